From an optimization exercise on the open Yosys and OpenROAD flow, aimed at small area and a short achievable clock period; shortcuts taken in it are not production practice.
At most, simulation tests tie the RTL to the original design; equivalence was not proved.
Order is by start time. A run may have started before the one above it ended, and the first run may already hold edits.
Some runs may be left out. An edit can pass the tests and still lose a function that they never use.
The RTL of runs 1, 5 and 6 was laid out without a check of its function.
Power is estimated from default activity; no workload was simulated.

==> design.v <==
`timescale 1ns / 1ps
module alu_fwd_mux #(
    parameter DATA_WIDTH = 32
)(
    input  wire [1:0]            sel,
    input  wire [DATA_WIDTH-1:0] operand,
    input  wire [DATA_WIDTH-1:0] ex_mem_result,
    input  wire [DATA_WIDTH-1:0] mem_wb_result,
    output wire [DATA_WIDTH-1:0] out
);
    assign out = (sel == 2'b00) ? operand :
                 (sel == 2'b10) ? ex_mem_result : mem_wb_result;
endmodule
module alu_div_step #(
    parameter J = 1
)(
    input  wire [7:0] rem_in,    
    input  wire       a_bit,     
    input  wire [7:0] d,         
    output wire       q,         
    output wire [7:0] rem_out    
);
    wire [J-1:0] t;
    generate
        if (J == 1) begin : g_first
            assign t = a_bit;
        end else begin : g_next
            assign t = {rem_in[J-2:0], a_bit};
        end
    endgenerate
    wire hi_zero;
    generate
        if (J == 8) begin : g_full
            assign hi_zero = 1'b1;
        end else begin : g_part
            assign hi_zero = ~|d[7:J];
        end
    endgenerate
    wire [J:0] diff = {1'b0, t} - {1'b0, d[J-1:0]};
    assign q = hi_zero & ~diff[J];
    wire [J-1:0] r = q ? diff[J-1:0] : t;
    generate
        if (J == 8) begin : g_out_full
            assign rem_out = r;
        end else begin : g_out_part
            assign rem_out = {{(8-J){1'b0}}, r};
        end
    endgenerate
endmodule
`timescale 1ns / 1ps
module alu_unit #(
    parameter DATA_WIDTH = 32
)(
    input  wire                  clk,
    input  wire                  reset,
    input  wire                  in_valid,
    input  wire [3:0]            alu_op,
    input  wire [1:0]            forward_a,
    input  wire [1:0]            forward_b,
    input  wire [DATA_WIDTH-1:0] operand1,
    input  wire [DATA_WIDTH-1:0] operand2,
    input  wire [DATA_WIDTH-1:0] ex_mem_result,
    input  wire [DATA_WIDTH-1:0] mem_wb_result,
    output reg                   out_valid,
    output reg  [DATA_WIDTH-1:0] result,
    output wire                  zero_flag
);
    localparam K1 = 2;   
    localparam K2 = 5;   
    genvar gi;
    wire [31:0] a_sel, b_sel;
    alu_fwd_mux #(.DATA_WIDTH(32)) mux_a (
        .sel(forward_a), .operand(operand1), .ex_mem_result(ex_mem_result),
        .mem_wb_result(mem_wb_result), .out(a_sel));
    alu_fwd_mux #(.DATA_WIDTH(32)) mux_b (
        .sel(forward_b), .operand(operand2), .ex_mem_result(ex_mem_result),
        .mem_wb_result(mem_wb_result), .out(b_sel));
    wire [31:0] a_rev;
    generate
        for (gi = 0; gi < 32; gi = gi + 1) begin : g_rev
            assign a_rev[gi] = a_sel[31-gi];
        end
    endgenerate
    wire is_sll = (alu_op == 4'b0101);
    wire [7:0] rem1 [0:K1];
    wire [7:0] quo1;
    assign rem1[0] = 8'd0;
    generate
        for (gi = 1; gi <= K1; gi = gi + 1) begin : g_div1
            alu_div_step #(.J(gi)) step (
                .rem_in(rem1[gi-1]), .a_bit(a_sel[8-gi]), .d(b_sel[7:0]),
                .q(quo1[8-gi]), .rem_out(rem1[gi]));
        end
    endgenerate
    reg         s1_valid;
    reg [3:0]   s1_op;
    reg [31:0]  s1_a, s1_b;
    reg [K1-1:0] s1_rem, s1_quo;
    always @(posedge clk) begin
        if (reset) s1_valid <= 1'b0;
        else       s1_valid <= in_valid;
        s1_op  <= alu_op;
        s1_a   <= is_sll ? a_rev : a_sel;
        s1_b   <= b_sel;
        s1_rem <= rem1[K1][K1-1:0];
        s1_quo <= quo1[7:8-K1];
    end
    wire        sub = (s1_op == 4'b0001);
    wire [31:0] sum = s1_a + (s1_b ^ {32{sub}}) + {31'd0, sub};
    wire        fill = (s1_op == 4'b0111) & s1_a[31];
    wire [31:0] shr = $signed({fill, s1_a}) >>> s1_b[4:0];
    wire [31:0] shl;
    generate
        for (gi = 0; gi < 32; gi = gi + 1) begin : g_rev2
            assign shl[gi] = shr[31-gi];
        end
    endgenerate
    wire signed [15:0] prod = $signed(s1_a[7:0]) * $signed(s1_b[7:0]);
    wire [7:0] rem2 [K1:K2];
    wire [7:0] quo2;
    assign rem2[K1] = {{(8-K1){1'b0}}, s1_rem};
    assign quo2[7:8-K1] = s1_quo;
    generate
        for (gi = K1 + 1; gi <= K2; gi = gi + 1) begin : g_div2
            alu_div_step #(.J(gi)) step (
                .rem_in(rem2[gi-1]), .a_bit(s1_a[8-gi]), .d(s1_b[7:0]),
                .q(quo2[8-gi]), .rem_out(rem2[gi]));
        end
    endgenerate
    assign quo2[7-K2:0] = {(8-K2){1'b0}};
    reg [31:0] s2_next;
    always @(*) begin
        case (s1_op)
            4'b0000, 4'b0001: s2_next = sum;
            4'b0010: s2_next = s1_a & s1_b;
            4'b0011: s2_next = s1_a | s1_b;
            4'b0100: s2_next = s1_a ^ s1_b;
            4'b0101: s2_next = shl;
            4'b0110, 4'b0111: s2_next = shr;
            4'b1000: s2_next = {16'd0, prod};
            4'b1001: s2_next = {s1_a[7:0], s1_b[7:0], quo2, rem2[K2]};
            default: s2_next = 32'd0;
        endcase
    end
    reg        s2_valid;
    reg        s2_div;
    reg [31:0] s2_val;
    always @(posedge clk) begin
        if (reset) s2_valid <= 1'b0;
        else       s2_valid <= s1_valid;
        s2_div <= (s1_op == 4'b1001);
        s2_val <= s2_next;
    end
    wire [7:0] d3 = s2_val[23:16];
    wire [7:0] a3 = s2_val[31:24];
    wire [7:0] rem3 [K2:8];
    wire [7:0] quo3;
    assign rem3[K2] = s2_val[7:0];
    assign quo3[7:8-K2] = s2_val[15:16-K2];
    generate
        for (gi = K2 + 1; gi <= 8; gi = gi + 1) begin : g_div3
            alu_div_step #(.J(gi)) step (
                .rem_in(rem3[gi-1]), .a_bit(a3[8-gi]), .d(d3),
                .q(quo3[8-gi]), .rem_out(rem3[gi]));
        end
    endgenerate
    always @(posedge clk) begin
        if (reset) out_valid <= 1'b0;
        else       out_valid <= s2_valid;
        result <= s2_div ? {16'd0, quo3, rem3[8]} : s2_val;
    end
    assign zero_flag = (result == 32'd0);
endmodule
==> run.sh <==
#!/bin/bash
# synth_recipe.tcl (not shown) runs the flow's synth.tcl, then flattens the netlist and writes it again
# the make line also repeats each setting of config.mk as NAME=value (left out here)
make -C /OpenROAD-flow-scripts/flow DESIGN_CONFIG=/design/flow/config.mk WORK_HOME=/design/flow/orfs CLKGATE_MAP_FILE= SYNTH_SCRIPT=/design/flow/synth_recipe.tcl finish
==> config.mk <==
export PLATFORM = sky130hd
export DESIGN_NAME = alu_unit
export DESIGN_NICKNAME = alu_unit
export VERILOG_FILES = /design/flow/design.v
export SDC_FILE = /design/flow/constraint.sdc
export NUM_CORES = 4
export LEC_CHECK = 0
export CAP_MARGIN = 20
export CORE_MARGIN = 2
export CORE_UTILIZATION = 40
export SLEW_MARGIN = 20
==> constraint.sdc <==
create_clock -name core_clock -period 18.0 [get_ports {clk}]
set_input_delay 3.6000 -clock core_clock [delete_from_list [all_inputs] [get_ports {clk}]]
set_output_delay 3.6000 -clock core_clock [all_outputs]
set_load 0.01 [all_outputs]
==> results.cfg, run 1 <==
[power_and_ir_drop]
leakagePower_nw = 7.67
internal-power_mw = 1.10
peakVddDrop_uv = 118
comb_power_share = 0.618
power_switching_mw = 0.961
cellPowerDensity_nw_per_um2 = 119
pwr-share-seq = 0.198
pwr-share-clk = 0.185
finalPower_mw = 2.06
p_sw_frac = 0.466

[logic_synthesis]
synth_edf_count = 0
ys_types = 60
synthSimpleGateAreaFrac = 0.126
synthFlopType = dfxtp_1
synth.area.mux_share = 0.132
yosys.area.top_type = dfxtp_1
synth_seq_cells = 140
synth_area_leaders = dfxtp_1 19%, ha_1 14%, fa_1 8.6%, mux2i_1 8.6%, o21ai_0 4.8%
syn-instance-count = 1780
synth_compound_area_frac = 0.195
ys_warn_count = 1
synthAdderAreaFrac = 0.225
ys_seq_area_frac = 0.192
postSynthAreaPerCell_um2 = 8.19
synth_top_family_by_area = adder cells
synth-async-reset-ratio = 0
synth_top_area_share = 0.192
synth_area_um2 = 14600
synth_nets = 2144
synth_xor_area_frac = 0.0535
synth_most_common_cell = inv_1
synth_common_cells = 188 x inv_1, 162 x ha_1, 156 x nor2_1

[setup_path]
r2r_start = s2_val[17]
crit_family = simple AND/OR/NAND/NOR gates
crit_buf_inv = 1
arrival_ps = 7410
regToRegSetupSlack_ps = 11300
cp.depth = 9
crit_fanout = 32
rr_worst_depth = 28
critPathKind = primary input to flip-flop
crit_path_cell_trace = buf_2 > mux2i_1 > o21ai_0 > or4_1 > nor4b_1 > mux2_2 > fa_1 > nor4_1 > mux2i_1
crit_path_start_kind = primary input
regToRegEndpoint = result[1]
critPathMaxStageDelay_ps = 700
required_ps = 18370
slowest_stage = nor4_1
crit_top_cell = mux2i_1
end_kind = flip-flop

[finish]
n_antenna_cell = 0
final_cell_area_um2 = 17300
fin_nets = 2260
layout-drive-gt1-share = 0.0592
syn2layout_area_growth_pct = 18.8
final_core_util = 0.485

[clocking]
clock-sinks = 140
cts_resized = 0
htree_levels = 4
cts_tree = done
clkSlewWorstSetupHoldPaths_ps = 70
clk_latency_ps = 440
hold_buffers = 0
cts_root_buf = clkbuf_16
cts_buffers = 17
clock_path_buffers = 2
post-cts-setup-buffers = 0

[sta]
final_hold_viol_count = 0
skew_ps = 13.7
finalCriticalPeriod_ps = 7040
finalSetupViolCount = 0
period_share = 0.391
slew_violations = 0
layout_setup_ws_ps = 10960
timing.slew.headroom = 0.257
grt_setup_unrepaired = false
max_freq_mhz = 142
worst_pin_slew_ps = 1100
setup-tns-final_ps = 0

[routing]
wl_um = 50700
drcViolationCount = 0
drt_iter0_markers = 1284
wl_per_cell_um = 21.4
firstDrtPassIters = 7
avgViaCountPerCell = 5.70
ant_nets = 0
num_vias = 13505

[floorplanning]
io-pin-count = 173
start_util = 0.408
core_um2 = 35700
chipWidth_um = 195
rows = 69
die_h_um = 195
dieArea_um2 = 38000

[grt]
met1_usage = 0.346
grt_max_degree = 65
grt_pass1_wl_um = 78200
top_usage_layer = met2
antenna_found_initial = 1
grt_use_total = 0.267
grt_overflow = 0
first_global_vias = 13462
grtUsageMet2 = 0.426
grt_use_met3 = 0.0508

[placed_design]
io_buffers = 172
placed_cell_area_um2 = 16700
pre_cts_ws_ps = 10530
hpwl_um = 39600
place.gp.congestion = 1.00

[min_path]
hold_end = result[15]
min_from = s2_val[15]
min-delay-path-class = flip-flop to flip-flop
min_path_cells = 0

[run_status]
status = finished clean

[run]
drv_cap = 0
-- metrics by stage --
step                hold WS [ps]  instances
floorplan                    310       1780
global placement             316       2338
detailed placement           317       2338
CTS                          333       2370
global route                 344       2370
finish                       330       2370
-- power by group through the flow --
stage,Clock (mW),Sequential [mW],Combinational [mW]
finish,0.381,0.408,1.27
global route,0.399,0.414,1.42
CTS,0.384,0.408,1.27
detailed placement,0,0.415,1.26
global placement,0,0.415,1.23
floorplan,0,0.402,0.870
-- cells by family after synthesis --
logic type      after synthesis
simple gates                415
buf+inv                     292
xor+xnor                     89
compound gates              454
mux                         165
flops                       140
fa+ha+maj                   225
-- area by class of cell --
| class | instances | area, um^2 |
|---|---|---|
| Fill cell | 3518 | 18400 |
| Multi-Input combinational cell | 1348 | 10700 |
| Sequential cell | 140 | 2810 |
| Timing Repair Buffer | 195 | 1870 |
| Inverter | 194 | 728 |
| Tap cell | 461 | 577 |
| Clock buffer | 18 | 439 |
| Clock inverter | 14 | 176 |
-- flip-flops by register name, summed over array words and instances (netlist names) --
register and count:
out_valid 1, s1_rem 2, result 32, s2_val 32, s1_valid 1, s2_valid 1
s1_a 32, s1_quo 2, s2_div 1, s1_b 32, s1_op 4
-- worst reg2reg max path: cells and delay by family (launching register included) --
kind / cells / cell delay (ps)
AO/OA/AOI/OAI: 16 / 3570
adder cells (fa/ha/maj): 3 / 1050
multiplexers: 2 / 690
buffers and inverters: 3 / 450
AND/OR/NAND/NOR: 4 / 450
flip-flops: 1 / 420
-- worst max path at each step --
stage | from | endpoint | slack, ps
after floorplan | forward_b[1] | s1_rem[0] | 10900
after global routing | s2_val[17] | result[1] | 10670
after global placement | forward_b[1] | s1_rem[1] | 10740
after CTS | forward_b[1] | s1_rem[1] | 10970
after detailed placement | forward_b[1] | s1_rem[1] | 10530
final | forward_b[1] | s1_rem[1] | 10960
-- cells in the final DEF, fill, tap and decap left out, types with 6 or more instances in the layout --
master,n
nand4_1,10
inv_1,188
mux2_2,19
nand2b_1,9
buf_4,23
o211ai_1,18
xnor2_1,74
nor2b_1,23
o211a_1,6
and3_1,7
nand3_1,13
a22oi_1,6
o221ai_1,14
mux4_2,20
o21bai_1,10
nor3_1,12
a21oi_1,137
dfxtp_1,138
mux2i_1,126
nor4_1,9
a221oi_1,16
xor2_1,15
o31ai_1,6
nand2_1,152
a221o_1,9
fa_1,63
clkbuf_16,17
ha_1,162
nor2_1,155
a222oi_1,17
clkdlybuf4s50_1,168
o21ai_0,141
a21o_1,31
a211oi_1,11
-- per-layer routing --
metal	up-vias	part of all wire
met4	2	0.054
met1	6319	0.42
li1	6434	-
met5	-	0.00028
met3	115	0.081
met2	635	0.44
==> inputs of run 2 (changes only) <==
==> design.v (replaced) <==
`timescale 1ns / 1ps
module alu_fwd_mux #(
    parameter DATA_WIDTH = 32
)(
    input  wire [1:0]            sel,
    input  wire [DATA_WIDTH-1:0] operand,
    input  wire [DATA_WIDTH-1:0] ex_mem_result,
    input  wire [DATA_WIDTH-1:0] mem_wb_result,
    output wire [DATA_WIDTH-1:0] out
);
    assign out = (sel == 2'b00) ? operand :
                 (sel == 2'b10) ? ex_mem_result : mem_wb_result;
endmodule
module alu_div_step #(
    parameter J = 1
)(
    input  wire [7:0] rem_in,    
    input  wire       a_bit,     
    input  wire [7:0] d,         
    output wire       q,         
    output wire [7:0] rem_out    
);
    wire [J-1:0] t;
    generate
        if (J == 1) begin : g_first
            assign t = a_bit;
        end else begin : g_next
            assign t = {rem_in[J-2:0], a_bit};
        end
    endgenerate
    wire hi_zero;
    generate
        if (J == 8) begin : g_full
            assign hi_zero = 1'b1;
        end else begin : g_part
            assign hi_zero = ~|d[7:J];
        end
    endgenerate
    wire [J:0] diff = {1'b0, t} - {1'b0, d[J-1:0]};
    assign q = hi_zero & ~diff[J];
    wire [J-1:0] r = q ? diff[J-1:0] : t;
    generate
        if (J == 8) begin : g_out_full
            assign rem_out = r;
        end else begin : g_out_part
            assign rem_out = {{(8-J){1'b0}}, r};
        end
    endgenerate
endmodule
module alu_addlogic (
    input  wire [31:0] a,
    input  wire [31:0] b,
    input  wire        sub,      
    input  wire        arith,    
    input  wire        sel_and,
    input  wire        sel_or,
    output wire [31:0] s
);
    wire [31:0] bb = b ^ {32{sub}};
    wire [31:0] g0 = a & bb;
    wire [31:0] x0 = a ^ bb;
    wire [31:0] y  = (x0 & {32{~sel_and}}) | (g0 & {32{sel_and | sel_or}});
    reg [31:0] G, P;
    integer i, k;
    always @(*) begin
        G = g0 & {32{arith}};
        P = x0;
        G[0] = G[0] | (x0[0] & sub);
        for (k = 1; k < 32; k = k * 2)
            for (i = 2 * k - 1; i < 32; i = i + 2 * k) begin
                G[i] = G[i] | (P[i] & G[i-k]);
                P[i] = P[i] & P[i-k];
            end
        for (k = 8; k >= 1; k = k / 2)
            for (i = 3 * k - 1; i < 32; i = i + 2 * k) begin
                G[i] = G[i] | (P[i] & G[i-k]);
                P[i] = P[i] & P[i-k];
            end
    end
    wire [31:0] c = {G[30:0], sub};
    assign s = y ^ c;
endmodule
module alu_mul_csa (
    input  wire [7:0]  a,
    input  wire [7:0]  b,
    output wire [15:0] r0,
    output wire [15:0] r1
);
    wire pp_0_0 = a[0] & b[0];
    wire pp_0_1 = a[0] & b[1];
    wire pp_0_2 = a[0] & b[2];
    wire pp_0_3 = a[0] & b[3];
    wire pp_0_4 = a[0] & b[4];
    wire pp_0_5 = a[0] & b[5];
    wire pp_0_6 = a[0] & b[6];
    wire pp_0_7 = ~(a[0] & b[7]);
    wire pp_1_0 = a[1] & b[0];
    wire pp_1_1 = a[1] & b[1];
    wire pp_1_2 = a[1] & b[2];
    wire pp_1_3 = a[1] & b[3];
    wire pp_1_4 = a[1] & b[4];
    wire pp_1_5 = a[1] & b[5];
    wire pp_1_6 = a[1] & b[6];
    wire pp_1_7 = ~(a[1] & b[7]);
    wire pp_2_0 = a[2] & b[0];
    wire pp_2_1 = a[2] & b[1];
    wire pp_2_2 = a[2] & b[2];
    wire pp_2_3 = a[2] & b[3];
    wire pp_2_4 = a[2] & b[4];
    wire pp_2_5 = a[2] & b[5];
    wire pp_2_6 = a[2] & b[6];
    wire pp_2_7 = ~(a[2] & b[7]);
    wire pp_3_0 = a[3] & b[0];
    wire pp_3_1 = a[3] & b[1];
    wire pp_3_2 = a[3] & b[2];
    wire pp_3_3 = a[3] & b[3];
    wire pp_3_4 = a[3] & b[4];
    wire pp_3_5 = a[3] & b[5];
    wire pp_3_6 = a[3] & b[6];
    wire pp_3_7 = ~(a[3] & b[7]);
    wire pp_4_0 = a[4] & b[0];
    wire pp_4_1 = a[4] & b[1];
    wire pp_4_2 = a[4] & b[2];
    wire pp_4_3 = a[4] & b[3];
    wire pp_4_4 = a[4] & b[4];
    wire pp_4_5 = a[4] & b[5];
    wire pp_4_6 = a[4] & b[6];
    wire pp_4_7 = ~(a[4] & b[7]);
    wire pp_5_0 = a[5] & b[0];
    wire pp_5_1 = a[5] & b[1];
    wire pp_5_2 = a[5] & b[2];
    wire pp_5_3 = a[5] & b[3];
    wire pp_5_4 = a[5] & b[4];
    wire pp_5_5 = a[5] & b[5];
    wire pp_5_6 = a[5] & b[6];
    wire pp_5_7 = ~(a[5] & b[7]);
    wire pp_6_0 = a[6] & b[0];
    wire pp_6_1 = a[6] & b[1];
    wire pp_6_2 = a[6] & b[2];
    wire pp_6_3 = a[6] & b[3];
    wire pp_6_4 = a[6] & b[4];
    wire pp_6_5 = a[6] & b[5];
    wire pp_6_6 = a[6] & b[6];
    wire pp_6_7 = ~(a[6] & b[7]);
    wire pp_7_0 = ~(a[7] & b[0]);
    wire pp_7_1 = ~(a[7] & b[1]);
    wire pp_7_2 = ~(a[7] & b[2]);
    wire pp_7_3 = ~(a[7] & b[3]);
    wire pp_7_4 = ~(a[7] & b[4]);
    wire pp_7_5 = ~(a[7] & b[5]);
    wire pp_7_6 = ~(a[7] & b[6]);
    wire pp_7_7 = a[7] & b[7];
    wire hs1 = pp_0_6 ^ pp_1_5;
    wire hc1 = pp_0_6 & pp_1_5;
    wire fs2 = pp_0_7 ^ pp_1_6 ^ pp_2_5;
    wire fc2 = (pp_0_7 & pp_1_6) | (pp_0_7 & pp_2_5) | (pp_1_6 & pp_2_5);
    wire hs3 = pp_3_4 ^ pp_4_3;
    wire hc3 = pp_3_4 & pp_4_3;
    wire fs4 = pp_1_7 ^ pp_2_6 ^ pp_3_5;
    wire fc4 = (pp_1_7 & pp_2_6) | (pp_1_7 & pp_3_5) | (pp_2_6 & pp_3_5);
    wire fs5 = pp_4_4 ^ pp_5_3 ^ pp_6_2;
    wire fc5 = (pp_4_4 & pp_5_3) | (pp_4_4 & pp_6_2) | (pp_5_3 & pp_6_2);
    wire fs6 = pp_2_7 ^ pp_3_6 ^ pp_4_5;
    wire fc6 = (pp_2_7 & pp_3_6) | (pp_2_7 & pp_4_5) | (pp_3_6 & pp_4_5);
    wire hs7 = pp_0_4 ^ pp_1_3;
    wire hc7 = pp_0_4 & pp_1_3;
    wire fs8 = pp_0_5 ^ pp_1_4 ^ pp_2_3;
    wire fc8 = (pp_0_5 & pp_1_4) | (pp_0_5 & pp_2_3) | (pp_1_4 & pp_2_3);
    wire hs9 = pp_3_2 ^ pp_4_1;
    wire hc9 = pp_3_2 & pp_4_1;
    wire fs10 = hs1 ^ pp_2_4 ^ pp_3_3;
    wire fc10 = (hs1 & pp_2_4) | (hs1 & pp_3_3) | (pp_2_4 & pp_3_3);
    wire fs11 = pp_4_2 ^ pp_5_1 ^ pp_6_0;
    wire fc11 = (pp_4_2 & pp_5_1) | (pp_4_2 & pp_6_0) | (pp_5_1 & pp_6_0);
    wire fs12 = hc1 ^ fs2 ^ hs3;
    wire fc12 = (hc1 & fs2) | (hc1 & hs3) | (fs2 & hs3);
    wire fs13 = pp_5_2 ^ pp_6_1 ^ pp_7_0;
    wire fc13 = (pp_5_2 & pp_6_1) | (pp_5_2 & pp_7_0) | (pp_6_1 & pp_7_0);
    wire fs14 = fc2 ^ hc3 ^ fs4;
    wire fc14 = (fc2 & hc3) | (fc2 & fs4) | (hc3 & fs4);
    wire fs15 = fs5 ^ pp_7_1 ^ 1'b1;
    wire fc15 = (fs5 & pp_7_1) | (fs5 & 1'b1) | (pp_7_1 & 1'b1);
    wire fs16 = fc4 ^ fc5 ^ fs6;
    wire fc16 = (fc4 & fc5) | (fc4 & fs6) | (fc5 & fs6);
    wire fs17 = pp_5_4 ^ pp_6_3 ^ pp_7_2;
    wire fc17 = (pp_5_4 & pp_6_3) | (pp_5_4 & pp_7_2) | (pp_6_3 & pp_7_2);
    wire fs18 = fc6 ^ pp_3_7 ^ pp_4_6;
    wire fc18 = (fc6 & pp_3_7) | (fc6 & pp_4_6) | (pp_3_7 & pp_4_6);
    wire fs19 = pp_5_5 ^ pp_6_4 ^ pp_7_3;
    wire fc19 = (pp_5_5 & pp_6_4) | (pp_5_5 & pp_7_3) | (pp_6_4 & pp_7_3);
    wire fs20 = pp_4_7 ^ pp_5_6 ^ pp_6_5;
    wire fc20 = (pp_4_7 & pp_5_6) | (pp_4_7 & pp_6_5) | (pp_5_6 & pp_6_5);
    wire hs21 = pp_0_3 ^ pp_1_2;
    wire hc21 = pp_0_3 & pp_1_2;
    wire fs22 = hs7 ^ pp_2_2 ^ pp_3_1;
    wire fc22 = (hs7 & pp_2_2) | (hs7 & pp_3_1) | (pp_2_2 & pp_3_1);
    wire fs23 = hc7 ^ fs8 ^ hs9;
    wire fc23 = (hc7 & fs8) | (hc7 & hs9) | (fs8 & hs9);
    wire fs24 = fc8 ^ hc9 ^ fs10;
    wire fc24 = (fc8 & hc9) | (fc8 & fs10) | (hc9 & fs10);
    wire fs25 = fc10 ^ fc11 ^ fs12;
    wire fc25 = (fc10 & fc11) | (fc10 & fs12) | (fc11 & fs12);
    wire fs26 = fc12 ^ fc13 ^ fs14;
    wire fc26 = (fc12 & fc13) | (fc12 & fs14) | (fc13 & fs14);
    wire fs27 = fc14 ^ fc15 ^ fs16;
    wire fc27 = (fc14 & fc15) | (fc14 & fs16) | (fc15 & fs16);
    wire fs28 = fc16 ^ fc17 ^ fs18;
    wire fc28 = (fc16 & fc17) | (fc16 & fs18) | (fc17 & fs18);
    wire fs29 = fc18 ^ fc19 ^ fs20;
    wire fc29 = (fc18 & fc19) | (fc18 & fs20) | (fc19 & fs20);
    wire fs30 = fc20 ^ pp_5_7 ^ pp_6_6;
    wire fc30 = (fc20 & pp_5_7) | (fc20 & pp_6_6) | (pp_5_7 & pp_6_6);
    wire hs31 = pp_0_2 ^ pp_1_1;
    wire hc31 = pp_0_2 & pp_1_1;
    wire fs32 = hs21 ^ pp_2_1 ^ pp_3_0;
    wire fc32 = (hs21 & pp_2_1) | (hs21 & pp_3_0) | (pp_2_1 & pp_3_0);
    wire fs33 = hc21 ^ fs22 ^ pp_4_0;
    wire fc33 = (hc21 & fs22) | (hc21 & pp_4_0) | (fs22 & pp_4_0);
    wire fs34 = fc22 ^ fs23 ^ pp_5_0;
    wire fc34 = (fc22 & fs23) | (fc22 & pp_5_0) | (fs23 & pp_5_0);
    wire fs35 = fc23 ^ fs24 ^ fs11;
    wire fc35 = (fc23 & fs24) | (fc23 & fs11) | (fs24 & fs11);
    wire fs36 = fc24 ^ fs25 ^ fs13;
    wire fc36 = (fc24 & fs25) | (fc24 & fs13) | (fs25 & fs13);
    wire fs37 = fc25 ^ fs26 ^ fs15;
    wire fc37 = (fc25 & fs26) | (fc25 & fs15) | (fs26 & fs15);
    wire fs38 = fc26 ^ fs27 ^ fs17;
    wire fc38 = (fc26 & fs27) | (fc26 & fs17) | (fs27 & fs17);
    wire fs39 = fc27 ^ fs28 ^ fs19;
    wire fc39 = (fc27 & fs28) | (fc27 & fs19) | (fs28 & fs19);
    wire fs40 = fc28 ^ fs29 ^ pp_7_4;
    wire fc40 = (fc28 & fs29) | (fc28 & pp_7_4) | (fs29 & pp_7_4);
    wire fs41 = fc29 ^ fs30 ^ pp_7_5;
    wire fc41 = (fc29 & fs30) | (fc29 & pp_7_5) | (fs30 & pp_7_5);
    wire fs42 = fc30 ^ pp_6_7 ^ pp_7_6;
    wire fc42 = (fc30 & pp_6_7) | (fc30 & pp_7_6) | (pp_6_7 & pp_7_6);
    assign r0 = {1'b1, fc42, fc41, fc40, fc39, fc38, fc37, fc36, fc35, fc34, fc33, fc32, hc31, hs31, pp_0_1, pp_0_0};
    assign r1 = {1'b0, pp_7_7, fs42, fs41, fs40, fs39, fs38, fs37, fs36, fs35, fs34, fs33, fs32, pp_2_0, pp_1_0, 1'b0};
endmodule
`timescale 1ns / 1ps
module alu_unit #(
    parameter DATA_WIDTH = 32
)(
    input  wire                  clk,
    input  wire                  reset,
    input  wire                  in_valid,
    input  wire [3:0]            alu_op,
    input  wire [1:0]            forward_a,
    input  wire [1:0]            forward_b,
    input  wire [DATA_WIDTH-1:0] operand1,
    input  wire [DATA_WIDTH-1:0] operand2,
    input  wire [DATA_WIDTH-1:0] ex_mem_result,
    input  wire [DATA_WIDTH-1:0] mem_wb_result,
    output reg                   out_valid,
    output reg  [DATA_WIDTH-1:0] result,
    output reg                   zero_flag
);
    localparam KD = 5;   
    genvar gi;
    wire [31:0] a_sel, b_sel;
    alu_fwd_mux #(.DATA_WIDTH(32)) mux_a (
        .sel(forward_a), .operand(operand1), .ex_mem_result(ex_mem_result),
        .mem_wb_result(mem_wb_result), .out(a_sel));
    alu_fwd_mux #(.DATA_WIDTH(32)) mux_b (
        .sel(forward_b), .operand(operand2), .ex_mem_result(ex_mem_result),
        .mem_wb_result(mem_wb_result), .out(b_sel));
    reg         s1_valid;
    reg [3:0]   s1_op;
    reg [31:0]  s1_a, s1_b;
    always @(posedge clk) begin
        if (reset) s1_valid <= 1'b0;
        else       s1_valid <= in_valid;
        s1_op <= alu_op;
        s1_a  <= a_sel;
        s1_b  <= b_sel;
    end
    wire op_add = (s1_op == 4'b0000);
    wire op_sub = (s1_op == 4'b0001);
    wire op_and = (s1_op == 4'b0010);
    wire op_or  = (s1_op == 4'b0011);
    wire op_xor = (s1_op == 4'b0100);
    wire op_sll = (s1_op == 4'b0101);
    wire op_srl = (s1_op == 4'b0110);
    wire op_sra = (s1_op == 4'b0111);
    wire op_mul = (s1_op == 4'b1000);
    wire op_div = (s1_op == 4'b1001);
    wire [31:0] al;
    alu_addlogic addlogic (
        .a(s1_a), .b(s1_b), .sub(op_sub), .arith(op_add | op_sub),
        .sel_and(op_and), .sel_or(op_or), .s(al));
    wire [31:0] a_rev, shr, shl;
    generate
        for (gi = 0; gi < 32; gi = gi + 1) begin : g_rev
            assign a_rev[gi] = s1_a[31-gi];
            assign shl[gi]   = shr[31-gi];
        end
    endgenerate
    wire [31:0] sh_in = op_sll ? a_rev : s1_a;
    wire        fill  = op_sra & s1_a[31];
    assign shr = $signed({fill, sh_in}) >>> s1_b[4:0];
    wire [15:0] mr0, mr1;
    alu_mul_csa mul_csa (.a(s1_a[7:0]), .b(s1_b[7:0]), .r0(mr0), .r1(mr1));
    wire [7:0] rem2 [0:KD];
    wire [7:0] quo2;
    assign rem2[0] = 8'd0;
    generate
        for (gi = 1; gi <= KD; gi = gi + 1) begin : g_div2
            alu_div_step #(.J(gi)) step (
                .rem_in(rem2[gi-1]), .a_bit(s1_a[8-gi]), .d(s1_b[7:0]),
                .q(quo2[8-gi]), .rem_out(rem2[gi]));
        end
    endgenerate
    assign quo2[7-KD:0] = {(8-KD){1'b0}};
    reg [31:0] s2_next;
    always @(*) begin
        s2_next = 32'd0;
        if (op_add | op_sub | op_and | op_or | op_xor) s2_next = al;
        if (op_sll) s2_next = shl;
        if (op_srl | op_sra) s2_next = shr;
        if (op_mul) s2_next = {mr1, mr0};
        if (op_div) s2_next = {s1_a[7:0], s1_b[7:0], quo2, rem2[KD]};
    end
    reg        s2_valid, s2_div, s2_mul;
    reg [31:0] s2_val;
    always @(posedge clk) begin
        if (reset) s2_valid <= 1'b0;
        else       s2_valid <= s1_valid;
        s2_div <= op_div;
        s2_mul <= op_mul;
        s2_val <= s2_next;
    end
    wire [15:0] prod = s2_val[15:0] + s2_val[31:16];
    wire [7:0] d3 = s2_val[23:16];
    wire [7:0] a3 = s2_val[31:24];
    wire [7:0] rem3 [KD:8];
    wire [7:0] quo3;
    assign rem3[KD] = s2_val[7:0];
    assign quo3[7:8-KD] = s2_val[15:16-KD];
    generate
        for (gi = KD + 1; gi <= 8; gi = gi + 1) begin : g_div3
            alu_div_step #(.J(gi)) step (
                .rem_in(rem3[gi-1]), .a_bit(a3[8-gi]), .d(d3),
                .q(quo3[8-gi]), .rem_out(rem3[gi]));
        end
    endgenerate
    wire div_zero = (a3 == 8'd0) & (d3 != 8'd0);
    always @(posedge clk) begin
        if (reset) out_valid <= 1'b0;
        else       out_valid <= s2_valid;
        result    <= s2_div ? {16'd0, quo3, rem3[8]} :
                     s2_mul ? {16'd0, prod} : s2_val;
        zero_flag <= s2_div ? div_zero :
                     s2_mul ? (prod == 16'd0) : (s2_val == 32'd0);
    end
endmodule
==> run 2 against run 1 <==
Combinational power down about 30%. Clock power down 9.2%. First-iteration DRC count down 13%. Wire length down 6.1%. Sequential cell count down 2. Worst hold slack better by 110 ps. Highest routed layer is now met4. Register-to-register slack worse by 1800 ps. Count of clock-buffer cells in the layout unchanged. Final area down 6.8%. Critical path depth up 17.
==> results.cfg, run 2 <==
[run_status]
status = finished clean

[finish]
final_common_cell = nand2_1
final_core_util = 0.483
num-fill-cells = 3241
fin_nets = 1993
n_antenna_cell = 0
layout_common_cells = 186 x nand2_1, 168 x clkdlybuf4s50_1, 138 x dfxtp_1
final_cell_area_um2 = 16100
layout-drive-gt1-share = 0.0861
syn2layout_area_growth_pct = 19.0
final_cells = 2178

[power_and_ir_drop]
pwr-share-seq = 0.242
power_switching_mw = 0.705
comb_power_share = 0.547
internal-power_mw = 0.928
leakagePower_nw = 6.92
p_sw_frac = 0.432
pwr-share-clk = 0.212
peakVddDrop_uv = 78.0
cellPowerDensity_nw_per_um2 = 101

[logic_synthesis]
synth-async-reset-ratio = 0
synth_seq_cells = 138
synth_area_um2 = 13600
ys_seq_area_frac = 0.204
synth_common_cells = 186 x nand2_1, 138 x dfxtp_1, 134 x o21ai_0
ys_types = 72
synth_area_leaders = dfxtp_1 20%, mux2i_1 9.5%, ha_1 8.7%, mux4_2 7.3%, fa_1 6.3%
synth_nets = 1888
synth_edf_count = 0
syn-instance-count = 1612
synth_most_common_cell = nand2_1
yosys.area.top_type = dfxtp_1
synthFlopType = dfxtp_1
postSynthAreaPerCell_um2 = 8.42
synth_top_area_share = 0.204
ys_warn_count = 2

[grt]
first_global_vias = 12588
grt_max_degree = 65
grt_overflow = 0
antenna_found_initial = 0
grt_use_total = 0.269
grt_pass1_wl_um = 73500

[setup_path]
crit_path_start_kind = flip-flop
critPathMaxStageDelay_ps = 720
crit_family = compound AO/OA/AOI/OAI gates
crit_fanout = 12
crit_buf_inv = 2
crit_top_cell = o21ai_0
critPathKind = flip-flop to flip-flop
slowest_stage = a211oi_1
required_ps = 18280
arrival_ps = 8760
end_kind = flip-flop

[clocking]
cts_root_buf = clkbuf_16
cts_buffers = 17
cts_tree = done
htree_levels = 4
clock-sinks = 138
clk_latency_ps = 440
clock_path_buffers = 2
hold_buffers = 0
post-cts-setup-buffers = 0
clkSlewWorstSetupHoldPaths_ps = 60
cts_resized = 0

[floorplanning]
core_um2 = 33400
die_h_um = 188
io-pin-count = 173
chipWidth_um = 188
rows = 67
start_util = 0.406
dieArea_um2 = 35400

[sta]
grt_setup_unrepaired = false
slew_violations = 0
timing.slew.headroom = 0.305
period_share = 0.471
worst_pin_slew_ps = 1040
setup-tns-final_ps = 0
finalCriticalPeriod_ps = 8480
final_hold_viol_count = 0
max_freq_mhz = 118
skew_ps = 9.25
finalSetupViolCount = 0

[routing]
drcViolationCount = 0
firstDrtPassIters = 6
wl_um = 47600
avgViaCountPerCell = 5.86
wl_per_cell_um = 21.8
ant_nets = 0
num_vias = 12755
drt_iter0_markers = 1114

[run]
drv_cap = 0

[placed_design]
hpwl_um = 37200
place.gp.congestion = 1.06
dp.cells = 2146
placed_cell_area_um2 = 15600
io_buffers = 172

[min_path]
min-delay-path-class = flip-flop to flip-flop
## run 2: final timing paths
kind	from	endpoint	slack, ps	cells past startpoint
min reg2reg	s1_valid	s2_valid	440	1
max	s1_a[7]	s2_val[1]	9520	26
min	s1_valid	s2_valid	440	1
max reg2reg	s1_a[7]	s2_val[1]	9520	26
## run 2: logic make-up after synthesis
group                    synth area share
AO/OA/AOI/OAI                       0.202
XOR/XNOR                           0.0426
adder cells (fa/ha/maj)             0.150
buffers and inverters              0.0562
flip-flops                          0.204
multiplexers                        0.191
AND/OR/NAND/NOR                     0.155
## run 2: power groups by stage
stage,Clock (mW),Combinational (mW),Sequential (mW)
after floorplan,0,0.612,0.386
after global routing,0.363,0.981,0.400
after CTS,0.350,0.882,0.394
after detailed placement,0,0.877,0.401
after global placement,0,0.863,0.401
final,0.346,0.893,0.394
## run 2: final cells by class
cell class / instances / area (um^2) / area share
clock buffers: 18 / 439 / 0.0272
clock inverters: 14 / 129 / 0.00798
inverters: 93 / 349 / 0.0216
multi-input cells: 1276 / 10100 / 0.623
flip-flops and latches: 138 / 2760 / 0.171
well taps: 448 / 561 / 0.0347
repair buffers: 191 / 1840 / 0.114
## run 2: routing by layer
metal	vias up	GRT usage	share of wire
li1	6052	-	-
met1	5982	0.342	0.42
met2	592	0.431	0.45
met3	129	0.0421	0.064
met4	0	0.163	0.065
met5	-	0	0
## run 2: metrics by stage
| stage | hold slack (ps) | worst slack [ps] | total power [mW] |
|---|---|---|---|
| detailed placement | 427 | 9590 | 1.28 |
| floorplan | 414 | 10630 | 0.998 |
| finish | 439 | 9520 | 1.63 |
| global placement | 421 | 9940 | 1.26 |
| global route | 463 | 8880 | 1.74 |
| CTS | 447 | 9570 | 1.63 |
==> inputs of run 3 (changes only) <==
--- a/design.v
+++ b/design.v
@@ -8,8 +8,12 @@
     input  wire [DATA_WIDTH-1:0] mem_wb_result,
     output wire [DATA_WIDTH-1:0] out
 );
-    assign out = (sel == 2'b00) ? operand :
-                 (sel == 2'b10) ? ex_mem_result : mem_wb_result;
+    wire s_op  = (sel == 2'b00);
+    wire s_exm = (sel == 2'b10);
+    wire s_mwb = sel[0];
+    assign out = (operand & {DATA_WIDTH{s_op}}) |
+                 (ex_mem_result & {DATA_WIDTH{s_exm}}) |
+                 (mem_wb_result & {DATA_WIDTH{s_mwb}});
 endmodule
 module alu_div_step #(
     parameter J = 1
@@ -255,7 +259,8 @@
     output reg  [DATA_WIDTH-1:0] result,
     output reg                   zero_flag
 );
-    localparam KD = 5;   
+    localparam K2 = 4;   
+    localparam K3 = 6;   
     genvar gi;
     wire [31:0] a_sel, b_sel;
     alu_fwd_mux #(.DATA_WIDTH(32)) mux_a (
@@ -266,14 +271,16 @@
         .mem_wb_result(mem_wb_result), .out(b_sel));
     reg         s1_valid;
     reg [3:0]   s1_op;
-    reg [31:0]  s1_a, s1_b;
+    reg [31:0]  s1_a_n, s1_b_n;
     always @(posedge clk) begin
         if (reset) s1_valid <= 1'b0;
         else       s1_valid <= in_valid;
-        s1_op <= alu_op;
-        s1_a  <= a_sel;
-        s1_b  <= b_sel;
+        s1_op  <= alu_op;
+        s1_a_n <= ~a_sel;
+        s1_b_n <= ~b_sel;
     end
+    wire [31:0] s1_a = ~s1_a_n;
+    wire [31:0] s1_b = ~s1_b_n;
     wire op_add = (s1_op == 4'b0000);
     wire op_sub = (s1_op == 4'b0001);
     wire op_and = (s1_op == 4'b0010);
@@ -300,17 +307,17 @@
     assign shr = $signed({fill, sh_in}) >>> s1_b[4:0];
     wire [15:0] mr0, mr1;
     alu_mul_csa mul_csa (.a(s1_a[7:0]), .b(s1_b[7:0]), .r0(mr0), .r1(mr1));
-    wire [7:0] rem2 [0:KD];
+    wire [7:0] rem2 [0:K2];
     wire [7:0] quo2;
     assign rem2[0] = 8'd0;
     generate
-        for (gi = 1; gi <= KD; gi = gi + 1) begin : g_div2
+        for (gi = 1; gi <= K2; gi = gi + 1) begin : g_div2
             alu_div_step #(.J(gi)) step (
                 .rem_in(rem2[gi-1]), .a_bit(s1_a[8-gi]), .d(s1_b[7:0]),
                 .q(quo2[8-gi]), .rem_out(rem2[gi]));
         end
     endgenerate
-    assign quo2[7-KD:0] = {(8-KD){1'b0}};
+    assign quo2[7-K2:0] = {(8-K2){1'b0}};
     reg [31:0] s2_next;
     always @(*) begin
         s2_next = 32'd0;
@@ -318,7 +325,7 @@
         if (op_sll) s2_next = shl;
         if (op_srl | op_sra) s2_next = shr;
         if (op_mul) s2_next = {mr1, mr0};
-        if (op_div) s2_next = {s1_a[7:0], s1_b[7:0], quo2, rem2[KD]};
+        if (op_div) s2_next = {s1_a[7:0], s1_b[7:0], quo2, rem2[K2]};
     end
     reg        s2_valid, s2_div, s2_mul;
     reg [31:0] s2_val;
@@ -330,26 +337,47 @@
         s2_val <= s2_next;
     end
     wire [15:0] prod = s2_val[15:0] + s2_val[31:16];
-    wire [7:0] d3 = s2_val[23:16];
-    wire [7:0] a3 = s2_val[31:24];
-    wire [7:0] rem3 [KD:8];
+    wire [7:0] d2 = s2_val[23:16];
+    wire [7:0] a2 = s2_val[31:24];
+    wire [7:0] rem3 [K2:K3];
     wire [7:0] quo3;
-    assign rem3[KD] = s2_val[7:0];
-    assign quo3[7:8-KD] = s2_val[15:16-KD];
+    assign rem3[K2] = s2_val[7:0];
+    assign quo3[7:8-K2] = s2_val[15:16-K2];
     generate
-        for (gi = KD + 1; gi <= 8; gi = gi + 1) begin : g_div3
+        for (gi = K2 + 1; gi <= K3; gi = gi + 1) begin : g_div3
             alu_div_step #(.J(gi)) step (
-                .rem_in(rem3[gi-1]), .a_bit(a3[8-gi]), .d(d3),
+                .rem_in(rem3[gi-1]), .a_bit(a2[8-gi]), .d(d2),
                 .q(quo3[8-gi]), .rem_out(rem3[gi]));
         end
     endgenerate
+    assign quo3[7-K3:0] = {(8-K3){1'b0}};
+    reg        s3_valid, s3_div;
+    reg [31:0] s3_val;
+    always @(posedge clk) begin
+        if (reset) s3_valid <= 1'b0;
+        else       s3_valid <= s2_valid;
+        s3_div <= s2_div;
+        s3_val <= s2_div ? {a2, d2, quo3, rem3[K3]} :
+                  s2_mul ? {16'd0, prod} : s2_val;
+    end
+    wire [7:0] d3 = s3_val[23:16];
+    wire [7:0] a3 = s3_val[31:24];
+    wire [7:0] rem4 [K3:8];
+    wire [7:0] quo4;
+    assign rem4[K3] = s3_val[7:0];
+    assign quo4[7:8-K3] = s3_val[15:16-K3];
+    generate
+        for (gi = K3 + 1; gi <= 8; gi = gi + 1) begin : g_div4
+            alu_div_step #(.J(gi)) step (
+                .rem_in(rem4[gi-1]), .a_bit(a3[8-gi]), .d(d3),
+                .q(quo4[8-gi]), .rem_out(rem4[gi]));
+        end
+    endgenerate
     wire div_zero = (a3 == 8'd0) & (d3 != 8'd0);
     always @(posedge clk) begin
         if (reset) out_valid <= 1'b0;
-        else       out_valid <= s2_valid;
-        result    <= s2_div ? {16'd0, quo3, rem3[8]} :
-                     s2_mul ? {16'd0, prod} : s2_val;
-        zero_flag <= s2_div ? div_zero :
-                     s2_mul ? (prod == 16'd0) : (s2_val == 32'd0);
+        else       out_valid <= s3_valid;
+        result    <= s3_div ? {16'd0, quo4, rem4[8]} : s3_val;
+        zero_flag <= s3_div ? div_zero : (s3_val == 32'd0);
     end
 endmodule
--- a/config.mk
+++ b/config.mk
@@ -5,6 +5,7 @@
 export SDC_FILE = /design/flow/constraint.sdc
 export NUM_CORES = 4
 export LEC_CHECK = 0
+export ABC_AREA = 1
 export CAP_MARGIN = 20
 export CORE_MARGIN = 2
 export CORE_UTILIZATION = 40
==> run 3 against run 2 <==
Register-to-register slack better by 2900 ps. Sequential power is 23% higher. Sequential cell count is 34 higher. Still clean. Wire length is 3.8% higher.
==> results.cfg, run 3 <==
[run_status]
status = finished clean

[finish]
layout_common_cells = 377 x nand2_1, 283 x inv_1, 201 x nor2_1
final_common_cell = nand2_1
syn2layout_area_growth_pct = 19.3
n_antenna_cell = 0
final_cells = 2585
final_cell_area_um2 = 16400
final_core_util = 0.487
fin_nets = 2399
layout-drive-gt1-share = 0.0445

[setup_path]
critPathMaxStageDelay_ps = 650
regToRegEndpoint = s2_val[1]
rr_worst_depth = 25
crit_family = simple AND/OR/NAND/NOR gates
r2r_start = s1_b_n[4]
critPathKind = flip-flop to flip-flop
arrival_ps = 5880
crit_buf_inv = 5
crit_top_cell = nand2_1
cp-startpoint = s1_b_n[4]
end_kind = flip-flop
regToRegSetupSlack_ps = 12410
crit_path_start_kind = flip-flop
required_ps = 18280
slowest_stage = nor4_1
crit_end = s2_val[1]
crit_fanout = 45
cp.depth = 25

[routing]
avgViaCountPerCell = 5.43
drcViolationCount = 0
wl_um = 49400
wl_per_cell_um = 19.1
num_vias = 14041
ant_nets = 0
firstDrtPassIters = 6
drt_iter0_markers = 1154

[logic_synthesis]
synth_area_leaders = dfxtp_1 25%, nand2_1 10%, ha_1 8.5%, inv_1 7.7%, fa_1 6.3%
synthAdderAreaFrac = 0.147
synth_seq_cells = 172
synth_compound_area_frac = 0.224
ys_seq_area_frac = 0.250
synth_nets = 2283
synth_most_common_cell = nand2_1
synth.area.mux_share = 0.00682
synth_top_family_by_area = compound AO/OA/AOI/OAI gates
synth-async-reset-ratio = 0
synthFlopType = dfxtp_1
synth_top_area_share = 0.250
synth_xor_area_frac = 0.0401
synth_area_um2 = 13800
yosys.area.top_type = dfxtp_1
ys_types = 51
postSynthAreaPerCell_um2 = 6.85
syn-instance-count = 2008
synth_edf_count = 0
ys_warn_count = 2
synth_common_cells = 378 x nand2_1, 283 x inv_1, 204 x nor2_1
synthSimpleGateAreaFrac = 0.219

[floorplanning]
die_h_um = 189
rows = 67
core_um2 = 33700
chipWidth_um = 189
io-pin-count = 173
start_util = 0.408
dieArea_um2 = 35900

[placed_design]
dp.cells = 2553
place.gp.congestion = 0.958
placed_cell_area_um2 = 15800
io_buffers = 172
hpwl_um = 38500

[grt]
grt_max_degree = 81
grt_overflow = 0
grt_use_total = 0.276
antenna_found_initial = 0
grt_pass1_wl_um = 76400
first_global_vias = 13632

[clocking]
cts_buffers = 17
post-cts-setup-buffers = 0
clock_path_buffers = 2
htree_levels = 4
cts_root_buf = clkbuf_16
clk_latency_ps = 450
clkSlewWorstSetupHoldPaths_ps = 80
cts_tree = done
hold_buffers = 0
cts_resized = 0
clock-sinks = 172

[min_path]
min-delay-path-class = flip-flop to flip-flop
min_path_cells = 0

[sta]
setup-tns-final_ps = 0
slew_violations = 0
period_share = 0.311
worst_pin_slew_ps = 1060
finalCriticalPeriod_ps = 5590
max_freq_mhz = 179
skew_ps = 20.7
final_hold_viol_count = 0
timing.slew.headroom = 0.287
grt_setup_unrepaired = false
finalSetupViolCount = 0

[power_and_ir_drop]
pwr-share-seq = 0.303
power_switching_mw = 0.679
comb_power_share = 0.453
leakagePower_nw = 7.59
peakVddDrop_uv = 63.4
cellPowerDensity_nw_per_um2 = 97.6
pwr-share-clk = 0.244
p_sw_frac = 0.424
internal-power_mw = 0.923

[run]
drv_cap = 0
==> run 3: cell types whose count changed after synthesis, moves of 25 or more <==
cell,previous run,this run
nand3_1,35,81
inv_1,90,283
nor2_1,91,204
and2_1,41,2
dfxtp_1,138,172
mux2i_1,129,6
o21ai_1,3,111
a22oi_1,26,1
mux4_2,44,0
nand2_1,186,378
a21oi_1,80,114
a22o_1,4,32
==> run 3: worst register-to-register path, stage by stage, from the launching register on <==
cell and delay [ps]:
dfxtp_1 330, buf_4 430, inv_1 420, nor4_1 650, nand2_1 110, inv_1 120
nand2_1 90, nor2_1 90, a21oi_1 70, fa_1 390, nand3_1 100, inv_1 90
o21ai_0 360, ha_1 310, nand3_1 80, nand2_1 50, nand2_1 160, mux2_2 380
ha_1 340, nand2_1 70, o21ai_0 150, nand2_1 100, inv_1 150, nor2_1 80
a21oi_1 170, o311ai_1 130
==> run 3: final cells by class <==
type                       instances  area [um^2]
tap                              448          561
sequential                       172         3440
multi-input combinational       1445         8770
timing repair buffer             198         1920
fill                            3435        17300
clock inverter                    15          210
clock buffer                      17          425
inverter                         290         1090
==> run 3: cells by family (layout without fill, tap and decap cells) <==
group                    count (synthesis)  in the layout
AND/OR/NAND/NOR                        727            727
AO/OA/AOI/OAI                          510            510
buffers and inverters                  391            520
flip-flops                             172            172
adder cells (fa/ha/maj)                136            136
XOR/XNOR                                63             63
multiplexers                             9              9
==> run 3: worst min-delay path by stage <==
stage,from,end
after global placement,s3_val[10],result[10]
final,s3_val[10],result[10]
after global routing,s3_val[10],result[10]
after floorplan,s3_val[12],result[12]
after CTS,s3_val[10],result[10]
after detailed placement,s3_val[13],result[13]
==> run 3: power by group through the flow <==
stage	logic, mW	registers (mW)	clock network, mW
floorplan	0.491	0.480	0
global placement	0.708	0.494	0
detailed placement	0.717	0.494	0
CTS	0.722	0.485	0.396
global route	0.819	0.490	0.412
finish	0.725	0.485	0.391
==> run 3: stage by stage <==
step | setup WS (ps) | power [mW] | hold WS, ps
after floorplan | 13280 | 0.971 | 331
after global placement | 11680 | 1.20 | 349
after detailed placement | 12100 | 1.21 | 350
after CTS | 12510 | 1.60 | 350
after global routing | 11990 | 1.72 | 359
final | 12410 | 1.60 | 349
==> run 3: routing by layer <==
metal / share of wire / up-vias / wire (um) / GRT usage
met3: 0.061 / 94 / 2990 / 0.0324
met4: 0.050 / 0 / 2480 / 0.130
met5: 0 / - / 0 / 0
met2: 0.47 / 592 / 23300 / 0.476
met1: 0.42 / 6468 / 20600 / 0.341
li1: - / 6887 / - / -
==> inputs of run 4 (changes only) <==
==> flow/run.sh (new file) <==
#!/bin/bash
# The standard layout, with the port buffers made from buf_2 cells instead of
# the cell buffer_ports picks by itself (a larger delay buffer).
set -euo pipefail
bash standard.sh "BUFFER_PORTS_ARGS=-buffer_cell sky130_fd_sc_hd__buf_2" finish > flow.log 2>&1
==> standard.sh (new file) <==
#!/bin/bash
# synth_recipe.tcl (not shown) runs the flow's synth.tcl, then flattens the netlist and writes it again
# the make line also repeats each setting of config.mk as NAME=value (left out here)
make -C /OpenROAD-flow-scripts/flow DESIGN_CONFIG=/design/flow/config.mk WORK_HOME=/design/flow/orfs CLKGATE_MAP_FILE= SYNTH_SCRIPT=/design/flow/synth_recipe.tcl "${@:-finish}"
removed: run.sh
==> run 4 against run 3 <==
Die area unchanged. Count of clock-buffer cells in the layout is the same. Combinational power fell by 4.0%. Wire length shrank 4.3%. Critical endpoint unchanged. Highest routed layer unchanged.
==> results.cfg, run 4 <==
[sta]
worst_pin_slew_ps = 1050
setup-tns-final_ps = 0
grt_setup_unrepaired = false
skew_ps = 11.8
timing.slew.headroom = 0.294
finalCriticalPeriod_ps = 5440
finalSetupViolCount = 0
final_hold_viol_count = 0
slew_violations = 0
period_share = 0.302
max_freq_mhz = 184

[power_and_ir_drop]
peakVddDrop_uv = 66.8
cellPowerDensity_nw_per_um2 = 99.7
leakagePower_nw = 7.61

[logic_synthesis]
synth_seq_cells = 172
synthAdderAreaFrac = 0.147
ys_types = 51
synth_xor_area_frac = 0.0401
synth-async-reset-ratio = 0
synth_area_leaders = dfxtp_1 25%, nand2_1 10%, ha_1 8.5%, inv_1 7.7%, fa_1 6.3%
synthFlopType = dfxtp_1
synth_most_common_cell = nand2_1
synthSimpleGateAreaFrac = 0.219
yosys.area.top_type = dfxtp_1
synth_compound_area_frac = 0.224
synth_edf_count = 0
synth_nets = 2283
ys_warn_count = 2
synth_top_family_by_area = compound AO/OA/AOI/OAI gates
synth_top_area_share = 0.250
synth_common_cells = 378 x nand2_1, 283 x inv_1, 204 x nor2_1
ys_seq_area_frac = 0.250
synth_area_um2 = 13800
postSynthAreaPerCell_um2 = 6.85
synth.area.mux_share = 0.00682
syn-instance-count = 2008

[setup_path]
regToRegSetupSlack_ps = 12560
cp-startpoint = s1_b_n[4]
end_kind = flip-flop
arrival_ps = 5730
crit_path_start_kind = flip-flop
crit_end = s2_val[1]
crit_fanout = 45
regToRegEndpoint = s2_val[1]
rr_worst_depth = 25
required_ps = 18290
critPathKind = flip-flop to flip-flop
r2r_start = s1_b_n[4]

[placed_design]
io_buffers = 172
place.gp.congestion = 1.01
placed_cell_area_um2 = 14900
hpwl_um = 37200

[routing]
drt_iter0_markers = 1138
drcViolationCount = 0
wl_um = 47300
wl_per_cell_um = 18.3
ant_nets = 0
firstDrtPassIters = 8
avgViaCountPerCell = 5.41
num_vias = 13972

[finish]
regArea_um2 = 3440
layout_common_cells = 377 x nand2_1, 283 x inv_1, 202 x nor2_1
syn2layout_area_growth_pct = 12.6
fin_nets = 2398
final_common_cell = nand2_1
n_antenna_cell = 0
layout-drive-gt1-share = 0.124
num-fill-cells = 3532
multi_input_area_um2 = 8770
final_cell_area_um2 = 15500

[floorplanning]
rows = 67
chipWidth_um = 189
io-pin-count = 173
core_um2 = 33700
start_util = 0.408
die_h_um = 189
dieArea_um2 = 35900

[clocking]
clock_path_buffers = 2
hold_buffers = 0
htree_levels = 4
clk_latency_ps = 440
cts_resized = 0
cts_tree = done
cts_root_buf = clkbuf_16
clkSlewWorstSetupHoldPaths_ps = 70
cts_buffers = 17
clock-sinks = 172
post-cts-setup-buffers = 0

[grt]
grt_use_total = 0.264
antenna_found_initial = 0
grt_overflow = 0
grt_max_degree = 81
grt_pass1_wl_um = 73600
first_global_vias = 13379

[min_path]
min_from = s3_val[11]
min-delay-path-class = flip-flop to flip-flop

[run_status]
status = finished clean

[run]
drv_cap = 0
run 4: cell counts after synthesis:
No cell type changed its count.
run 4: how the worst min path moves through the flow:
stage | end | cells past startpoint
after global placement | result[10] | 0
after CTS | result[11] | 0
after global routing | result[10] | 0
after floorplan | result[12] | 0
after detailed placement | result[10] | 0
final | result[11] | 0
run 4: layout make-up:
| class | count | share of cell area |
|---|---|---|
| clock inverters | 15 | 0.0102 |
| multi-input cells | 1445 | 0.566 |
| flip-flops and latches | 172 | 0.222 |
| repair buffers | 197 | 0.0677 |
| well taps | 448 | 0.0362 |
| clock buffers | 17 | 0.0275 |
| inverters | 290 | 0.0703 |
run 4: kinds of logic (layout without fill, tap and decap cells):
| kind of cell | after synthesis | count (layout) |
|---|---|---|
| fa+ha+maj | 136 | 136 |
| simple gates | 727 | 727 |
| compound gates | 510 | 510 |
| xor+xnor | 63 | 63 |
| mux | 9 | 9 |
| flops | 172 | 172 |
| buf+inv | 391 | 519 |
run 4: metrics by stage:
| step | util | hold WS [ps] | total power [mW] | std cells | worst slack [ps] |
|---|---|---|---|---|---|
| floorplan | - | 331 | 0.971 | 2008 | 13280 |
| global placement | 0.442 | 349 | 1.17 | 2552 | 12600 |
| detailed placement | 0.442 | 350 | 1.18 | 2552 | 12640 |
| CTS | 0.460 | 360 | 1.54 | 2584 | 12680 |
| global route | 0.460 | 363 | 1.67 | 2584 | 12060 |
| finish | 0.460 | 358 | 1.54 | 2584 | 12560 |
run 4: critical path, cell delays in order, from the launching register on:
cell and delay, ps:
dfxtp_1 310, buf_4 410, inv_1 370, nor4_1 570, nand2_1 90, inv_1 110, nand2_1 90, nor2_1 90
a21oi_1 70, fa_1 390, nand3_1 100, inv_1 80, o21ai_0 350, ha_1 310, nand3_1 80, nand2_1 60
nand2_1 160, mux2_2 380, ha_1 350, nand2_1 60, o21ai_0 170, nand2_1 100, inv_1 150, nor2_1 80
a21oi_1 190, o311ai_1 140
run 4: power by group:
group	switching (mW)	internal [mW]
Sequential	0.0454	0.439
Clock	0.180	0.185
Combinational	0.433	0.262
Total	0.658	0.886
run 4: routing by layer:
metal / part of all wire / track usage
met3: 0.064 / 0.0397
met5: 0 / 0
met1: 0.42 / 0.331
met4: 0.054 / 0.135
met2: 0.46 / 0.440
==> inputs of run 5 (changes only) <==
--- a/design.v
+++ b/design.v
@@ -8,12 +8,8 @@
     input  wire [DATA_WIDTH-1:0] mem_wb_result,
     output wire [DATA_WIDTH-1:0] out
 );
-    wire s_op  = (sel == 2'b00);
-    wire s_exm = (sel == 2'b10);
-    wire s_mwb = sel[0];
-    assign out = (operand & {DATA_WIDTH{s_op}}) |
-                 (ex_mem_result & {DATA_WIDTH{s_exm}}) |
-                 (mem_wb_result & {DATA_WIDTH{s_mwb}});
+    wire [DATA_WIDTH-1:0] t = sel[1] ? ex_mem_result : operand;
+    assign out = sel[0] ? mem_wb_result : t;
 endmodule
 module alu_div_step #(
     parameter J = 1
@@ -84,6 +80,34 @@
     wire [31:0] c = {G[30:0], sub};
     assign s = y ^ c;
 endmodule
+module alu_div_stage #(
+    parameter FROM = 0,
+    parameter TO   = 8
+)(
+    input  wire [31:0] st_in,
+    output wire [31:0] st_out
+);
+    wire [7:0] a = st_in[31:24];
+    wire [7:0] d = st_in[23:16];
+    wire [7:0] rem [FROM:TO];
+    wire [7:0] q;
+    assign rem[FROM] = st_in[7:0];
+    genvar j;
+    generate
+        for (j = FROM + 1; j <= TO; j = j + 1) begin : g_step
+            alu_div_step #(.J(j)) step (
+                .rem_in(rem[j-1]), .a_bit(a[8-j]), .d(d),
+                .q(q[8-j]), .rem_out(rem[j]));
+        end
+        if (FROM > 0) begin : g_qin
+            assign q[7:8-FROM] = st_in[15:16-FROM];
+        end
+        if (TO < 8) begin : g_qrest
+            assign q[7-TO:0] = {(8-TO){1'b0}};
+        end
+    endgenerate
+    assign st_out = {a, d, q, rem[TO]};
+endmodule
 module alu_mul_csa (
     input  wire [7:0]  a,
     input  wire [7:0]  b,
@@ -259,8 +283,9 @@
     output reg  [DATA_WIDTH-1:0] result,
     output reg                   zero_flag
 );
-    localparam K2 = 4;   
-    localparam K3 = 6;   
+    localparam K2 = 3;   
+    localparam K3 = 5;   
+    localparam K4 = 7;   
     genvar gi;
     wire [31:0] a_sel, b_sel;
     alu_fwd_mux #(.DATA_WIDTH(32)) mux_a (
@@ -269,18 +294,19 @@
     alu_fwd_mux #(.DATA_WIDTH(32)) mux_b (
         .sel(forward_b), .operand(operand2), .ex_mem_result(ex_mem_result),
         .mem_wb_result(mem_wb_result), .out(b_sel));
+    wire in_shift = (alu_op == 4'b0101) | (alu_op == 4'b0110) | (alu_op == 4'b0111);
     reg         s1_valid;
     reg [3:0]   s1_op;
-    reg [31:0]  s1_a_n, s1_b_n;
+    reg [31:0]  s1_a, s1_b;
+    reg [4:0]   s1_sh;
     always @(posedge clk) begin
         if (reset) s1_valid <= 1'b0;
         else       s1_valid <= in_valid;
-        s1_op  <= alu_op;
-        s1_a_n <= ~a_sel;
-        s1_b_n <= ~b_sel;
+        s1_op <= alu_op;
+        s1_a  <= a_sel;
+        s1_b  <= b_sel;
+        s1_sh <= b_sel[4:0] & {5{in_shift}};
     end
-    wire [31:0] s1_a = ~s1_a_n;
-    wire [31:0] s1_b = ~s1_b_n;
     wire op_add = (s1_op == 4'b0000);
     wire op_sub = (s1_op == 4'b0001);
     wire op_and = (s1_op == 4'b0010);
@@ -304,20 +330,12 @@
     endgenerate
     wire [31:0] sh_in = op_sll ? a_rev : s1_a;
     wire        fill  = op_sra & s1_a[31];
-    assign shr = $signed({fill, sh_in}) >>> s1_b[4:0];
+    assign shr = $signed({fill, sh_in}) >>> s1_sh;
     wire [15:0] mr0, mr1;
     alu_mul_csa mul_csa (.a(s1_a[7:0]), .b(s1_b[7:0]), .r0(mr0), .r1(mr1));
-    wire [7:0] rem2 [0:K2];
-    wire [7:0] quo2;
-    assign rem2[0] = 8'd0;
-    generate
-        for (gi = 1; gi <= K2; gi = gi + 1) begin : g_div2
-            alu_div_step #(.J(gi)) step (
-                .rem_in(rem2[gi-1]), .a_bit(s1_a[8-gi]), .d(s1_b[7:0]),
-                .q(quo2[8-gi]), .rem_out(rem2[gi]));
-        end
-    endgenerate
-    assign quo2[7-K2:0] = {(8-K2){1'b0}};
+    wire [31:0] div2;
+    alu_div_stage #(.FROM(0), .TO(K2)) div_s2 (
+        .st_in({s1_a[7:0], s1_b[7:0], 16'd0}), .st_out(div2));
     reg [31:0] s2_next;
     always @(*) begin
         s2_next = 32'd0;
@@ -325,7 +343,7 @@
         if (op_sll) s2_next = shl;
         if (op_srl | op_sra) s2_next = shr;
         if (op_mul) s2_next = {mr1, mr0};
-        if (op_div) s2_next = {s1_a[7:0], s1_b[7:0], quo2, rem2[K2]};
+        if (op_div) s2_next = div2;
     end
     reg        s2_valid, s2_div, s2_mul;
     reg [31:0] s2_val;
@@ -337,47 +355,33 @@
         s2_val <= s2_next;
     end
     wire [15:0] prod = s2_val[15:0] + s2_val[31:16];
-    wire [7:0] d2 = s2_val[23:16];
-    wire [7:0] a2 = s2_val[31:24];
-    wire [7:0] rem3 [K2:K3];
-    wire [7:0] quo3;
-    assign rem3[K2] = s2_val[7:0];
-    assign quo3[7:8-K2] = s2_val[15:16-K2];
-    generate
-        for (gi = K2 + 1; gi <= K3; gi = gi + 1) begin : g_div3
-            alu_div_step #(.J(gi)) step (
-                .rem_in(rem3[gi-1]), .a_bit(a2[8-gi]), .d(d2),
-                .q(quo3[8-gi]), .rem_out(rem3[gi]));
-        end
-    endgenerate
-    assign quo3[7-K3:0] = {(8-K3){1'b0}};
+    wire [31:0] div3;
+    alu_div_stage #(.FROM(K2), .TO(K3)) div_s3 (.st_in(s2_val), .st_out(div3));
     reg        s3_valid, s3_div;
     reg [31:0] s3_val;
     always @(posedge clk) begin
         if (reset) s3_valid <= 1'b0;
         else       s3_valid <= s2_valid;
         s3_div <= s2_div;
-        s3_val <= s2_div ? {a2, d2, quo3, rem3[K3]} :
-                  s2_mul ? {16'd0, prod} : s2_val;
+        s3_val <= s2_div ? div3 : s2_mul ? {16'd0, prod} : s2_val;
     end
-    wire [7:0] d3 = s3_val[23:16];
-    wire [7:0] a3 = s3_val[31:24];
-    wire [7:0] rem4 [K3:8];
-    wire [7:0] quo4;
-    assign rem4[K3] = s3_val[7:0];
-    assign quo4[7:8-K3] = s3_val[15:16-K3];
-    generate
-        for (gi = K3 + 1; gi <= 8; gi = gi + 1) begin : g_div4
-            alu_div_step #(.J(gi)) step (
-                .rem_in(rem4[gi-1]), .a_bit(a3[8-gi]), .d(d3),
-                .q(quo4[8-gi]), .rem_out(rem4[gi]));
-        end
-    endgenerate
-    wire div_zero = (a3 == 8'd0) & (d3 != 8'd0);
+    wire [31:0] div4;
+    alu_div_stage #(.FROM(K3), .TO(K4)) div_s4 (.st_in(s3_val), .st_out(div4));
+    reg        s4_valid, s4_div;
+    reg [31:0] s4_val;
+    always @(posedge clk) begin
+        if (reset) s4_valid <= 1'b0;
+        else       s4_valid <= s3_valid;
+        s4_div <= s3_div;
+        s4_val <= s3_div ? div4 : s3_val;
+    end
+    wire [31:0] div5;
+    alu_div_stage #(.FROM(K4), .TO(8)) div_s5 (.st_in(s4_val), .st_out(div5));
+    wire div_zero = (s4_val[31:24] == 8'd0) & (s4_val[23:16] != 8'd0);
     always @(posedge clk) begin
         if (reset) out_valid <= 1'b0;
-        else       out_valid <= s3_valid;
-        result    <= s3_div ? {16'd0, quo4, rem4[8]} : s3_val;
-        zero_flag <= s3_div ? div_zero : (s3_val == 32'd0);
+        else       out_valid <= s4_valid;
+        result    <= s4_div ? {16'd0, div5[15:0]} : s4_val;
+        zero_flag <= s4_div ? div_zero : (s4_val == 32'd0);
     end
 endmodule
==> run 5 against run 4 <==
Fmax increased by 5.4%. Die area rose by 9.7%. Global-route usage is 2.2 points lower. Wire length is 0.40% higher. Largest cell class unchanged. Non-clock buffer count down 6. Clock power is 41% higher. Final area rose by 11%. Synthesized cell count is 12% higher. Worst setup slack gained 280 ps. Combinational power increased by 0.9%.
==> results.cfg, run 5 <==
[logic_synthesis]
synth.area.mux_share = 0.00670
yosys.area.top_type = dfxtp_1
synthSimpleGateAreaFrac = 0.210
synth_edf_count = 0
synth_top_area_share = 0.279
synth_area_leaders = dfxtp_1 28%, nand2_1 12%, inv_1 8.6%, ha_1 7.6%, o21ai_0 6.3%
synthFlopType = dfxtp_1
synth_common_cells = 493 x nand2_1, 346 x inv_1, 211 x dfxtp_1
synthAdderAreaFrac = 0.133
synth_area_um2 = 15100
synth_xor_area_frac = 0.0371
synth-async-reset-ratio = 0
synth_seq_cells = 211
ys_types = 50
synth_most_common_cell = nand2_1
synth_compound_area_frac = 0.213
synth_nets = 2515
synth_top_family_by_area = compound AO/OA/AOI/OAI gates
ys_seq_area_frac = 0.279
ys_warn_count = 6
syn-instance-count = 2241
postSynthAreaPerCell_um2 = 6.75

[setup_path]
crit_family = buffers and inverters
slowest_stage = clkinv_1
crit_path_start_kind = primary input
critPathKind = primary input to flip-flop
crit_path_cell_trace = buf_2 > clkinv_1 > o21ai_0 > inv_1 > nor2_1
crit_fanout = 37
arrival_ps = 5640
end_kind = flip-flop
required_ps = 18480
crit_buf_inv = 3
critPathMaxStageDelay_ps = 850

[clocking]
clkSlewWorstSetupHoldPaths_ps = 60
cts_tree = done
htree_levels = 1
clock_path_buffers = 3
clock-sinks = 211
cts_resized = 0
clk_latency_ps = 550
post-cts-setup-buffers = 0
hold_buffers = 0
cts_buffers = 23
cts_root_buf = clkbuf_16

[run_status]
status = finished clean

[grt]
grt_overflow = 0
grt_use_total = 0.242
first_global_vias = 14205
grt_pass1_wl_um = 74900
antenna_found_initial = 0
grt_max_degree = 64

[routing]
num_vias = 14732
drcViolationCount = 0
drt_iter0_markers = 1105
avgViaCountPerCell = 5.14
wl_um = 47400
firstDrtPassIters = 6
wl_per_cell_um = 16.5
ant_nets = 0

[sta]
worst_pin_slew_ps = 1060
skew_ps = 10.6
finalSetupViolCount = 0
setup-tns-final_ps = 0
finalCriticalPeriod_ps = 5160
final_hold_viol_count = 0
period_share = 0.287
slew_violations = 0
layout_setup_ws_ps = 12840
timing.slew.headroom = 0.293
max_freq_mhz = 194
grt_setup_unrepaired = false

[finish]
final_core_util = 0.458
syn2layout_area_growth_pct = 13.4
final_cells = 2868
final_common_cell = nand2_1
fin_nets = 2614
layout-drive-gt1-share = 0.110
num-fill-cells = 3877
n_antenna_cell = 0
layout_common_cells = 492 x nand2_1, 345 x inv_1, 211 x dfxtp_1

[power_and_ir_drop]
peakVddDrop_uv = 60.9
leakagePower_nw = 8.52
cellPowerDensity_nw_per_um2 = 106
finalPower_mw = 1.82

[floorplanning]
core_um2 = 37400
dieArea_um2 = 39400
chipWidth_um = 198
io-pin-count = 173
rows = 71
start_util = 0.404
die_h_um = 198

[placed_design]
pre_cts_ws_ps = 12260
io_buffers = 172
hpwl_um = 37800
place.gp.congestion = 1.00
dp.cells = 2825

[min_path]
min-delay-path-class = flip-flop to flip-flop

[run]
drv_cap = 0
## run 5: layout make-up
class	instances	area [um^2]	share of cell area
clock buffers	28	614	0.0358
flip-flops and latches	211	4220	0.246
clock inverters	14	230	0.0134
repair buffers	191	1020	0.0597
multi-input cells	1560	9080	0.530
inverters	353	1330	0.0775
well taps	511	639	0.0373
## run 5: kinds of logic (layout without fill, tap and decap cells)
family / Yosys count / after routing
buffers and inverters: 470 / 586
muxes: 10 / 10
DFF: 211 / 211
adders and majority gates: 135 / 135
AOI/OAI and AO/OA: 578 / 578
and+or+nand+nor: 773 / 773
xor gates and xnor gates: 64 / 64
## run 5: stage by stage
stage          cell area [um^2]  hold WS [ps]
6_report                  17100           320
5_1_grt                   17100           331
4_1_cts                   17100           321
3_5_place_dp              16300           312
3_3_place_gp              16300           315
2_1_floorplan             15100           310
## run 5: per-layer routing
metal / GRT usage / wire length (um) / vias to the layer above
met5: 0 / 0 / -
met4: 0.104 / 2110 / 0
met3: 0.0319 / 2640 / 104
met2: 0.425 / 22400 / 498
met1: 0.296 / 20300 / 6658
li1: - / - / 7472
## run 5: worst register-to-register path, cell delays in order (launching register included)
cell and delay, ps:
dfxtp_1 330, inv_1 100, ha_1 200, inv_1 90, fa_1 210, nand3_1 70, and2_1 190, o21bai_1 150
a21o_1 140, nand3_1 260, o21ai_0 460, inv_1 130, ha_1 300, nand2_1 50, o21ai_0 280, a21oi_1 140
inv_1 70, a21oi_1 80, o21ai_0 200, a21o_1 140, nand2_1 110, inv_1 290, a21oi_1 100, o21ai_0 120
nand2_1 80
## run 5: power by group
part / total, mW / leakage, nW / internal (mW) / switching [mW]
Sequential: 0.599 / 1.76 / 0.542 / 0.0563
Clock: 0.515 / 0.407 / 0.319 / 0.196
Combinational: 0.702 / 6.35 / 0.265 / 0.438
Total: 1.82 / 8.52 / 1.13 / 0.690
## run 5: final timing paths
check / slack (ps) / depth (start not counted) / to / from
setup / recovery: 12840 / 5 / s1_sh[1] / forward_b[0]
hold / removal: 320 / 0 / s4_val[15] / s3_val[15]
hold reg to reg: 320 / 0 / s4_val[15] / s3_val[15]
setup reg to reg: 13620 / 24 / s4_val[5] / s3_val[26]
==> inputs of run 6 (changes only) <==
==> flow/run.sh (replaced) <==
#!/bin/bash
# Own layout flow: the standard flow (standard.sh), with two changes to how
# the layout is made:
#  - the port buffers that buffer_ports inserts are buf_2 cells;
#  - after placement, the driver of every net with a large fanout is swapped
#    for a stronger cell of the same function (flow/upsize.tcl), and the
#    placement is legalised again.
# Each tool's output goes to a log file of its own in this folder.
set -euo pipefail
ARGS=("BUFFER_PORTS_ARGS=-buffer_cell sky130_fd_sc_hd__buf_2")
bash standard.sh "${ARGS[@]}" place > flow_place.log 2>&1
openroad -no_init -exit flow/upsize.tcl > flow_upsize.log 2>&1
bash standard.sh "${ARGS[@]}" finish > flow_finish.log 2>&1
==> flow/upsize.tcl (new file) <==
# Swap the driver of each high-fanout net for a stronger cell of the same
# function, then legalise the placement. Reads and rewrites 3_place.odb.
set results orfs/results/$::env(FLOW_PLATFORM)/alu_unit/base
read_db $results/3_place.odb
read_liberty $::env(FLOW_HOME)/platforms/$::env(FLOW_PLATFORM)/lib/sky130_fd_sc_hd__tt_025C_1v80.lib

set n 0
foreach inst [get_cells *] {
  set ref [get_property $inst ref_name]
  if {![regexp {^(sky130_fd_sc_hd__[a-z0-9]+)_([0-9]+)$} $ref -> base drv]} continue
  # leave registers, fill, tap and tie cells alone
  if {[regexp {__(df|sdf|edf|fill|tap|conb|decap)} $base]} continue
  set fo 0
  set on_clock 0
  foreach pin [get_pins -of_objects $inst] {
    set net [get_nets -quiet -of_objects $pin]
    if {$net == ""} continue
    if {[get_full_name $net] == "clk"} { set on_clock 1 }
    if {[get_property $pin direction] != "output"} continue
    set f [llength [get_pins -quiet -of_objects $net -filter "direction==input"]]
    if {$f > $fo} { set fo $f }
  }
  if {$on_clock} continue
  set want 0
  if {$fo >= 24} { set want 8 } elseif {$fo >= 12} { set want 4 } elseif {$fo >= 6} { set want 2 }
  if {$want <= $drv} continue
  set best ""
  foreach d {8 6 4 3 2} {
    if {$d > $want || $d <= $drv} continue
    if {[get_lib_cells -quiet */${base}_$d] != ""} { set best ${base}_$d; break }
  }
  if {$best == ""} continue
  replace_cell $inst $best
  incr n
}
puts "upsized $n cells"
detailed_placement
check_placement
write_db $results/3_place.odb
==> run 6 against run 5 <==
Clock power hardly changed. Die area stayed put. Core utilization is 0.55 points higher. Still clean on timing, DRC and antenna. Clock skew about the same. Combinational power rose by 1%. Total power is 0.54% higher. Synthesized cell count is the same.
==> results.cfg, run 6 <==
[run_status]
status = finished clean

[finish]
final_cells = 2867
layout-drive-gt1-share = 0.121
final_common_cell = nand2_1
fin_nets = 2613
syn2layout_area_growth_pct = 14.7
layout_common_cells = 489 x nand2_1, 335 x inv_1, 211 x dfxtp_1
n_antenna_cell = 0

[clocking]
htree_levels = 1
cts_buffers = 23
post-cts-setup-buffers = 0
cts_resized = 0
clock-sinks = 211
clkSlewWorstSetupHoldPaths_ps = 60
hold_buffers = 0
clock_path_buffers = 3
clk_latency_ps = 550
cts_root_buf = clkbuf_16
cts_tree = done

[setup_path]
regToRegSetupSlack_ps = 13880
crit_buf_inv = 1
slowest_stage = dfxtp_1
arrival_ps = 980
required_ps = 14400
rr_worst_depth = 23
regToRegEndpoint = s4_val[5]
crit_path_cell_trace = buf_2
critPathMaxStageDelay_ps = 300
crit_path_start_kind = flip-flop
crit_fanout = 1
critPathKind = flip-flop to primary output
r2r_start = s3_val[26]
crit_family = flip-flops
end_kind = primary output

[power_and_ir_drop]
cellPowerDensity_nw_per_um2 = 105
pwr-share-seq = 0.328
peakVddDrop_uv = 60.9
internal-power_mw = 1.13
comb_power_share = 0.389
pwr-share-clk = 0.282
power_switching_mw = 0.695
leakagePower_nw = 8.55
p_sw_frac = 0.381

[logic_synthesis]
ys_types = 50
ys_seq_area_frac = 0.279
synth_most_common_cell = nand2_1
synth_edf_count = 0
synth-async-reset-ratio = 0
synth_top_area_share = 0.279
yosys.area.top_type = dfxtp_1
synthFlopType = dfxtp_1
synth_common_cells = 493 x nand2_1, 346 x inv_1, 211 x dfxtp_1
ys_warn_count = 6
synth_nets = 2515
synth_seq_cells = 211
postSynthAreaPerCell_um2 = 6.75
synth_area_um2 = 15100
synth_area_leaders = dfxtp_1 28%, nand2_1 12%, inv_1 8.6%, ha_1 7.6%, o21ai_0 6.3%
syn-instance-count = 2241

[routing]
num_vias = 14733
wl_um = 47300
avgViaCountPerCell = 5.14
ant_nets = 0
firstDrtPassIters = 5
drt_iter0_markers = 1133
wl_per_cell_um = 16.5
drcViolationCount = 0

[sta]
worst_pin_slew_ps = 967
slew_violations = 0
timing.slew.headroom = 0.354
finalSetupViolCount = 0
finalCriticalPeriod_ps = 4580
skew_ps = 10.7
period_share = 0.254
final_hold_viol_count = 0
grt_setup_unrepaired = false
setup-tns-final_ps = 0
max_freq_mhz = 219

[floorplanning]
rows = 71
core_um2 = 37400
dieArea_um2 = 39400
chipWidth_um = 198
start_util = 0.404
io-pin-count = 173
die_h_um = 198

[grt]
grt_use_total = 0.242
first_global_vias = 14253
grt_pass1_wl_um = 75100
antenna_found_initial = 0
grt_max_degree = 64
grt_overflow = 0

[placed_design]
io_buffers = 172
hpwl_um = 37800
place.gp.congestion = 1.00
dp.cells = 2825

[min_path]
min_path_cells = 0
min_from = s3_val[15]
hold_end = s4_val[15]
min-delay-path-class = flip-flop to flip-flop

[run]
drv_cap = 0
==> run 6: cell count changes in the layout (fill, tap and decap cells not counted), moves of 5 or more <==
cell / delta
inv_8: +5
buf_4: -5
clkinv_1: -5
buf_8: +8
inv_1: -10
==> run 6: power by group through the flow <==
stage | Combinational, mW | Sequential [mW] | Clock, mW
3_5_place_dp | 0.696 | 0.609 | 0
2_1_floorplan | 0.507 | 0.589 | 0
3_3_place_gp | 0.680 | 0.608 | 0
6_report | 0.711 | 0.599 | 0.516
5_1_grt | 0.810 | 0.609 | 0.546
4_1_cts | 0.710 | 0.599 | 0.526
==> run 6: kinds of logic (layout without fill, tap and decap cells) <==
family | Yosys count | in the layout | synth area share
adder cells (fa/ha/maj) | 135 | 135 | 0.133
XOR/XNOR | 64 | 64 | 0.0371
buffers and inverters | 470 | 585 | 0.120
AND/OR/NAND/NOR | 773 | 773 | 0.210
AO/OA/AOI/OAI | 578 | 578 | 0.213
multiplexers | 10 | 10 | 0.00670
flip-flops | 211 | 211 | 0.279
==> run 6: worst max path at each step <==
stage	start	to	slack (ps)	cells past startpoint
3_3_place_gp	forward_b[0]	s1_sh[4]	12330	6
2_1_floorplan	forward_b[0]	s1_sh[0]	13340	6
5_1_grt	result[18]	result[18]	13370	1
3_5_place_dp	forward_b[0]	s1_sh[1]	12260	5
6_report	result[18]	result[18]	13420	1
4_1_cts	result[18]	result[18]	13400	1
==> run 6: per-layer routing <==
layer,track usage,part of all wire
met4,0.109,0.048
met1,0.296,0.42
met2,0.422,0.47
met5,0,0
met3,0.0336,0.061
==> run 6: cell type report <==
| cell class | count | area [um^2] |
|---|---|---|
| Fill cell | 3853 | 20100 |
| Multi-Input combinational cell | 1560 | 9160 |
| Sequential cell | 211 | 4220 |
| Inverter | 353 | 1410 |
| Timing Repair Buffer | 190 | 1060 |
| Tap cell | 511 | 639 |
| Clock buffer | 28 | 614 |
| Clock inverter | 14 | 230 |
==> run 6: metrics by stage <==
step / hold slack, ps / power [mW] / util / worst slack [ps] / cell area (um^2)
after CTS: 321 / 1.83 / 0.464 / 13400 / 17300
after global routing: 331 / 1.96 / 0.464 / 13370 / 17300
after detailed placement: 312 / 1.30 / 0.435 / 12260 / 16300
after global placement: 315 / 1.29 / 0.435 / 12330 / 16300
final: 320 / 1.83 / 0.464 / 13420 / 17300
after floorplan: 310 / 1.10 / - / 13340 / 15100
==> inputs of run 7 (changes only) <==
--- a/design.v
+++ b/design.v
@@ -8,8 +8,12 @@
     input  wire [DATA_WIDTH-1:0] mem_wb_result,
     output wire [DATA_WIDTH-1:0] out
 );
-    wire [DATA_WIDTH-1:0] t = sel[1] ? ex_mem_result : operand;
-    assign out = sel[0] ? mem_wb_result : t;
+    wire s_op  = (sel == 2'b00);
+    wire s_exm = (sel == 2'b10);
+    wire s_mwb = sel[0];
+    assign out = (operand & {DATA_WIDTH{s_op}}) |
+                 (ex_mem_result & {DATA_WIDTH{s_exm}}) |
+                 (mem_wb_result & {DATA_WIDTH{s_mwb}});
 endmodule
 module alu_div_step #(
     parameter J = 1
@@ -108,6 +112,69 @@
     endgenerate
     assign st_out = {a, d, q, rem[TO]};
 endmodule
+module alu_div_first #(
+    parameter TO = 3
+)(
+    input  wire [7:0]  a,
+    input  wire [7:0]  d,
+    output wire [31:0] st_out    
+);
+    wire [2:0] q_head, r_head;
+    alu_div_head head (
+        .a_hi(a[7:5]), .d_lo(d[2:0]), .hi_zero(~|d[7:3]),
+        .q(q_head), .r(r_head));
+    alu_div_stage #(.FROM(3), .TO(TO)) rest (
+        .st_in({a, d, q_head, 5'd0, 5'd0, r_head}), .st_out(st_out));
+endmodule
+module alu_div_head (
+    input  wire [2:0] a_hi,    
+    input  wire [2:0] d_lo,    
+    input  wire       hi_zero,
+    output wire [2:0] q,       
+    output wire [2:0] r        
+);
+    wire [5:0] idx = {a_hi, d_lo};
+    localparam [63:0] TQ0 = 64'hf7753b190f050301;
+    localparam [63:0] TR0 = 64'h5d20d508f500fd00;
+    localparam [63:0] TQ1 = 64'h0f0f050503030101;
+    localparam [63:0] TR1 = 64'h31910800f1f90000;
+    localparam [63:0] TQ2 = 64'h0303030301010101;
+    localparam [63:0] TR2 = 64'h0181c1e100000000;
+    wire [2:0] tq, tr;
+    assign tq[0] = TQ0[idx];
+    assign tr[0] = TR0[idx];
+    assign tq[1] = TQ1[idx];
+    assign tr[1] = TR1[idx];
+    assign tq[2] = TQ2[idx];
+    assign tr[2] = TR2[idx];
+    assign q = hi_zero ? tq : 3'd0;
+    assign r = hi_zero ? tr : a_hi;
+endmodule
+module alu_cpa16 (
+    input  wire [15:0] x,
+    input  wire [15:0] y,
+    output wire [15:0] s
+);
+    wire [15:0] g0 = x & y;
+    wire [15:0] p0 = x ^ y;
+    reg [15:0] G, P;
+    integer i, k;
+    always @(*) begin
+        G = g0;
+        P = p0;
+        for (k = 1; k < 16; k = k * 2)
+            for (i = 2 * k - 1; i < 16; i = i + 2 * k) begin
+                G[i] = G[i] | (P[i] & G[i-k]);
+                P[i] = P[i] & P[i-k];
+            end
+        for (k = 4; k >= 1; k = k / 2)
+            for (i = 3 * k - 1; i < 16; i = i + 2 * k) begin
+                G[i] = G[i] | (P[i] & G[i-k]);
+                P[i] = P[i] & P[i-k];
+            end
+    end
+    assign s = p0 ^ {G[14:0], 1'b0};
+endmodule
 module alu_mul_csa (
     input  wire [7:0]  a,
     input  wire [7:0]  b,
@@ -283,9 +350,8 @@
     output reg  [DATA_WIDTH-1:0] result,
     output reg                   zero_flag
 );
-    localparam K2 = 3;   
-    localparam K3 = 5;   
-    localparam K4 = 7;   
+    localparam K2 = 4;   
+    localparam K3 = 6;   
     genvar gi;
     wire [31:0] a_sel, b_sel;
     alu_fwd_mux #(.DATA_WIDTH(32)) mux_a (
@@ -294,18 +360,15 @@
     alu_fwd_mux #(.DATA_WIDTH(32)) mux_b (
         .sel(forward_b), .operand(operand2), .ex_mem_result(ex_mem_result),
         .mem_wb_result(mem_wb_result), .out(b_sel));
-    wire in_shift = (alu_op == 4'b0101) | (alu_op == 4'b0110) | (alu_op == 4'b0111);
     reg         s1_valid;
     reg [3:0]   s1_op;
     reg [31:0]  s1_a, s1_b;
-    reg [4:0]   s1_sh;
     always @(posedge clk) begin
         if (reset) s1_valid <= 1'b0;
         else       s1_valid <= in_valid;
         s1_op <= alu_op;
         s1_a  <= a_sel;
         s1_b  <= b_sel;
-        s1_sh <= b_sel[4:0] & {5{in_shift}};
     end
     wire op_add = (s1_op == 4'b0000);
     wire op_sub = (s1_op == 4'b0001);
@@ -330,12 +393,11 @@
     endgenerate
     wire [31:0] sh_in = op_sll ? a_rev : s1_a;
     wire        fill  = op_sra & s1_a[31];
-    assign shr = $signed({fill, sh_in}) >>> s1_sh;
+    assign shr = $signed({fill, sh_in}) >>> s1_b[4:0];
     wire [15:0] mr0, mr1;
     alu_mul_csa mul_csa (.a(s1_a[7:0]), .b(s1_b[7:0]), .r0(mr0), .r1(mr1));
     wire [31:0] div2;
-    alu_div_stage #(.FROM(0), .TO(K2)) div_s2 (
-        .st_in({s1_a[7:0], s1_b[7:0], 16'd0}), .st_out(div2));
+    alu_div_first #(.TO(K2)) div_s2 (.a(s1_a[7:0]), .d(s1_b[7:0]), .st_out(div2));
     reg [31:0] s2_next;
     always @(*) begin
         s2_next = 32'd0;
@@ -354,7 +416,8 @@
         s2_mul <= op_mul;
         s2_val <= s2_next;
     end
-    wire [15:0] prod = s2_val[15:0] + s2_val[31:16];
+    wire [15:0] prod;
+    alu_cpa16 mul_cpa (.x(s2_val[15:0]), .y(s2_val[31:16]), .s(prod));
     wire [31:0] div3;
     alu_div_stage #(.FROM(K2), .TO(K3)) div_s3 (.st_in(s2_val), .st_out(div3));
     reg        s3_valid, s3_div;
@@ -366,22 +429,12 @@
         s3_val <= s2_div ? div3 : s2_mul ? {16'd0, prod} : s2_val;
     end
     wire [31:0] div4;
-    alu_div_stage #(.FROM(K3), .TO(K4)) div_s4 (.st_in(s3_val), .st_out(div4));
-    reg        s4_valid, s4_div;
-    reg [31:0] s4_val;
-    always @(posedge clk) begin
-        if (reset) s4_valid <= 1'b0;
-        else       s4_valid <= s3_valid;
-        s4_div <= s3_div;
-        s4_val <= s3_div ? div4 : s3_val;
-    end
-    wire [31:0] div5;
-    alu_div_stage #(.FROM(K4), .TO(8)) div_s5 (.st_in(s4_val), .st_out(div5));
-    wire div_zero = (s4_val[31:24] == 8'd0) & (s4_val[23:16] != 8'd0);
+    alu_div_stage #(.FROM(K3), .TO(8)) div_s4 (.st_in(s3_val), .st_out(div4));
+    wire div_zero = (s3_val[31:24] == 8'd0) & (s3_val[23:16] != 8'd0);
     always @(posedge clk) begin
         if (reset) out_valid <= 1'b0;
-        else       out_valid <= s4_valid;
-        result    <= s4_div ? {16'd0, div5[15:0]} : s4_val;
-        zero_flag <= s4_div ? div_zero : (s4_val == 32'd0);
+        else       out_valid <= s3_valid;
+        result    <= s3_div ? {16'd0, div4[15:0]} : s3_val;
+        zero_flag <= s3_div ? div_zero : (s3_val == 32'd0);
     end
 endmodule
--- a/flow/upsize.tcl
+++ b/flow/upsize.tcl
@@ -21,6 +21,15 @@
     if {$f > $fo} { set fo $f }
   }
   if {$on_clock} continue
+  # input port buffers that drive one or two pins can be the smallest buffer
+  if {$base == "sky130_fd_sc_hd__buf" && $fo <= 2 && $drv > 1} {
+    set in_net [get_nets -quiet -of_objects [get_pins -of_objects $inst -filter "direction==input"]]
+    if {$in_net != "" && [get_ports -quiet [get_full_name $in_net]] != ""} {
+      replace_cell $inst sky130_fd_sc_hd__buf_1
+      incr n
+      continue
+    }
+  }
   set want 0
   if {$fo >= 24} { set want 8 } elseif {$fo >= 12} { set want 4 } elseif {$fo >= 6} { set want 2 }
   if {$want <= $drv} continue
--- a/config.mk
+++ b/config.mk
@@ -9,4 +9,5 @@
 export CAP_MARGIN = 20
 export CORE_MARGIN = 2
 export CORE_UTILIZATION = 40
+export CTS_BUF_LIST = sky130_fd_sc_hd__clkbuf_8
 export SLEW_MARGIN = 20
==> run 7 against run 6 <==
Via count shrank 4.5%. Worst hold slack gained 37 ps. Worst setup slack improved by 40 ps. Critical path type unchanged. Wire length fell by 0.20%. Synthesized cell count decreased by 7.0%. Clock skew up 2.9 ps. Global-route usage is 2.2 points higher.
==> results.cfg, run 7 <==
[grt]
grt_use_total = 0.264
grt_overflow = 0
grt_max_degree = 63
antenna_found_initial = 0
grt_pass1_wl_um = 74000
first_global_vias = 13598

[setup_path]
end_kind = primary output
arrival_ps = 940
crit_fanout = 1
crit_path_cell_trace = buf_2
crit_path_start_kind = flip-flop
required_ps = 14400
crit_family = flip-flops
slowest_stage = dfxtp_1
critPathMaxStageDelay_ps = 340
crit_buf_inv = 1
critPathKind = flip-flop to primary output

[routing]
ant_nets = 0
firstDrtPassIters = 6
drt_iter0_markers = 1032
wl_per_cell_um = 17.8
num_vias = 14070
drcViolationCount = 0
avgViaCountPerCell = 5.29
wl_um = 47200

[run_status]
status = finished clean

[clocking]
cts_resized = 0
clock-sinks = 172
cts_tree = done
clock_path_buffers = 2
cts_root_buf = clkbuf_8
clk_latency_ps = 480
post-cts-setup-buffers = 0
hold_buffers = 0
clkSlewWorstSetupHoldPaths_ps = 100
cts_buffers = 17
htree_levels = 4

[run]
drv_cap = 0

[finish]
layout_common_cells = 594 x nand2_1, 241 x inv_1, 172 x dfxtp_1
layout-drive-gt1-share = 0.0767
syn2layout_area_growth_pct = 11.2
final_core_util = 0.449
n_antenna_cell = 0
final_cells = 2659
final_cell_area_um2 = 15400
fin_nets = 2467
final_common_cell = nand2_1
num-fill-cells = 3706

[sta]
max_freq_mhz = 221
grt_setup_unrepaired = false
finalCriticalPeriod_ps = 4540
fin_hold_ws_ps = 357
timing.slew.headroom = 0.419
setup-tns-final_ps = 0
worst_pin_slew_ps = 871
period_share = 0.252
layout_setup_ws_ps = 13460
skew_ps = 13.6
finalSetupViolCount = 0
final_hold_viol_count = 0
slew_violations = 0

[floorplanning]
chipWidth_um = 190
die_h_um = 190
start_util = 0.403
io-pin-count = 173
core_um2 = 34400
rows = 68
dieArea_um2 = 36200

[logic_synthesis]
ys_types = 52
synth_top_area_share = 0.248
synth_area_leaders = dfxtp_1 25%, nand2_1 16%, ha_1 8.0%, fa_1 6.9%, inv_1 6.8%
synth_most_common_cell = nand2_1
synth_common_cells = 598 x nand2_1, 250 x inv_1, 172 x dfxtp_1
synth_nets = 2361
postSynthAreaPerCell_um2 = 6.65
synth_seq_cells = 172
synth_area_um2 = 13900
synth_edf_count = 0
ys_warn_count = 6
syn-instance-count = 2085
synth-async-reset-ratio = 0
yosys.area.top_type = dfxtp_1
ys_seq_area_frac = 0.248
synthFlopType = dfxtp_1

[placed_design]
io_buffers = 172
pre_cts_ws_ps = 12790
place.gp.congestion = 0.963
dp.cells = 2627
hpwl_um = 37000
placed_cell_area_um2 = 15000

[power_and_ir_drop]
cellPowerDensity_nw_per_um2 = 92.8
finalPower_mw = 1.43
peakVddDrop_uv = 48.1
leakagePower_nw = 7.32

[min_path]
min-delay-path-class = flip-flop to flip-flop
## run 7: path summary, 6_finish.rpt
check | startpoint | endpoint | slack [ps] | cells past startpoint
worst max-delay path | result[21] | result[21] | 13460 | 1
worst min-delay path | s3_val[12] | result[12] | 360 | 0
worst max register to register | s3_val[18] | result[1] | 13710 | 27
worst min register to register | s3_val[12] | result[12] | 360 | 0
## run 7: logic make-up after synthesis
family                   share of synthesized area
flip-flops                                   0.248
XOR/XNOR                                    0.0366
multiplexers                               0.00451
buffers and inverters                        0.106
AND/OR/NAND/NOR                              0.284
adder cells (fa/ha/maj)                      0.150
AO/OA/AOI/OAI                                0.172
## run 7: metal layers
metal / vias to the layer above / routed length, um / track usage
met5: - / 0 / 0
met4: 0 / 2240 / 0.115
met3: 75 / 2200 / 0.0282
met2: 460 / 22500 / 0.461
met1: 6557 / 20300 / 0.329
li1: 6978 / - / -
## run 7: cell type report
| cell class | instances | area [um^2] | share of cell area |
|---|---|---|---|
| Multi-Input combinational cell | 1544 | 9010 | 0.584 |
| Sequential cell | 172 | 3440 | 0.223 |
| Inverter | 259 | 1020 | 0.0661 |
| Timing Repair Buffer | 197 | 997 | 0.0647 |
| Tap cell | 455 | 569 | 0.0369 |
| Clock buffer | 17 | 234 | 0.0152 |
| Clock inverter | 15 | 149 | 0.00965 |
## run 7: power by group
group / internal, mW / leakage, nW / switching, mW
Combinational: 0.253 / 5.68 / 0.419
Sequential: 0.439 / 1.44 / 0.0498
Clock: 0.103 / 0.199 / 0.166
==> inputs of run 8 (changes only) <==
--- a/config.mk
+++ b/config.mk
@@ -8,6 +8,5 @@
 export ABC_AREA = 1
 export CAP_MARGIN = 20
 export CORE_MARGIN = 2
-export CORE_UTILIZATION = 40
-export CTS_BUF_LIST = sky130_fd_sc_hd__clkbuf_8
+export CORE_UTILIZATION = 60
 export SLEW_MARGIN = 20
==> run 8 against run 7 <==
Count of clock-buffer cells in the layout is 2 higher. Sequential share of layout area hardly changed. Core utilization is 23 points higher. Fmax is 1.2% higher. Via count is 2.4% higher. Sequential cell count stayed put. Worst hold slack worse by 4.8 ps. Die area is 33% lower. Synthesized cell count stayed put. Combinational power is 0.6% higher. Synthesized area stayed put. Critical path depth stayed put.
==> results.cfg, run 8 <==
[grt]
grt_use_met3 = 0.0644
met1_usage = 0.445
antenna_found_initial = 1
grt_use_total = 0.375
grt_pass1_wl_um = 70800
grt_overflow = 0
first_global_vias = 13560
grtUsageMet2 = 0.639
top_usage_layer = met2
grt_max_degree = 63

[logic_synthesis]
yosys.area.top_type = dfxtp_1
syn-instance-count = 2085
ys_seq_area_frac = 0.248
ys_warn_count = 6
synth_seq_cells = 172
synth_nets = 2361
synth_common_cells = 598 x nand2_1, 250 x inv_1, 172 x dfxtp_1
synth_edf_count = 0
synth_top_area_share = 0.248
ys_types = 52
synth-async-reset-ratio = 0
synthFlopType = dfxtp_1
synth_area_leaders = dfxtp_1 25%, nand2_1 16%, ha_1 8.0%, fa_1 6.9%, inv_1 6.8%
postSynthAreaPerCell_um2 = 6.65
synth_most_common_cell = nand2_1
synth_area_um2 = 13900

[min_path]
min-delay-path-class = flip-flop to flip-flop
min_from = s3_val[14]
hold_end = result[14]
min_path_cells = 0

[floorplanning]
die_h_um = 156
rows = 55
core_um2 = 22600
start_util = 0.612
io-pin-count = 173
chipWidth_um = 156
dieArea_um2 = 24300

[sta]
slew_violations = 0
timing.slew.headroom = 0.349
layout_setup_ws_ps = 13520
period_share = 0.249
final_hold_viol_count = 0
setup-tns-final_ps = 0
grt_setup_unrepaired = false
max_freq_mhz = 223
fin_hold_ws_ps = 352
worst_pin_slew_ps = 975
finalCriticalPeriod_ps = 4480
finalSetupViolCount = 0
skew_ps = 20.7

[routing]
ant_nets = 0
wl_um = 45400
wl_per_cell_um = 18.3
firstDrtPassIters = 6
num_vias = 14406
drcViolationCount = 0
avgViaCountPerCell = 5.80
drt_iter0_markers = 1538

[setup_path]
rr_worst_depth = 17
crit_path_cell_trace = buf_2
crit_path_start_kind = flip-flop
critPathMaxStageDelay_ps = 310
slowest_stage = dfxtp_1
r2r_start = s1_op[0]
required_ps = 14400
crit_buf_inv = 1
crit_family = flip-flops
end_kind = primary output
critPathKind = flip-flop to primary output
regToRegSetupSlack_ps = 13660
arrival_ps = 880
crit_fanout = 1
cp.depth = 1
regToRegEndpoint = s2_val[27]

[power_and_ir_drop]
power_switching_mw = 0.644
pwr-share-clk = 0.240
comb_power_share = 0.442
p_sw_frac = 0.421
cellPowerDensity_nw_per_um2 = 99.3
peakVddDrop_uv = 56.2
pwr-share-seq = 0.318
internal-power_mw = 0.886
leakagePower_nw = 7.38

[placed_design]
pre_cts_ws_ps = 12790
dp.cells = 2452
place.gp.congestion = 0.990
io_buffers = 172
hpwl_um = 35000

[clocking]
cts_tree = done
post-cts-setup-buffers = 0
hold_buffers = 0
cts_buffers = 17
cts_resized = 0
htree_levels = 4
cts_root_buf = clkbuf_16
clk_latency_ps = 440
clkSlewWorstSetupHoldPaths_ps = 70
clock_path_buffers = 2
clock-sinks = 172

[finish]
final_cells = 2483
layout_common_cells = 594 x nand2_1, 241 x inv_1, 172 x dfxtp_1
syn2layout_area_growth_pct = 11.1
final_common_cell = nand2_1
final_core_util = 0.680
layout-drive-gt1-share = 0.0746
n_antenna_cell = 0
fin_nets = 2462

[run]
drv_cap = 0

[run_status]
status = finished clean
-- run 8: cell counts after synthesis --
Identical to the previous run, type by type.
-- run 8: cells by family (layout without fill, tap and decap cells) --
kind of cell / Yosys count / in the layout / share of synthesized area
AOI/OAI and AO/OA: 404 / 404 / 0.172
xor gates and xnor gates: 58 / 58 / 0.0366
adders and majority gates: 137 / 137 / 0.150
buffers and inverters: 369 / 482 / 0.106
DFF: 172 / 172 / 0.248
muxes: 6 / 6 / 0.00451
and+or+nand+nor: 939 / 939 / 0.284
-- run 8: layout make-up --
class | instances | area (um^2)
Fill cell | 2075 | 7240
Inverter | 259 | 1020
Tap cell | 285 | 357
Timing Repair Buffer | 192 | 937
Sequential cell | 172 | 3440
Clock buffer | 19 | 433
Clock inverter | 12 | 133
Multi-Input combinational cell | 1544 | 9080
-- run 8: power groups by stage --
| stage | logic, mW | registers (mW) | clock network [mW] |
|---|---|---|---|
| 2_1_floorplan | 0.473 | 0.484 | 0 |
| 3_3_place_gp | 0.634 | 0.492 | 0 |
| 3_5_place_dp | 0.654 | 0.493 | 0 |
| 4_1_cts | 0.667 | 0.485 | 0.369 |
| 5_1_grt | 0.760 | 0.492 | 0.387 |
| 6_report | 0.677 | 0.486 | 0.367 |
-- run 8: worst max path at each step --
| stage | to | from |
|---|---|---|
| final | result[14] | result[14] |
| after global routing | result[1] | s3_val[17] |
| after CTS | result[14] | result[14] |
| after detailed placement | s1_a[30] | forward_a[0] |
| after global placement | s1_b[23] | forward_b[0] |
| after floorplan | s1_b[10] | forward_b[0] |
-- run 8: metal layers --
metal  up-vias  wire length (um)
li1       6972                 -
met1      6492             17100
met2       761             21300
met3       181              4000
met4         0              3000
met5         -                 0
-- run 8: metrics by stage --
step	power, mW	area [um^2]
after floorplan	0.957	13900
after global placement	1.13	14800
after detailed placement	1.15	14800
after CTS	1.52	15400
after global routing	1.64	15400
final	1.53	15400
==> inputs of run 9 (changes only) <==
--- a/config.mk
+++ b/config.mk
@@ -9,4 +9,5 @@
 export CAP_MARGIN = 20
 export CORE_MARGIN = 2
 export CORE_UTILIZATION = 60
+export CTS_BUF_LIST = sky130_fd_sc_hd__clkbuf_8
 export SLEW_MARGIN = 20
==> run 9 against run 8 <==
Still clean. Fmax is 1.1% lower. Clock skew is 11 ps higher. Worst setup slack worse by 51 ps. Largest cell class unchanged. Highest routed layer unchanged.
==> results.cfg, run 9 <==
[run_status]
status = finished clean

[floorplanning]
chipWidth_um = 156
rows = 55
dieArea_um2 = 24300
io-pin-count = 173
die_h_um = 156
start_util = 0.612
core_um2 = 22600

[setup_path]
rr_worst_depth = 17
critPathMaxStageDelay_ps = 320
arrival_ps = 930
regToRegEndpoint = s2_val[27]
required_ps = 14400
crit_family = flip-flops
critPathKind = flip-flop to primary output
crit_path_start_kind = flip-flop
r2r_start = s1_op[0]
end_kind = primary output
slowest_stage = dfxtp_1
crit_path_cell_trace = buf_2
crit_fanout = 1
crit_buf_inv = 1
regToRegSetupSlack_ps = 13650

[logic_synthesis]
ys_types = 52
synth_area_um2 = 13900
synth-async-reset-ratio = 0
ys_seq_area_frac = 0.248
postSynthAreaPerCell_um2 = 6.65
syn-instance-count = 2085
synth_most_common_cell = nand2_1
yosys.area.top_type = dfxtp_1
ys_warn_count = 6
synth_area_leaders = dfxtp_1 25%, nand2_1 16%, ha_1 8.0%, fa_1 6.9%, inv_1 6.8%
synth_top_area_share = 0.248
synth_seq_cells = 172
synth_edf_count = 0
synth_nets = 2361
synthFlopType = dfxtp_1
synth_common_cells = 598 x nand2_1, 250 x inv_1, 172 x dfxtp_1

[clocking]
cts_tree = done
clock_path_buffers = 2
cts_buffers = 17
clock-sinks = 172
cts_resized = 0
clk_latency_ps = 480
post-cts-setup-buffers = 0
cts_root_buf = clkbuf_8
htree_levels = 4
hold_buffers = 0
clkSlewWorstSetupHoldPaths_ps = 100

[routing]
drt_iter0_markers = 1540
drcViolationCount = 0
wl_um = 45000
num_vias = 14409
ant_nets = 0
wl_per_cell_um = 18.1
avgViaCountPerCell = 5.80
firstDrtPassIters = 7

[grt]
grt_overflow = 0
grt_use_total = 0.371
antenna_found_initial = 0
first_global_vias = 13472
grt_pass1_wl_um = 70200
grt_max_degree = 63

[placed_design]
io_buffers = 172
place.gp.congestion = 0.990
hpwl_um = 35000

[power_and_ir_drop]
cellPowerDensity_nw_per_um2 = 94.2
leakagePower_nw = 7.30
peakVddDrop_uv = 47.7
finalPower_mw = 1.43

[sta]
slew_violations = 0
final_hold_viol_count = 0
max_freq_mhz = 221
grt_setup_unrepaired = false
finalSetupViolCount = 0
timing.slew.headroom = 0.360
finalCriticalPeriod_ps = 4530
setup-tns-final_ps = 0
skew_ps = 31.5
worst_pin_slew_ps = 958
period_share = 0.252

[run]
drv_cap = 0

[finish]
layout-drive-gt1-share = 0.0746
syn2layout_area_growth_pct = 9.67
final_common_cell = nand2_1
num-fill-cells = 2117
layout_common_cells = 594 x nand2_1, 243 x inv_1, 172 x dfxtp_1
fin_nets = 2462
n_antenna_cell = 0

[min_path]
hold_end = result[15]
min_from = s3_val[15]
min_path_cells = 0
min-delay-path-class = flip-flop to flip-flop
-- run 9: changes by cell type in the layout (fill, tap and decap cells not counted), sizes merged --
cell | previous run | this run
inv | 258 | 260
clkbuf | 19 | 17
-- run 9: logic make-up (layout without fill, tap and decap cells) --
group | count (synthesis) | after routing | share of synthesized area
and+or+nand+nor | 939 | 939 | 0.284
AOI/OAI and AO/OA | 404 | 404 | 0.172
buffers and inverters | 369 | 482 | 0.106
DFF | 172 | 172 | 0.248
adders and majority gates | 137 | 137 | 0.150
xor gates and xnor gates | 58 | 58 | 0.0366
muxes | 6 | 6 | 0.00451
-- run 9: stage by stage --
stage,area (um^2),setup WS (ps),cells,utilization,hold slack (ps)
2_1_floorplan,13900,13340,2085,-,331
4_1_cts,15200,13450,2483,0.672,358
3_3_place_gp,14800,12690,2452,0.652,336
3_5_place_dp,14800,12790,2452,0.652,340
6_report,15200,13470,2483,0.672,357
5_1_grt,15200,13410,2483,0.672,360
-- run 9: how the worst max path moves through the flow --
stage,start,to,depth (start not counted)
2_1_floorplan,forward_b[0],s1_b[10],8
5_1_grt,s3_val[17],result[1],26
3_5_place_dp,forward_a[0],s1_a[30],6
3_3_place_gp,forward_b[0],s1_b[23],4
4_1_cts,result[14],result[14],1
6_report,result[14],result[14],1
-- run 9: layout make-up --
cell class / instances / area (um^2) / share of cell area
multi-input cells: 1544 / 9080 / 0.597
clock buffers: 17 / 234 / 0.0154
flip-flops and latches: 172 / 3440 / 0.226
repair buffers: 192 / 937 / 0.0616
clock inverters: 14 / 140 / 0.00921
inverters: 259 / 1020 / 0.0671
well taps: 285 / 357 / 0.0234
-- run 9: layer usage --
metal	share of wire	vias to the layer above	track usage
li1	-	6973	-
met1	0.38	6505	0.441
met2	0.47	759	0.636
met3	0.091	172	0.0617
met4	0.063	0	0.211
met5	0	-	0
-- run 9: report_power, final --
part | leakage [nW] | switching (mW) | internal [mW]
clock network | 0.186 | 0.162 | 0.112
registers | 1.44 | 0.0464 | 0.439
logic | 5.67 | 0.421 | 0.253
total | 7.30 | 0.629 | 0.803
==> inputs of run 10 (changes only) <==
--- a/design.v
+++ b/design.v
@@ -60,7 +60,7 @@
     input  wire        sel_or,
     output wire [31:0] s
 );
-    wire [31:0] bb = b ^ {32{sub}};
+    wire [31:0] bb = b;          
     wire [31:0] g0 = a & bb;
     wire [31:0] x0 = a ^ bb;
     wire [31:0] y  = (x0 & {32{~sel_and}}) | (g0 & {32{sel_and | sel_or}});
@@ -368,7 +368,7 @@
         else       s1_valid <= in_valid;
         s1_op <= alu_op;
         s1_a  <= a_sel;
-        s1_b  <= b_sel;
+        s1_b  <= b_sel ^ {32{alu_op == 4'b0001}};
     end
     wire op_add = (s1_op == 4'b0000);
     wire op_sub = (s1_op == 4'b0001);
--- a/config.mk
+++ b/config.mk
@@ -8,6 +8,6 @@
 export ABC_AREA = 1
 export CAP_MARGIN = 20
 export CORE_MARGIN = 2
-export CORE_UTILIZATION = 60
+export CORE_UTILIZATION = 40
 export CTS_BUF_LIST = sky130_fd_sc_hd__clkbuf_8
 export SLEW_MARGIN = 20
==> run 10 against run 9 <==
Final cell count is 6.8% higher. Worst hold slack better by 6.3 ps. Synthesized area down 1.1%. Die area rose by 47%. Global-route usage down 9.9 points. Clock power increased by 11%. Critical path type unchanged. Critical endpoint is now result[13]. Largest power group unchanged.
==> results.cfg, run 10 <==
[finish]
syn2layout_area_growth_pct = 12.1
fin_nets = 2468
multi_input_area_um2 = 8910
layout-drive-gt1-share = 0.0726
num-fill-cells = 3600
layout_common_cells = 617 x nand2_1, 237 x inv_1, 172 x dfxtp_1
n_antenna_cell = 0
regArea_um2 = 3440
final_common_cell = nand2_1
final_core_util = 0.457

[routing]
drcViolationCount = 0
avgViaCountPerCell = 5.30
firstDrtPassIters = 5
drt_iter0_markers = 1123
wl_per_cell_um = 18.1
num_vias = 14049
ant_nets = 0
wl_um = 47900

[logic_synthesis]
synth-async-reset-ratio = 0
synth_seq_cells = 172
postSynthAreaPerCell_um2 = 6.59
synthFlopType = dfxtp_1
synth_edf_count = 0
synth_area_um2 = 13700
ys_warn_count = 6
synth_most_common_cell = nand2_1
synth_nets = 2356
ys_seq_area_frac = 0.251
synth_common_cells = 619 x nand2_1, 249 x inv_1, 172 x dfxtp_1
synth_top_area_share = 0.251
synth_area_leaders = dfxtp_1 25%, nand2_1 17%, ha_1 8.1%, fa_1 7.0%, inv_1 6.8%
syn-instance-count = 2080
yosys.area.top_type = dfxtp_1
ys_types = 55

[clocking]
hold_buffers = 0
clock-sinks = 172
cts_root_buf = clkbuf_8
clkSlewWorstSetupHoldPaths_ps = 100
cts_buffers = 17
cts_resized = 0
post-cts-setup-buffers = 0
clock_path_buffers = 2
htree_levels = 4
clk_latency_ps = 510
cts_tree = done

[sta]
finalCriticalPeriod_ps = 4580
grt_setup_unrepaired = false
setup-tns-final_ps = 0
max_freq_mhz = 218
final_hold_viol_count = 0
period_share = 0.254
skew_ps = 24.2
finalSetupViolCount = 0
timing.slew.headroom = 0.481
worst_pin_slew_ps = 777
slew_violations = 0

[floorplanning]
die_h_um = 189
io-pin-count = 173
dieArea_um2 = 35800
core_um2 = 33600
chipWidth_um = 189
start_util = 0.408
rows = 67

[power_and_ir_drop]
comb_power_share = 0.476
pwr-share-seq = 0.324
leakagePower_nw = 7.42
cellPowerDensity_nw_per_um2 = 98.8
pwr-share-clk = 0.200
power_switching_mw = 0.664
internal-power_mw = 0.855
p_sw_frac = 0.437
peakVddDrop_uv = 57.9

[setup_path]
crit_buf_inv = 1
end_kind = primary output
crit_family = flip-flops
crit_path_cell_trace = buf_2
crit_path_start_kind = flip-flop
critPathKind = flip-flop to primary output
required_ps = 14400
crit_fanout = 1
slowest_stage = dfxtp_1
arrival_ps = 980
critPathMaxStageDelay_ps = 350

[run]
drv_cap = 0

[min_path]
min-delay-path-class = flip-flop to flip-flop

[grt]
grt_overflow = 0
antenna_found_initial = 0
first_global_vias = 13813
grt_max_degree = 72
grt_pass1_wl_um = 75700
grt_use_total = 0.272

[placed_design]
hpwl_um = 37300
place.gp.congestion = 1.01
io_buffers = 172

[run_status]
status = finished clean
[run 10: cell types whose count changed after synthesis, sizes merged, moves of 8 or more]
cell,change
xnor2,-26
xor2,+24
nand2,+19
o21ai,-16
buf,-14
clkbuf,+9
o22ai,+8
[run 10: through the flow]
stage / std cells / cell area (um^2) / total power, mW / hold WS, ps / setup slack, ps
floorplan: 2080 / 13700 / 0.994 / 329 / 13010
global placement: 2621 / 14900 / 1.20 / 349 / 12770
detailed placement: 2621 / 14900 / 1.21 / 352 / 12780
CTS: 2653 / 15400 / 1.53 / 368 / 13360
global route: 2653 / 15400 / 1.65 / 380 / 13230
finish: 2653 / 15400 / 1.52 / 363 / 13420
[run 10: routing by layer]
metal  track usage  up-vias  wire (um)
li1              -     6963          -
met1         0.339     6437      20400
met2         0.453      542      22100
met3        0.0432      107       2920
met4         0.142        0       2500
met5             0        -          0
[run 10: cells by family after synthesis]
kind of cell,count (synthesis),share of synthesized area
mux,7,0.00529
fa+ha+maj,137,0.151
xor+xnor,56,0.0358
flops,172,0.251
buf+inv,362,0.103
compound gates,393,0.167
simple gates,953,0.287
[run 10: cell type report]
cell class                 instances  share of cell area
clock buffer                      17              0.0152
clock inverter                    15              0.0129
sequential                       172               0.224
inverter                         257              0.0656
tap                              448              0.0365
multi-input combinational       1546               0.579
timing repair buffer             198              0.0663
[run 10: worst paths after layout]
| kind | from | cells after the start | slack, ps | endpoint |
|---|---|---|---|---|
| worst max register to register | s3_val[17] | 27 | 13700 | result[1] |
| worst max-delay path | result[13] | 1 | 13420 | result[13] |
| worst min register to register | s3_val[15] | 0 | 360 | result[15] |
| worst min-delay path | s3_val[15] | 0 | 360 | result[15] |
[run 10: power by group through the flow]
stage / combinational [mW] / clock (mW) / sequential (mW)
2_1_floorplan: 0.506 / 0 / 0.489
3_3_place_gp: 0.695 / 0 / 0.501
3_5_place_dp: 0.709 / 0 / 0.502
4_1_cts: 0.719 / 0.314 / 0.493
5_1_grt: 0.823 / 0.326 / 0.500
6_report: 0.724 / 0.304 / 0.492

[static timing again, ports no longer ideal]
Ports are ideal in the flow. The routed layouts listed here were re-timed in OpenROAD.
Step 1 (the two cells are an assumption about what drives the block):
set clk [get_ports {clk}]
set_driving_cell -lib_cell sky130_fd_sc_hd__clkbuf_16 $clk
set_driving_cell -lib_cell sky130_fd_sc_hd__buf_2 [delete_from_list [all_inputs] $clk]
Step 2 also shifts input and output timing later by t, the mid clock arrival at the registers, as if the neighbouring blocks saw the same clock.
Three values: ideal ports, drivers, drivers and shift; two values: the first two.
run	t, ns	setup slack, ns	slew at the worst register clock pin (ns)
run 1	0.490	10.955 / 10.984 / 10.494	0.07 / 0.07
run 2	0.489	9.518 / 9.518 / 9.518	0.07 / 0.07
run 3	0.495	12.408 / 12.408 / 12.057	0.10 / 0.10
run 4	0.493	12.558 / 12.558 / 12.558	0.08 / 0.08
run 5	0.593	12.836 / 12.864 / 12.271	0.06 / 0.06
run 6	0.594	13.424 / 13.372 / 13.403	0.06 / 0.06
run 7	0.518	13.465 / 13.417 / 13.461	0.11 / 0.11
run 8	0.482	13.518 / 13.466 / 13.400	0.08 / 0.08
run 9	0.511	13.467 / 13.419 / 13.398	0.12 / 0.12
run 10	0.550	13.422 / 13.371 / 13.273	0.12 / 0.12
After both steps setup and hold are still met in every run listed. The setup slack of run 5, which loses most, moves by +0.028 ns with the drivers and by -0.565 ns with both steps.
